This design comes from an exercise in tuning for small area and a short achievable clock period on the open sky130 flow, not from production work. At most, simulation tests tie the RTL to the original design; equivalence was not proved. Order is by start time. A run may have started before the one above it ended, and the first run may already hold edits. Not every run is shown, and edits may drop behaviour that the tests do not exercise. For run 2, only the layout was checked, not whether the RTL still works. Power and IR drop assume default switching activity.

## flow/run.sh

```bash
#!/bin/bash
# synth_recipe.tcl (not shown) runs the flow's synth.tcl, then flattens the netlist and writes it again
# the make line also repeats each setting of config.mk as NAME=value (left out here)
make -C /OpenROAD-flow-scripts/flow DESIGN_CONFIG=/design/flow/config.mk WORK_HOME=/design/flow/orfs CLKGATE_MAP_FILE= SYNTH_SCRIPT=/design/flow/synth_recipe.tcl finish
```

## flow/config.mk

```make
export PLATFORM = sky130hd
export DESIGN_NAME = core
export DESIGN_NICKNAME = core
export VERILOG_FILES = /design/flow/design.v
export SDC_FILE = /design/flow/constraint.sdc
export NUM_CORES = 4
export LEC_CHECK = 0
export CAP_MARGIN = 20
export CORE_MARGIN = 2
export CORE_UTILIZATION = 35
export PLACE_DENSITY = 0.55
export SLEW_MARGIN = 20
```

## flow/constraint.sdc

```tcl
create_clock -name core_clock -period 13.0 [get_ports {CLK}]
set_input_delay 2.6000 -clock core_clock [delete_from_list [all_inputs] [get_ports {CLK}]]
set_output_delay 2.6000 -clock core_clock [all_outputs]
set_load 0.01 [all_outputs]
```

## flow/design.v

```verilog
`timescale 1ns / 1ps
module miriscv_alu (operator_i, operand_a_i, operand_b_i, result_o, flag_o);
input		[5-1:0]	operator_i;
input		[31:0]				operand_a_i;
input		[31:0]				operand_b_i;
output 		[31:0]				result_o;
output 							flag_o;
assign	result_o	= alu_solve(operator_i, operand_a_i, operand_b_i);
assign	flag_o		= alu_compare(operator_i, operand_a_i, operand_b_i);
function automatic [31:0] alu_solve;
	input [5-1:0] operator_i;
	input [31:0] operand_a_i;
	input [31:0] operand_b_i;
	begin
		case (operator_i)
			5'b00000: alu_solve = operand_a_i  +  operand_b_i;
			5'b01000: alu_solve = operand_a_i  -  operand_b_i;
			5'b00100: alu_solve = operand_a_i  ^  operand_b_i;
			5'b00110 : alu_solve = operand_a_i  |  operand_b_i;
			5'b00111: alu_solve = operand_a_i  &  operand_b_i;
			5'b00101: alu_solve = operand_a_i >>  operand_b_i;
			5'b00001: alu_solve = operand_a_i <<  operand_b_i;
			5'b11110: alu_solve = operand_a_i  <  operand_b_i;
			5'b11111: alu_solve = operand_a_i >=  operand_b_i;
			5'b11000 : alu_solve = operand_a_i ==  operand_b_i;
			5'b11001 : alu_solve = operand_a_i !=  operand_b_i;
			5'b01101: alu_solve = $signed(operand_a_i) >>> $signed(operand_b_i);
			5'b11100: alu_solve = $signed(operand_a_i)  <  $signed(operand_b_i);
			5'b11101: alu_solve = $signed(operand_a_i) >=  $signed(operand_b_i);
			5'b00010: alu_solve = $signed(operand_a_i) < $signed(operand_b_i);
			5'b00011: alu_solve = operand_a_i < operand_b_i;
			default: alu_solve = 32'b0;
		endcase
	end
endfunction
function automatic [31:0] alu_compare;
	input [5-1:0] operator_i;
	input [31:0] operand_a_i;
	input [31:0] operand_b_i;
	begin
		case (operator_i)
			5'b00000: alu_compare = 32'b0;
			5'b01000: alu_compare = 32'b0;
			5'b00100: alu_compare = 32'b0;
			5'b00110 : alu_compare = 32'b0;
			5'b00111: alu_compare = 32'b0;
			5'b01101: alu_compare = 32'b0;
			5'b00101: alu_compare = 32'b0;
			5'b00001: alu_compare = 32'b0;
			5'b11100: alu_compare = result_o;
			5'b11110: alu_compare = result_o;
			5'b11101: alu_compare = result_o;
			5'b11111: alu_compare = result_o;
			5'b11000 : alu_compare = result_o;
			5'b11001 : alu_compare = result_o;
			default: alu_compare = 32'b0;
		endcase
	end
endfunction
endmodule
`timescale 1ns / 1ps
module reg_file (
	input						rst,
	input						clk,
	input			[4:0]		ra1,
	input			[4:0]		ra2,
	input			[4:0]		wa,
	input			[31:0]	wd,
	input						we,
	output 		[31:0]	rd1,
	output 		[31:0]	rd2
);
reg	[31 : 0]	REG	[0:31];
assign rd1 = (ra1 == 5'd0) ? 32'd0 : REG[ra1];
assign rd2 = (ra2 == 5'd0) ? 32'd0 : REG[ra2];
always @(posedge clk) begin
	if (we && wa != 3'b000)
		REG[wa] <= wd;
end
endmodule
`timescale 1ns / 1ps
module miriscv_decode (fetched_instr_i, int_i, int_rst_o, ex_op_a_sel_o,
   ex_op_b_sel_o, alu_op_o, mem_req_o, mem_we_o, mem_size_o, gpr_we_a_o,
   wb_src_sel_o, illegal_instr_o, branch_o, jal_o, jalr_o, csr_sel_o,
   csr_opcode_o);
input        [31:0]               fetched_instr_i;
input                             int_i;
output reg                        int_rst_o;
output reg   [1:0]                ex_op_a_sel_o;
output reg   [2:0]                ex_op_b_sel_o;
output reg   [5-1:0]  alu_op_o;
output reg                        mem_req_o;
output reg                        mem_we_o;
output reg   [2:0]                mem_size_o;
output reg                        gpr_we_a_o;
output reg                        wb_src_sel_o;
output reg                        illegal_instr_o;
output reg                        branch_o;
output reg                        jal_o;
output reg  [1:0]                 jalr_o;
output reg                        csr_sel_o;
output      [2:0]                 csr_opcode_o;
wire     [4:0] op_code  = fetched_instr_i[6:2];
wire     [2:0] funct3   = fetched_instr_i[14:12];
wire     [6:0] funct7   = fetched_instr_i[31:25];
wire           ecall    = fetched_instr_i == 32'h100073;
wire           op_code_2= ecall || int_i;  
reg     [1:0] op_code_10;
assign csr_opcode_o = {op_code_2, op_code_10};
always @(*) begin
   ex_op_a_sel_o     <= 0;
   ex_op_b_sel_o     <= 0;
   alu_op_o          <= 0;
   mem_req_o         <= 0;
   mem_we_o          <= 0;
   mem_size_o        <= 0;
   gpr_we_a_o        <= 0;
   wb_src_sel_o      <= 0;
   illegal_instr_o   <= 0;
   branch_o          <= 0;
   jal_o             <= 0;
   jalr_o            <= 0;
   csr_sel_o         <= 0;
   op_code_10        <= 0;
   int_rst_o         <= 0;
   if (op_code_2) begin
      jalr_o         <= 2'd3;
   end else if (fetched_instr_i[1:0] != 2'b11) begin
      illegal_instr_o <= 1'b1;
   end else begin
   case (op_code)
      5'b01_100:                                                                
         begin                                                                   
            ex_op_a_sel_o  <= 2'd0;
            ex_op_b_sel_o  <= 3'd0;
            mem_req_o      <= 1'd0;
            mem_we_o       <= 0;
            mem_size_o     <= 0;
            gpr_we_a_o     <= 1'd1;
            wb_src_sel_o   <= 1'd0;
            branch_o       <= 1'd0;
            jal_o          <= 1'd0;
            jalr_o         <= 2'd0;
            alu_op_o       <= 0;
            case (funct3)
               3'b000:                                                           
                  begin
                     if (funct7 == 7'b0000000) begin                             
                        alu_op_o          <= 5'b00000;
                     end else if (funct7 == 7'b0100000) begin                    
                        alu_op_o          <= 5'b01000;
                     end else begin                                              
                        illegal_instr_o   <= 1'b1;
                     end
                  end
               3'b001:
                  begin
                     if (funct7 == 7'b0000000) begin                             
                        alu_op_o          <= 5'b00001;
                     end else begin                                              
                        illegal_instr_o   <= 1'b1;
                     end
                  end
               3'b010:
                  begin
                     if (funct7 == 7'b0000000) begin                             
                        alu_op_o          <= 5'b00010;
                     end else begin                                              
                        illegal_instr_o   <= 1'b1;
                     end
                  end
               3'b011:
                   begin
                     if (funct7 == 7'b0000000) begin                             
                        alu_op_o          <= 5'b00011;
                     end else begin                                              
                        illegal_instr_o   <= 1'b1;
                     end
                  end
               3'b100:
                   begin
                     if (funct7 == 7'b0000000) begin                             
                        alu_op_o          <= 5'b00100;
                     end else begin                                              
                        illegal_instr_o   <= 1'b1;
                     end
                  end
               3'b101:
                   begin
                     if (funct7 == 7'b0000000) begin                             
                        alu_op_o          <= 5'b00101;
                     end else if (funct7 == 7'b0000001) begin                    
                        alu_op_o          <= 5'b01101;
                     end else begin                                              
                        illegal_instr_o   <= 1'b1;
                     end
                  end
               3'b110:
                   begin
                     if (funct7 == 7'b0000000) begin                             
                        alu_op_o          <= 5'b00110;
                     end else begin                                              
                        illegal_instr_o   <= 1'b1;
                     end
                  end
               3'b111:
                   begin
                     if (funct7 == 7'b0000000) begin                             
                        alu_op_o          <= 5'b00111;
                     end else begin                                              
                        illegal_instr_o   <= 1'b1;
                     end
                  end
               default:
                     illegal_instr_o      <= 1'b1;
            endcase
         end
      5'b00_100:                                                            
         begin                                                                   
            ex_op_a_sel_o  <= 2'd0;
            ex_op_b_sel_o  <= 3'd1;
            mem_req_o      <= 1'd0;
            mem_we_o       <= 0;
            mem_size_o     <= 0;
            gpr_we_a_o     <= 1'd1;
            wb_src_sel_o   <= 1'd0;
            branch_o       <= 1'd0;
            jal_o          <= 1'd0;
            jalr_o         <= 2'd0;
            alu_op_o       <= 0;
            case (funct3)
               3'b000: alu_op_o             <= 5'b00000;                         
               3'b010: alu_op_o             <= 5'b00010;                        
               3'b011: alu_op_o             <= 5'b00011;                        
               3'b100: alu_op_o             <= 5'b00100;                         
               3'b110: alu_op_o             <= 5'b00110;                          
               3'b111: alu_op_o             <= 5'b00111;                         
               3'b001:
                  begin
                     if (funct7 == 7'b0000000) begin                             
                        alu_op_o          <= 5'b00001;
                     end else begin                                              
                        illegal_instr_o   <= 1'd1;
                     end
                  end
               3'b101:
                  begin
                     if (funct7 == 7'b0000000) begin                             
                        alu_op_o          <= 5'b00101;
                     end else if (funct7 == 7'b0100000) begin                    
                        alu_op_o          <= 5'b01101;
                     end else begin                                              
                        illegal_instr_o   <= 1'd1;
                     end
                  end
               default:
                     illegal_instr_o      <= 1'd1;
            endcase
         end
      5'b01_101:                                                               
         begin
            ex_op_a_sel_o     <= 2'd2;
            ex_op_b_sel_o     <= 3'd2;
            alu_op_o          <= 0;
            mem_req_o         <= 1'd0;
            mem_we_o          <= 0;
            mem_size_o        <= 0;
            gpr_we_a_o        <= 1'd1;
            wb_src_sel_o      <= 1'd0;
            illegal_instr_o   <= 1'd0;
            branch_o          <= 1'd0;
            jal_o             <= 1'd0;
            jalr_o            <= 2'd0;
         end
      5'b00_000:                                                              
         begin
            ex_op_a_sel_o  <= 2'd0;
            ex_op_b_sel_o  <= 3'd1;
            alu_op_o       <= 5'b00000;
            mem_we_o       <= 0;
            gpr_we_a_o     <= 1'd1;
            wb_src_sel_o   <= 1'd1;
            branch_o       <= 1'd0;
            jal_o          <= 1'd0;
            jalr_o         <= 2'd0;
            case (funct3)
               3'b000,                                                           
               3'b001,                                                           
               3'b010,                                                           
               3'b100,                                                           
               3'b101:                                                           
                  begin
                     mem_req_o         <= 1'd1;
                     mem_size_o        <= funct3;
                  end
               default:                                                          
                  begin
                     illegal_instr_o   <= 1'd1;
                     gpr_we_a_o        <= 1'd0;
                  end
            endcase
         end
      5'b01_000:                                                             
         begin
            ex_op_a_sel_o  <= 2'd0;
            ex_op_b_sel_o  <= 3'd3;
            alu_op_o       <= 5'b00000;
            mem_we_o       <= 1'b1;
            gpr_we_a_o     <= 1'd0;
            wb_src_sel_o   <= 1'd1;
            branch_o       <= 1'd0;
            jal_o          <= 1'd0;
            jalr_o         <= 2'd0;
            case (funct3)
               3'b000,                                                           
               3'b001,                                                           
               3'b010:                                                           
                  begin
                     mem_req_o         <= 1'd1;
                     mem_size_o        <= funct3;
                  end
               default:                                                          
                     illegal_instr_o   <= 1'd1;
            endcase
         end
      5'b11_000:                                                            
         begin
            ex_op_a_sel_o     <= 2'd0;
            ex_op_b_sel_o     <= 3'd0;
            mem_req_o         <= 1'd0;
            mem_we_o          <= 0;
            mem_size_o        <= 0;
            gpr_we_a_o        <= 1'd0;
            wb_src_sel_o      <= 0;
            branch_o          <= 1'd1;
            jal_o             <= 1'd0;
            jalr_o            <= 2'd0;
            case (funct3)
               3'b000: alu_op_o   <= 5'b11000;                                    
               3'b001: alu_op_o   <= 5'b11001;                                    
               3'b100: alu_op_o   <= 5'b11100;                                   
               3'b101: alu_op_o   <= 5'b11101;                                   
               3'b110: alu_op_o   <= 5'b11110;                                   
               3'b111: alu_op_o   <= 5'b11111;                                   
               default:
                  illegal_instr_o  <= 1'd1;                                      
            endcase
         end
      5'b11_011:                                                               
         begin
            ex_op_a_sel_o        <= 1'd1;
            ex_op_b_sel_o        <= 3'd4;
            alu_op_o             <= 5'b00000;
            mem_req_o            <= 1'd0;
            mem_we_o             <= 0;
            mem_size_o           <= 0;
            gpr_we_a_o           <= 1'd1;
            wb_src_sel_o         <= 1'd0;
            illegal_instr_o      <= 0;
            branch_o             <= 1'd0;
            jal_o                <= 1'd1;
            jalr_o               <= 2'd0;
         end
      5'b11_001:                                                              
         begin
            if (funct3 == 3'b000) begin
               ex_op_a_sel_o     <= 1'd1;
               ex_op_b_sel_o     <= 3'd4;
               alu_op_o          <= 5'b00000;
               mem_req_o         <= 1'd0;
               mem_we_o          <= 0;
               mem_size_o        <= 0;
               gpr_we_a_o        <= 1'd1;
               wb_src_sel_o      <= 1'd0;
               illegal_instr_o   <= 0;
               branch_o          <= 1'd0;
               jal_o             <= 1'd0;
               jalr_o            <= 2'd1;
            end else begin
               illegal_instr_o   <= 1'b1;
            end
         end
      5'b00_101:                                                             
         begin
            ex_op_a_sel_o        <= 2'd1;
            ex_op_b_sel_o        <= 3'd2;
            alu_op_o             <= 5'b00000;
            mem_req_o            <= 1'd0;
            mem_we_o             <= 0;
            mem_size_o           <= 0;
            gpr_we_a_o           <= 1'd1;
            wb_src_sel_o         <= 1'd0;
            illegal_instr_o      <= 0;
            branch_o             <= 1'd0;
            jal_o                <= 1'd0;
            jalr_o               <= 2'd0;
         end
      5'b00_011:                                                             
         begin
         end
      5'b11_100:                                                            
         begin
            if (fetched_instr_i[31:7] == 25'h2000) begin  
               jalr_o         <= 2'd3;
            end else if (fetched_instr_i[31:7] == 25'h0) begin  
               jalr_o         <= 2'd2;
               int_rst_o      <= 1'd1;
            end else begin
               case (funct3) 
                  3'b001,                                                        
                  3'b010,                                                        
                  3'b011:                                                        
                     begin
                        csr_sel_o   <= 1'd1;
                        op_code_10  <= funct3[1:0];
                        gpr_we_a_o  <= 1'd1;
                     end
               default:
                  illegal_instr_o <= 1'b1;
               endcase
            end
         end
      default:
            illegal_instr_o <= 1'b1;
   endcase
end
end
endmodule
`timescale 1ns / 1ps
module miriscv_lsu (clk, reset, lsu_addr_i, lsu_we_i, lsu_size_i, lsu_data_i,
    lsu_req_i, lsu_busy_o, lsu_data_o, mem_data_mi, mem_req_mo, mem_we_mo,
    mem_mask_mo, mem_addr_mo, mem_data_mo);
input   clk;
input   reset;
input       [31:0]  lsu_addr_i;
input               lsu_we_i;
input       [2:0]   lsu_size_i;
input       [31:0]  lsu_data_i;
input               lsu_req_i;
output              lsu_busy_o;
output reg  [31:0]  lsu_data_o;
input       [31:0]  mem_data_mi;
output              mem_req_mo;
output              mem_we_mo;
output reg  [3:0]   mem_mask_mo;
output      [31:0]  mem_addr_mo;
output reg  [31:0]  mem_data_mo;
wire    [1:0]   offset          = lsu_addr_i[1:0];
wire    [31:0]  x8offset        = offset << 3;
wire    [31:0]  srl_rdata       = mem_data_mi >> x8offset;
assign  lsu_busy_o  = 1'b0;
assign  mem_req_mo  = lsu_req_i;
assign  mem_we_mo   = lsu_we_i;
assign  mem_addr_mo = lsu_addr_i;
always @(*) begin
    lsu_data_o  = srl_rdata;
    mem_mask_mo = 4'b1111;
    mem_data_mo = lsu_data_i;
    case (lsu_size_i)
        3'b000: lsu_data_o    = sign_8extend(srl_rdata);
        3'b001: lsu_data_o    = sign_16extend(srl_rdata);
        3'b010: lsu_data_o    = srl_rdata;
        3'b100: lsu_data_o    = srl_rdata & 'hff;
        3'b101: lsu_data_o    = srl_rdata & 'hffff;
    endcase
    case (lsu_size_i)
        3'b100,
        3'b000: mem_mask_mo   = 4'b1  << offset;
        3'b001,
        3'b101: mem_mask_mo   = 4'b11 << offset;
        3'b010: mem_mask_mo   = 4'b1111;
    endcase
    case (lsu_size_i)
        3'b000: mem_data_mo   = {4{lsu_data_i[7:0]}};
        3'b001: mem_data_mo   = {2{lsu_data_i[15:0]}};
        3'b010: mem_data_mo   = lsu_data_i;
    endcase
end
function automatic [31:0] sign_8extend;
    input [7:0] val;
    begin
        sign_8extend = {{24{val[7]}}, val[7:0]};
    end
endfunction
function automatic [31:0] sign_16extend;
    input [15:0] val;
    begin
        sign_16extend = {{16{val[15]}}, val[15:0]};
    end
endfunction
endmodule
`timescale 1ns / 1ps
module miriscv_csr(clk, reset, csr_opcode_i, csr_mcause_i, csr_pc_i,
    csr_address_i, csr_write_data_i, csr_mie_o, csr_mtvec_o, csr_mepc_o,
    csr_read_data_o);
input           clk;
input           reset;
input   [2:0]   csr_opcode_i;
input   [31:0]  csr_mcause_i;
input   [31:0]  csr_pc_i;
input   [11:0]  csr_address_i;
input   [31:0]  csr_write_data_i;
output  [31:0]  csr_mie_o;
output  [31:0]  csr_mtvec_o;
output  [31:0]  csr_mepc_o;
output  [31:0]  csr_read_data_o;
reg     [31:0]  mie;
reg     [31:0]  mtvec;
reg     [31:0]  mscratch;
reg     [31:0]  mepc;
reg     [31:0]  mcause;
assign  csr_mie_o       = mie;
assign  csr_mtvec_o     = mtvec;
assign  csr_mepc_o      = mepc;
assign  csr_read_data_o = get_reg(csr_address_i);
always @(posedge clk) begin
    if (reset) begin
        mie         <= ~(32'd0);
        mtvec       <= 32'd0;
        mscratch    <= 32'd0;
        mepc        <= 32'd0;
        mcause      <= 32'd0;
    end else if (csr_opcode_i[2]) begin
        mepc        <= csr_pc_i;
        mcause      <= csr_mcause_i;
    end else if (csr_opcode_i != 2'd0) begin
        case (csr_address_i)
            12'h304: mie      <= do_instr(mie);
            12'h305: mtvec    <= do_instr(mtvec);
            12'h340: mscratch <= do_instr(mscratch);
            12'h341: mepc     <= do_instr(mepc);
            12'h342: mcause   <= do_instr(mcause);
        endcase
    end
end
function automatic [31:0] do_instr;
    input   [31:0]  reg_val;
    begin
        case (csr_opcode_i[1:0])
            2'd1: do_instr = csr_write_data_i;
            2'd2: do_instr = csr_write_data_i | reg_val;
            2'd3: do_instr = ~csr_write_data_i & reg_val;
            default: do_instr = reg_val;
        endcase
    end
endfunction
function automatic [31:0] get_reg;
    input   [11:0]  address;
    begin
        case (address)
            12'h304: get_reg = mie;
            12'h305: get_reg = mtvec;
            12'h340: get_reg = mscratch;
            12'h341: get_reg = mepc;
            12'h342: get_reg = mcause;
            default: get_reg = 32'd0;
        endcase
    end
endfunction
endmodule
`timescale 1ns / 1ps
module core(RESET, CLK, raw_instr_mi, core_mem_pc_mo, mem_lsu_data_mi,
    lsu_mem_req_mo, lsu_mem_we_mo, lsu_mem_mask_mo, lsu_mem_addr_mo,
    lsu_mem_data_mo, int_i, dcode_int_rst_o, int_csr_mcause_i, csr_int_mie_o);
input               RESET;
input               CLK;
input       [31:0]  raw_instr_mi;
output      [31:0]  core_mem_pc_mo;
input       [31:0]  mem_lsu_data_mi;
output              lsu_mem_req_mo;
output              lsu_mem_we_mo;
output      [3:0]   lsu_mem_mask_mo;
output      [31:0]  lsu_mem_addr_mo;
output      [31:0]  lsu_mem_data_mo;
input               int_i;
output              dcode_int_rst_o;
input      [31:0]   int_csr_mcause_i;         
output      [31:0]  csr_int_mie_o;
wire            pc_do_branch;
wire    [31:0]  imm_I;
wire    [31:0]  imm_S;
wire    [31:0]  imm_J;
wire    [31:0]  imm_B;
wire    [31:0]  imm_U;
wire    [31:0]  alu_op1_i;
wire    [31:0]  alu_op2_i;
wire    [5 - 1:0]   alu_opcode_i;
wire            alu_flag_o;
wire    [31:0]  alu_sol_o;
wire    [4:0]   rf_ra1_i;
wire    [4:0]   rf_ra2_i;
wire    [4:0]   rf_wa_i;
wire    [31:0]  rf_wd_i;
wire            rf_we_i;
wire    [31:0]  rf_rd1_o;
wire    [31:0]  rf_rd2_o;
wire    [31:0]  dcode_isntr_i;
wire            dcode_int_i;
wire    [1:0]   dcode_alu_op1_sel_o;
wire    [2:0]   dcode_alu_op2_sel_o;
wire    [5-1:0] dcode_alu_opode_o;
wire            dcode_mem_req_o;
wire            dcode_mem_we_o;
wire    [2:0]   dcode_mem_size_o;
wire            dcode_rf_we_o;
wire            dcode_rf_wd_sel_o;
wire            illegal_instr_o;
wire            branch_o;
wire            jal_o;
wire   [1:0]    jalr_o;
wire            dcode_csr_sel_o;
wire     [2:0]  dcode_csr_opcode_o;
wire    [31:0]  lsu_addr_i;
wire            lsu_we_i;
wire    [2:0]   lsu_size_i;
wire    [31:0]  lsu_data_i;
wire            lsu_req_i;
wire    [31:0]  lsu_data_o;
wire    [2:0]  csr_opcode_i;
wire    [31:0] csr_mcause_i;
wire    [11:0]  csr_address_i;
wire    [31:0]  csr_write_data_i;
wire    [31:0]  csr_mie_o;
wire    [31:0]  csr_mtvec_o;
wire    [31:0]  csr_mepc_o;
wire    [31:0]  csr_read_data_o;
reg     [31:0]  reg_pc;
miriscv_alu ALU (
    .operand_a_i    (alu_op1_i   ),         
    .operand_b_i    (alu_op2_i   ),         
    .operator_i     (alu_opcode_i),         
    .flag_o         (alu_flag_o  ),         
    .result_o       (alu_sol_o   )          
);
reg_file REG_FILE (
    .rst            (RESET   ),             
    .clk            (CLK     ),             
    .ra1            (rf_ra1_i),             
    .ra2            (rf_ra2_i),             
    .wa             (rf_wa_i ),             
    .wd             (rf_wd_i ),             
    .we             (rf_we_i ),             
    .rd1            (rf_rd1_o),             
    .rd2            (rf_rd2_o)              
);
miriscv_decode MAIN_DECODER (
    .fetched_instr_i(dcode_isntr_i      ),  
    .int_i          (dcode_int_i        ),  
    .int_rst_o      (dcode_int_rst_o    ),  
    .ex_op_a_sel_o  (dcode_alu_op1_sel_o),  
    .ex_op_b_sel_o  (dcode_alu_op2_sel_o),  
    .alu_op_o       (dcode_alu_opode_o  ),  
    .mem_req_o      (dcode_mem_req_o    ),  
    .mem_we_o       (dcode_mem_we_o     ),  
    .mem_size_o     (dcode_mem_size_o   ),  
    .gpr_we_a_o     (dcode_rf_we_o      ),  
    .wb_src_sel_o   (dcode_rf_wd_sel_o  ),  
    .illegal_instr_o(illegal_instr_o    ),  
    .branch_o       (branch_o           ),  
    .jal_o          (jal_o              ),  
    .jalr_o         (jalr_o             ),  
    .csr_sel_o      (dcode_csr_sel_o    ),  
    .csr_opcode_o   (dcode_csr_opcode_o )   
);
miriscv_lsu LSU (
    .clk            (CLK                ),
    .reset          (RESET              ),
    .lsu_addr_i     (lsu_addr_i         ),
    .lsu_we_i       (lsu_we_i           ),
    .lsu_size_i     (lsu_size_i         ),
    .lsu_data_i     (lsu_data_i         ),
    .lsu_req_i      (lsu_req_i          ),
    .lsu_busy_o     (                   ),
    .lsu_data_o     (lsu_data_o         ),
    .mem_data_mi    (mem_lsu_data_mi    ),
    .mem_req_mo     (lsu_mem_req_mo     ),
    .mem_we_mo      (lsu_mem_we_mo      ),
    .mem_mask_mo    (lsu_mem_mask_mo    ),
    .mem_addr_mo    (lsu_mem_addr_mo    ),
    .mem_data_mo    (lsu_mem_data_mo    )
);
miriscv_csr CSR (
    .clk             (CLK),
    .reset           (RESET),
    .csr_opcode_i    (csr_opcode_i),
    .csr_mcause_i    (csr_mcause_i),
    .csr_pc_i        (reg_pc),
    .csr_address_i   (csr_address_i),
    .csr_write_data_i(csr_write_data_i),
    .csr_mie_o       (csr_mie_o),
    .csr_mtvec_o     (csr_mtvec_o),
    .csr_mepc_o      (csr_mepc_o),
    .csr_read_data_o (csr_read_data_o)
);
assign  alu_op1_i       = decoder_3 (
    dcode_alu_op1_sel_o,                   
    rf_rd1_o,                              
    reg_pc,                                
    32'b0                                  
);
assign  alu_op2_i       = decoder_5 (
    dcode_alu_op2_sel_o,                   
    rf_rd2_o,                              
    imm_I,                                 
    {raw_instr_mi[31:12], 12'b0},          
    imm_S,                                 
    32'd4                                  
);
assign alu_opcode_i     = dcode_alu_opode_o;
assign  rf_ra1_i        = raw_instr_mi[19:15];
assign  rf_ra2_i        = raw_instr_mi[24:20];
assign  rf_wa_i         = raw_instr_mi[11:7];
assign  rf_wd_i         = dcode_csr_sel_o ? csr_read_data_o :
    (dcode_rf_wd_sel_o ? lsu_data_o : alu_sol_o);
assign  rf_we_i         = dcode_rf_we_o;
assign  lsu_addr_i      = alu_sol_o;
assign  lsu_data_i      = rf_rd2_o;
assign  lsu_req_i       = dcode_mem_req_o;
assign  lsu_we_i        = dcode_mem_we_o;
assign  lsu_size_i      = dcode_mem_size_o;
assign  core_mem_pc_mo  = reg_pc;
assign  dcode_isntr_i   = raw_instr_mi;
assign  dcode_int_i     = int_i;
assign  csr_opcode_i    = dcode_csr_opcode_o;
assign  csr_mcause_i    = int_csr_mcause_i;
assign  csr_address_i   = raw_instr_mi[31:20];
assign  csr_write_data_i= rf_rd1_o;
assign  csr_int_mie_o   = csr_mie_o;
assign  pc_do_branch    = jal_o || (alu_flag_o && branch_o);
assign  imm_I           = {
    {21{raw_instr_mi[31]}}, raw_instr_mi[30:20]
};
assign  imm_S           = {
    {21{raw_instr_mi[31]}}, raw_instr_mi[30:25], raw_instr_mi[11:7]
};
assign  imm_B           = {
    {20{raw_instr_mi[31]}}, raw_instr_mi[7], raw_instr_mi[30:25],
    raw_instr_mi[11:8], 1'b0
};
assign  imm_J           = {
    {12{raw_instr_mi[31]}}, raw_instr_mi[19:12], raw_instr_mi[20],
    raw_instr_mi[30:21], 1'b0
};
assign  imm_U           = {
    raw_instr_mi[31:12], 12'b0
};
always @(posedge CLK) begin
    if (RESET) begin
        reg_pc <= 32'b0;
    end
    else begin
        case (jalr_o)
            2'd0:
                begin
                    if (pc_do_branch) begin
                        reg_pc <= reg_pc + (branch_o ? imm_B : imm_J);
                    end else begin
                        reg_pc <= reg_pc + 31'd4;
                    end
                end
            2'd1: reg_pc <= rf_rd1_o + (imm_I << 2);
            2'd2: reg_pc <= csr_mepc_o;
            2'd3: reg_pc <= csr_mtvec_o;
        endcase
    end
end
function automatic [31:0] decoder_3;
    input [1:0]     select;
    input [31:0]    out_0;
    input [31:0]    out_1;
    input [31:0]    out_2;
    begin
        case (select)
            2'd0: decoder_3 = out_0;
            2'd1: decoder_3 = out_1;
            2'd2: decoder_3 = out_2;
            default: decoder_3 = 32'd0;
        endcase
    end
endfunction
function automatic [31:0] decoder_5;
    input [2:0]     select;
    input [31:0]    out_0;
    input [31:0]    out_1;
    input [31:0]    out_2;
    input [31:0]    out_3;
    input [31:0]    out_4;
    begin
        case (select)
            3'd0: decoder_5 = out_0;
            3'd1: decoder_5 = out_1;
            3'd2: decoder_5 = out_2;
            3'd3: decoder_5 = out_3;
            3'd4: decoder_5 = out_4;
            default: decoder_5 = 32'd0;
        endcase
    end
endfunction
function automatic [31:0] reg_file_ws;
    input   ws;
    input   csr;
    begin
        if (csr) begin
            reg_file_ws = csr_read_data_o;
        end else if (ws) begin
            reg_file_ws = lsu_data_o;
        end else begin
            reg_file_ws = alu_sol_o;
        end
    end
endfunction
endmodule
```

==> impl_metrics.csv, run 1 <==
group,metric,value,unit
sta,final.period_utilization,98.00,%
logic_synthesis,synthFlopType,"sky130_fd_sc_hd__edfxtp_1",
global_route,grt_first_pass_wirelength,478200,µm
final_layout,layout.cells.most_common,"sky130_fd_sc_hd__edfxtp_1",
detailed_routing,first_iter_violations,10250,
sta,worst_clock_skew,38.85,ps
die,fp.coreArea,207100,µm²
logic_synthesis,synth_top_family_by_area,"multiplexers",
sta,unrepaired_setup_endpoints_after_global_routing,"no",
detailed_routing,drt_wl_total,350700,µm
global_route,groute.layer.met2.usage,47.02,%
final_layout,design.final.nets,6914,
critical_path,arrival,10140,ps
critical_path,worstSetupStartpointType,"primary input",
detailed_routing,wl_per_cell,36.72,µm
final_layout,layout_common_cells,"sky130_fd_sc_hd__edfxtp_1 (1024), sky130_fd_sc_hd__nand2_1 (493), sky130_fd_sc_hd__buf_4 (474)",
logic_synthesis,post-synth-top-area-cell,"sky130_fd_sc_hd__edfxtp_1",
sta,fin_setup_tns,0,ps
pwr,power_density,142.8,nW/µm²
sta,number_of_endpoints_failing_setup_at_the_final_stage,0,
clock_tree,postCtsSetupRepairBufs,0,
critical_path,timing.critical_path.from,"raw_instr_mi[21]",
place,dp.cells,9302,
die,floorplan.die.width,460.4,µm
detailed_routing,detailedRoute.firstPassIterationCount,7,
clock_tree,ctsResizeCount,0,
logic_synthesis,synth-xor-area-share,1.057,%
place,detailedPlace.worstSlack,360.1,ps
global_route,maximum_number_of_pins_on_one_net_before_global_route_repair,104,
logic_synthesis,synth-edff-count,1024,
critical_path,crit_required,10400,ps
sta,max_freq,0.07849,GHz
die,chipHeight,460.4,µm
detailed_routing,route.antenna.remaining_nets,0,
logic_synthesis,synth_top_cell_area_share,42.17,%
detailed_routing,via_per_inst,6.532,
critical_path,worst-path-max-fanout,38,
sta,final_period_minus_worst_setup_slack,12740,ps
clock_tree,max-clock-path-buffers,3,
sta,worst_slew_pin_tran,1325,ps
final_layout,post_route_cells_drive_above_1_share,19.06,%
die,fp-row-count,167,
logic_synthesis,synth_simple_gate_area_share,10.26,%
sta,fin_hold_ws,476.2,ps
place,place_congestion,1.033,
global_route,global_route.usage.total,32.18,%
sta,final_hold_viol_count,0,
critical_path,cpPeakStageDelay,700,ps
logic_synthesis,async_reset_ff_share,0,%
logic_synthesis,postSynthCellCount,6247,
global_route,grt_pass1_vias,58580,
logic_synthesis,share_of_the_synthesized_area_in_compound_gates_ao_oa_aoi_oai,15.89,%
clock_tree,clock_root_buffer,"sky130_fd_sc_hd__clkbuf_16",
logic_synthesis,synth_mux_area_share,18.73,%
place,hpwlAfterDp,245700,µm
final_layout,fill_cells,19470,
critical_path,rr_endpoint,"REG_FILE.REG[4][25]",
clock_tree,clk_transition_reported_paths,50,ps
detailed_routing,drc,0,
pwr,static-leakage-power,29.86,nW
critical_path,rrSetupSlack,4680,ps
global_route,grt-busiest-layer,"met2",
logic_synthesis,yosys.area_share.adder,2.855,%
logic_synthesis,post_synth_instance_area,72910,µm²
worst_hold_path,hold_class,"reg -> reg",
clock_tree,cts-htree-levels,4,
critical_path,timing.critical_path.max_delay_family,"buffers and inverters",
clock_tree,cts_hold_repair.buffers,0,
global_route,groute.layer.met3.usage,6.794,%
critical_path,cp.buffers_inverters,9,
sta,finalMaxSlewViolations,0,
logic_synthesis,ys_seq_elements,1216,
critical_path,crit_path_capture_type,"output port",
critical_path,critical_path.most_common_cell,"sky130_fd_sc_hd__buf_4",
global_route,overflow,0,
sta,timing.max_slew.rel_slack,10.85,%
final_layout,post-route-util,41.33,%
die,initial_core_utilization,35.21,%
logic_synthesis,synth.area.top_cells,"sky130_fd_sc_hd__edfxtp_1 (42%), sky130_fd_sc_hd__mux4_2 (11%), sky130_fd_sc_hd__mux2i_1 (6.5%), sky130_fd_sc_hd__dfxtp_1 (5.3%), sky130_fd_sc_hd__ha_1 (2.7%)",
sta,worst_slack,259.7,ps
status,outcome,"finished clean",
clock_tree,numCtsBuffers,135,
global_route,antenna_found_initial,20,
global_route,groute.layer.met1.usage,43.31,%
final_layout,finish.cell_count_without_fillers,9552,
critical_path,worstSetupEndpoint,"lsu_mem_mask_mo[0]",
clock_tree,cts_tree,"done",
die,design.portCount,234,
final_layout,areaGrowthSynthToFinish,17.39,%
critical_path,critical_path.slowest_cell,"sky130_fd_sc_hd__buf_4",
critical_path,reg2regPathDepth,24,
logic_synthesis,syn_area_per_cell,11.67,µm²
place,port_buffers,233,
die,floorplan.die_area,212000,µm²
run,maxCapViolCount,0,
pwr,irDropWorstVdd,0.0001587,V
logic_synthesis,synth_warnings,6,
detailed_routing,routed-via-count,62390,
logic_synthesis,yosysUniqueCellTypes,109,
clock_tree,clk-insertion-delay-late,800,ps
clock_tree,cts_sink_count,1216,
logic_synthesis,synth_sequential_area_ratio,47.44,%
critical_path,rr_startpoint,"REG_FILE.REG[11][27]",
critical_path,worstSetupPathType,"in -> out",
critical_path,crit_cells,25,
cells in the mapped netlist, types with 30 or more instances:
cell type	n
sky130_fd_sc_hd__xnor2_1	58
sky130_fd_sc_hd__nor4_1	30
sky130_fd_sc_hd__a31oi_1	54
sky130_fd_sc_hd__nand3_1	133
sky130_fd_sc_hd__nand4_1	31
sky130_fd_sc_hd__a22o_1	44
sky130_fd_sc_hd__a21oi_1	310
sky130_fd_sc_hd__and3_1	37
sky130_fd_sc_hd__o221ai_1	49
sky130_fd_sc_hd__buf_1	43
sky130_fd_sc_hd__nand2_1	494
sky130_fd_sc_hd__a22oi_1	244
sky130_fd_sc_hd__o211ai_1	55
sky130_fd_sc_hd__mux2i_1	470
sky130_fd_sc_hd__buf_4	46
sky130_fd_sc_hd__xor2_1	30
sky130_fd_sc_hd__a211oi_1	101
sky130_fd_sc_hd__a221o_1	30
sky130_fd_sc_hd__a21o_1	43
sky130_fd_sc_hd__buf_2	99
sky130_fd_sc_hd__and2_1	60
sky130_fd_sc_hd__mux4_2	368
sky130_fd_sc_hd__nor2_1	424
sky130_fd_sc_hd__inv_1	120
sky130_fd_sc_hd__edfxtp_1	1024
sky130_fd_sc_hd__a221oi_1	83
sky130_fd_sc_hd__clkbuf_1	284
sky130_fd_sc_hd__o22ai_1	118
sky130_fd_sc_hd__ha_1	160
sky130_fd_sc_hd__mux2_2	48
sky130_fd_sc_hd__nand2b_1	69
sky130_fd_sc_hd__nor3_1	133
sky130_fd_sc_hd__o21bai_1	33
sky130_fd_sc_hd__or3_1	31
sky130_fd_sc_hd__o21ai_0	290
sky130_fd_sc_hd__dfxtp_1	192
routing by layer:
layer / vias up / part of all wire (%) / wire length, µm
met5: - / 0.020 / 70
met4: 12 / 7.5 / 26470
met3: 857 / 12 / 40490
met2: 4471 / 42 / 148600
met1: 31530 / 39 / 135100
li1: 25520 / - / -
state kept, by name, indices dropped and copies added, names as in the netlist:
register	cells
REG_FILE.REG	1024
reg_pc	32
CSR.mie	32
CSR.mepc	32
CSR.mscratch	32
CSR.mcause	32
CSR.mtvec	32
worst min path at each step:
stage	depth (start not counted)	slack, ps	endpoint	from
floorplan	2	450	CSR.mscratch[19]	CSR.mscratch[19]
global placement	2	460	CSR.mscratch[29]	CSR.mscratch[29]
detailed placement	2	470	CSR.mscratch[25]	CSR.mscratch[25]
CTS	2	470	CSR.mscratch[25]	CSR.mscratch[25]
global route	2	500	CSR.mscratch[25]	CSR.mscratch[25]
finish	2	480	CSR.mscratch[23]	CSR.mscratch[23]
area by class of cell:
type | count | area, µm² | share of cell area [%]
flip-flops and latches | 1216 | 34590 | 40.42
repair buffers | 725 | 6259 | 7.312
diodes | 7 | 17.52 | 0.02047
clock buffers | 167 | 3623 | 4.233
inverters | 127 | 476.7 | 0.5570
well taps | 2788 | 3488 | 4.076
multi-input cells | 4446 | 36380 | 42.50
clock inverters | 76 | 757.0 | 0.8844
logic make-up (layout without fill, tap and decap cells):
| group | Yosys count | after routing |
|---|---|---|
| other | 1 | 39 |
| muxes | 892 | 892 |
| and+or+nand+nor | 1582 | 1582 |
| buffers and inverters | 616 | 1095 |
| DFF | 1216 | 1216 |
| adders and majority gates | 164 | 164 |
| AOI/OAI and AO/OA | 1688 | 1688 |
| xor gates and xnor gates | 88 | 88 |
through the flow:
step	area (µm²)	total power [W]
2_1_floorplan	73030	0.006563
3_3_place_gp	81180	0.008286
3_5_place_dp	81190	0.008303
4_1_cts	85570	0.01212
5_1_grt	85570	0.01251
6_report	85590	0.01223
power by group:
group	total (W)	switching, W	internal, W
Combinational	0.00358	0.00244	0.00115
Sequential	0.00478	0.0000601	0.00472
Clock	0.00386	0.00168	0.00218
Total	0.0122	0.00418	0.00805
worst min-delay path, delay by kind of cell (launching register included):
kind	cells	cell delay [ps]
AOI/OAI and AO/OA	2	130
DFF	1	310
==> run 2, diff against run 1 <==
==> flow/design.v (replaced) <==
module miriscv_alu (
	input		[31:0]	a_i,
	input		[31:0]	b_i,
	input				left_i,
	input				arith_i,
	output		[31:0]	shift_o
);
function automatic [31:0] rev;
	input [31:0] x;
	integer k;
	begin
		for (k = 0; k < 32; k = k + 1)
			rev[k] = x[31-k];
	end
endfunction
wire        fill = arith_i & a_i[31];
wire [31:0] x    = left_i ? rev(a_i) : a_i;
wire        big  = |b_i[31:5];
wire [63:0] sh   = {{32{fill}}, x} >> b_i[4:0];
wire [31:0] r    = big ? {32{fill}} : sh[31:0];
assign shift_o = left_i ? rev(r) : r;
endmodule
module reg_file (
	input				clk,
	input		[4:0]	ra1,
	input		[4:0]	ra2,
	input		[4:0]	wa,
	input		[31:0]	wd,
	input				we,
	output reg	[31:0]	rd1,
	output reg	[31:0]	rd2
);
wire [32*32-1:0] flat;
assign flat[31:0] = 32'd0;
genvar g;
generate
	for (g = 1; g < 32; g = g + 1) begin : r
		reg [31:0] q;
		always @(posedge clk)
			if (we && wa == g)
				q <= wd;
		assign flat[g*32 +: 32] = q;
	end
endgenerate
integer i;
always @(*) begin
	rd1 = 32'd0;
	rd2 = 32'd0;
	for (i = 1; i < 32; i = i + 1) begin
		rd1 = rd1 | (flat[i*32 +: 32] & {32{ra1 == i}});
		rd2 = rd2 | (flat[i*32 +: 32] & {32{ra2 == i}});
	end
end
endmodule
module miriscv_lsu (
	input		[2:0]	size_i,		 
	input		[1:0]	off_i,		 
	input		[31:0]	mem_data_i,
	input		[31:0]	st_data_i,
	output		[31:0]	ld_data_o,
	output		[3:0]	mask_o,
	output		[31:0]	st_data_o
);
wire [31:0] srl = mem_data_i >> {off_i, 3'b000};
wire        sx  = ~size_i[2];
assign ld_data_o = size_i[1] ? srl :
                   size_i[0] ? {{16{sx & srl[15]}}, srl[15:0]} :
                               {{24{sx & srl[7]}},  srl[7:0]};
assign mask_o = size_i[1] ? 4'b1111 :
                size_i[0] ? (4'b0011 << off_i) : (4'b0001 << off_i);
assign st_data_o = (size_i[2] | size_i[1]) ? st_data_i :
                   size_i[0] ? {2{st_data_i[15:0]}} : {4{st_data_i[7:0]}};
endmodule
module miriscv_csr (
	input				clk,
	input				reset,
	input				trap_i,		 
	input				csr_i,		 
	input		[1:0]	op_i,		 
	input		[11:0]	addr_i,
	input		[31:0]	wdata_i,
	input		[31:0]	pc_i,
	input		[31:0]	mcause_i,
	output reg	[31:0]	mie,
	output reg	[31:0]	mtvec,
	output reg	[31:0]	mepc,
	output		[31:0]	rdata_o
);
reg [31:0] mscratch;
reg [31:0] mcause;
wire h_mie   = addr_i == 12'h304;
wire h_mtvec = addr_i == 12'h305;
wire h_mscr  = addr_i == 12'h340;
wire h_mepc  = addr_i == 12'h341;
wire h_mcau  = addr_i == 12'h342;
assign rdata_o = ({32{h_mie}}   & mie)
               | ({32{h_mtvec}} & mtvec)
               | ({32{h_mscr}}  & mscratch)
               | ({32{h_mepc}}  & mepc)
               | ({32{h_mcau}}  & mcause);
wire [31:0] nv = op_i[1] ? (op_i[0] ? (~wdata_i & rdata_o) : (wdata_i | rdata_o))
                         : wdata_i;
always @(posedge clk) begin
	if (reset) begin
		mie      <= 32'hffffffff;
		mtvec    <= 32'd0;
		mscratch <= 32'd0;
		mepc     <= 32'd0;
		mcause   <= 32'd0;
	end else if (trap_i) begin
		mepc     <= pc_i;
		mcause   <= mcause_i;
	end else if (csr_i) begin
		if (h_mie)   mie      <= nv;
		if (h_mtvec) mtvec    <= nv;
		if (h_mscr)  mscratch <= nv;
		if (h_mepc)  mepc     <= nv;
		if (h_mcau)  mcause   <= nv;
	end
end
endmodule
`timescale 1ns / 1ps
module core(RESET, CLK, raw_instr_mi, core_mem_pc_mo, mem_lsu_data_mi,
    lsu_mem_req_mo, lsu_mem_we_mo, lsu_mem_mask_mo, lsu_mem_addr_mo,
    lsu_mem_data_mo, int_i, dcode_int_rst_o, int_csr_mcause_i, csr_int_mie_o);
input               RESET;
input               CLK;
input       [31:0]  raw_instr_mi;
output      [31:0]  core_mem_pc_mo;
input       [31:0]  mem_lsu_data_mi;
output              lsu_mem_req_mo;
output              lsu_mem_we_mo;
output      [3:0]   lsu_mem_mask_mo;
output      [31:0]  lsu_mem_addr_mo;
output      [31:0]  lsu_mem_data_mo;
input               int_i;
output              dcode_int_rst_o;
input       [31:0]  int_csr_mcause_i;
output      [31:0]  csr_int_mie_o;
reg     [31:0]  reg_pc;
wire    [31:0]  ir  = raw_instr_mi;
wire    [4:0]   opc = ir[6:2];
wire    [2:0]   f3  = ir[14:12];
wire    [6:0]   f7  = ir[31:25];
wire    trap    = (ir == 32'h00100073) | int_i;
wire    ok      = ~trap & (ir[1:0] == 2'b11);
wire    op_op    = opc == 5'b01_100;
wire    op_imm   = opc == 5'b00_100;
wire    op_lui   = opc == 5'b01_101;
wire    op_auipc = opc == 5'b00_101;
wire    op_load  = opc == 5'b00_000;
wire    op_store = opc == 5'b01_000;
wire    op_br    = opc == 5'b11_000;
wire    op_jal   = opc == 5'b11_011;
wire    op_jalr  = opc == 5'b11_001;
wire    op_sys   = opc == 5'b11_100;
wire    ld_ok    = ok & op_load  & ~(f3[1] & f3[0]) & ~(f3[2] & f3[1]);
wire    st_ok    = ok & op_store & ~f3[2] & ~(f3[1] & f3[0]);
wire    jalr_ok  = ok & op_jalr  & (f3 == 3'b000);
wire    jal_ok   = ok & op_jal;
wire    br_ok    = ok & op_br;
wire    csr_ok   = ok & op_sys & ~f3[2] & (f3[1:0] != 2'b00);
wire    eret     = (ir == 32'h00000073) & ~int_i;
wire    gpr_we   = ok & (op_op | op_imm | op_lui | op_auipc | jal_ok | jalr_ok | csr_ok)
                 | ld_ok;
wire    f7z     = f7 == 7'b0000000;
wire    f7alt   = f7 == 7'b0100000;
wire    f7one   = f7 == 7'b0000001;
wire    alu_sub = op_op & (f3 == 3'b000) & f7alt;
wire    alu_sll = (f3 == 3'b001) & f7z;
wire    alu_srl = (f3 == 3'b101) & f7z;
wire    alu_sra = (f3 == 3'b101) & (op_op ? f7one : f7alt);
wire    f7ok    = op_op ? f7z : 1'b1;
wire    alu_slt = (f3 == 3'b010) & f7ok;
wire    alu_sltu= (f3 == 3'b011) & f7ok;
wire    alu_xor = (f3 == 3'b100) & f7ok;
wire    alu_or  = (f3 == 3'b110) & f7ok;
wire    alu_and = (f3 == 3'b111) & f7ok;
wire    alu_shf = alu_sll | alu_srl | alu_sra;
wire    alu_add = ~(alu_shf | alu_slt | alu_sltu | alu_xor | alu_or | alu_and);
wire    [31:0]  imm_I = {{21{ir[31]}}, ir[30:20]};
wire    [31:0]  imm_S = {{21{ir[31]}}, ir[30:25], ir[11:7]};
wire    [31:0]  imm_B = {{20{ir[31]}}, ir[7], ir[30:25], ir[11:8], 1'b0};
wire    [31:0]  imm_J = {{12{ir[31]}}, ir[19:12], ir[20], ir[30:21], 1'b0};
wire    [31:0]  imm_U = {ir[31:12], 12'b0};
wire    [31:0]  rs1, rs2;
wire    [31:0]  wb;
reg_file REG_FILE (
    .clk    (CLK),
    .ra1    (ir[19:15]),
    .ra2    (ir[24:20]),
    .wa     (ir[11:7]),
    .wd     (wb),
    .we     (gpr_we),
    .rd1    (rs1),
    .rd2    (rs2)
);
wire            a_pc  = op_auipc | op_jal | op_br;
wire    [31:0]  add_a = (a_pc ? reg_pc : rs1) & {32{~op_lui}};
wire    [31:0]  add_b = op_op    ? rs2 :
                        op_store ? imm_S :
                        op_jalr  ? {imm_I[29:0], 2'b00} :
                        op_jal   ? imm_J :
                        op_br    ? imm_B :
                        (op_lui | op_auipc) ? imm_U :
                        imm_I;
wire    [32:0]  sum_x = {add_a, 1'b1} + {add_b ^ {32{alu_sub}}, alu_sub};
wire    [31:0]  sum   = sum_x[32:1];
wire    [31:0]  opb   = opc[3] ? rs2 : imm_I;    
wire            ltu   = rs1 < opb;
wire            lts   = (rs1[31] ^ opb[31]) ? rs1[31] : ltu;
wire            eq    = rs1 == opb;
wire            taken = br_ok & (f3[2] ? ((f3[1] ? ltu : lts) ^ f3[0])
                                       : (~f3[1] & (eq ^ f3[0])));
wire    [31:0]  shf;
miriscv_alu ALU (
    .a_i     (rs1),
    .b_i     (opb),
    .left_i  (alu_sll),
    .arith_i (alu_sra),
    .shift_o (shf)
);
wire    [31:0]  ld_data;
miriscv_lsu LSU (
    .size_i     (f3),
    .off_i      (sum[1:0]),
    .mem_data_i (mem_lsu_data_mi),
    .st_data_i  (rs2),
    .ld_data_o  (ld_data),
    .mask_o     (lsu_mem_mask_mo),
    .st_data_o  (lsu_mem_data_mo)
);
wire    [31:0]  csr_rd, mtvec, mepc;
miriscv_csr CSR (
    .clk      (CLK),
    .reset    (RESET),
    .trap_i   (trap),
    .csr_i    (csr_ok),
    .op_i     (f3[1:0]),
    .addr_i   (ir[31:20]),
    .wdata_i  (rs1),
    .pc_i     (reg_pc),
    .mcause_i (int_csr_mcause_i),
    .mie      (csr_int_mie_o),
    .mtvec    (mtvec),
    .mepc     (mepc),
    .rdata_o  (csr_rd)
);
wire    [31:0]  pc4   = {reg_pc[31:2] + 30'd1, reg_pc[1:0]};
wire            alu_c = op_op | op_imm;
wire            w_lnk = op_jal | op_jalr;
wire            w_oth = ~(alu_c | op_sys | op_load | w_lnk);    
assign wb = ({32{op_sys}} & csr_rd)
          | ({32{op_load}} & ld_data)
          | ({32{w_lnk}} & pc4)
          | ({32{w_oth | (alu_c & alu_add)}} & sum)
          | ({32{alu_c & alu_shf}} & shf)
          | ({32{alu_c & alu_xor}} & (rs1 ^ opb))
          | ({32{alu_c & alu_or}}  & (rs1 | opb))
          | ({32{alu_c & alu_and}} & (rs1 & opb))
          | {31'd0, alu_c & ((alu_slt & lts) | (alu_sltu & ltu))};
always @(posedge CLK) begin
    if (RESET)
        reg_pc <= 32'h00000000;
    else if (trap)
        reg_pc <= mtvec;
    else if (eret)
        reg_pc <= mepc;
    else if (jal_ok | jalr_ok | taken)
        reg_pc <= sum;
    else
        reg_pc <= pc4;
end
assign core_mem_pc_mo  = reg_pc;
assign lsu_mem_req_mo  = ld_ok | st_ok;
assign lsu_mem_we_mo   = opc[3];
assign lsu_mem_addr_mo = sum;
assign dcode_int_rst_o = eret;
endmodule
--- a/flow/config.mk
+++ b/flow/config.mk
@@ -8,5 +8,8 @@
 export CAP_MARGIN = 20
 export CORE_MARGIN = 2
-export CORE_UTILIZATION = 35
-export PLACE_DENSITY = 0.55
+export CORE_UTILIZATION = 55
+export CTS_BUF_LIST = sky130_fd_sc_hd__clkbuf_8
+export PLACE_DENSITY = 0.7
+export SETUP_SLACK_MARGIN = 4
 export SLEW_MARGIN = 20
+export TNS_END_PERCENT = 5
==> impl_metrics.csv, run 2 <==
group,metric,value,unit
logic_synthesis,post-synth-top-area-cell,"sky130_fd_sc_hd__edfxtp_1",
logic_synthesis,yosysUniqueCellTypes,106,
clock_tree,numCtsBuffers,185,
clock_tree,cts-htree-levels,4,
die,design.portCount,234,
status,first-error,"[ERROR GRT-0232] Routing congestion too high. Check the congestion heatmap in the GUI.",
logic_synthesis,postSynthCellCount,6203,
place,dp.cells,7841,
clock_tree,cts_sink_count,1184,
clock_tree,cts_hold_repair.buffers,0,
logic_synthesis,synth_commonest_cells,"sky130_fd_sc_hd__edfxtp_1 (992), sky130_fd_sc_hd__and3_1 (487), sky130_fd_sc_hd__nor2_1 (485)",
die,chipHeight,347.0,µm
logic_synthesis,syn_area_per_cell,10.43,µm²
logic_synthesis,synth.most_common_cell,"sky130_fd_sc_hd__edfxtp_1",
logic_synthesis,ys_seq_elements,1184,
clock_tree,max-clock-path-buffers,3,
place,place_congestion,1.146,
logic_synthesis,post_synth_instance_area,64710,µm²
logic_synthesis,synth-edff-count,992,
clock_tree,clock_root_buffer,"sky130_fd_sc_hd__clkbuf_8",
die,initial_core_utilization,55.54,%
logic_synthesis,synthFlopType,"sky130_fd_sc_hd__edfxtp_1",
place,port_buffers,233,
global_route,overflow,6,
global_route,maximum_number_of_pins_on_one_net_before_global_route_repair,89,
place,placement.cell_area,70830,µm²
logic_synthesis,synth.area.top_cells,"sky130_fd_sc_hd__edfxtp_1 (46%), sky130_fd_sc_hd__dfxtp_1 (5.9%), sky130_fd_sc_hd__a22oi_1 (5.6%), sky130_fd_sc_hd__and3_1 (4.7%), sky130_fd_sc_hd__nand3_1 (3.7%)",
global_route,global_route.usage.total,73.49,%
logic_synthesis,synth_top_cell_area_share,46.03,%
status,lastStage,"global routing (5_1_grt)",
logic_synthesis,synth_sequential_area_ratio,51.97,%
die,fp-row-count,125,
logic_synthesis,synth_warnings,4,
place,hpwlAfterDp,262300,µm
logic_synthesis,async_reset_ff_share,0,%
status,outcome,"stopped before the end",
die,floorplan.die.width,347.0,µm
[run 2: cell types whose count changed after synthesis, sizes merged, moves of 67 or more]
cell	change
a211oi	+82
mux4	-370
nand3	+340
o21ai	-164
nand2	-110
clkbuf	+67
a22oi	+236
o22ai	-100
a2111oi	+107
mux2i	-324
and3	+450
nand4	+133
[run 2: cell families after synthesis]
logic type / synth area share [%]
xor+xnor: 1.270
mux: 3.099
fa+ha+maj: 1.895
compound gates: 18.54
buf+inv: 4.128
flops: 51.97
simple gates: 19.10
[run 2: worst min-delay path by stage]
stage / from / to / slack (ps) / cells after the start
after CTS: CSR.mcause[13] / CSR.mcause[13] / 460 / 2
after detailed placement: CSR.mcause[18] / CSR.mcause[18] / 450 / 2
after global placement: CSR.mcause[17] / CSR.mcause[17] / 440 / 2
after floorplan: CSR.mcause[11] / CSR.mcause[11] / 430 / 2
[run 2: power groups by stage]
stage	logic (W)	clock network, W	registers, W
4_1_cts	0.00314	0.00310	0.00462
3_5_place_dp	0.00273	0	0.00470
3_3_place_gp	0.00272	0	0.00470
2_1_floorplan	0.00125	0	0.00470
[run 2: what timing repair did]
item,4_1_cts
cloned,39
buffers inserted,347
endpoints found under the hold margin,0
setup endpoints to repair,558
resized for setup,748
pin swaps,149
[run 2: routing by layer]
layer / global-route usage (%) / GRT overflow
met5: 38.70 / 0
met4: 71.32 / 2
met3: 57.97 / 0
met2: 87.38 / 3
met1: 75.67 / 1
[run 2: per-stage QoR]
step	setup slack [ps]	hold WS (ps)
floorplan	3830	431.6
global placement	795.0	440.7
detailed placement	744.9	448.8
CTS	3246	460.4
==> run 3, diff against run 2 <==
--- a/flow/design.v
+++ b/flow/design.v
@@ -21,4 +21,63 @@
 assign shift_o = left_i ? rev(r) : r;
 endmodule
+module miriscv_add (
+	input		[127:0]	rs1_part_i,	 
+	input		[31:0]	pc_i,
+	input				a_pc_i,		 
+	input				a_zero_i,	 
+	input		[31:0]	b_i,
+	input				c_i,
+	output		[31:0]	s_o
+);
+wire [31:0] p0, g0;
+add_pg PG (.rs1_part_i(rs1_part_i), .pc_i(pc_i), .a_pc_i(a_pc_i), .a_zero_i(a_zero_i),
+           .b_i(b_i), .c_i(c_i), .p_o(p0), .g_o(g0));
+wire [31:0] p1, g1, p2, g2, p3, g3, p4, g4, g5;
+add_lvl #(.D(1)) L1 (.p_i(p0), .g_i(g0), .p_o(p1), .g_o(g1));
+add_lvl #(.D(2)) L2 (.p_i(p1), .g_i(g1), .p_o(p2), .g_o(g2));
+add_lvl #(.D(4)) L3 (.p_i(p2), .g_i(g2), .p_o(p3), .g_o(g3));
+add_lvl #(.D(8)) L4 (.p_i(p3), .g_i(g3), .p_o(p4), .g_o(g4));
+add_last L5 (.p_i(p4), .g_i(g4), .g_o(g5));
+add_sum SUM (.p_i(p0), .g_i(g5), .c_i(c_i), .s_o(s_o));
+endmodule
+module add_pg (
+	input		[127:0]	rs1_part_i,
+	input		[31:0]	pc_i,
+	input				a_pc_i,
+	input				a_zero_i,
+	input		[31:0]	b_i,
+	input				c_i,
+	output		[31:0]	p_o,
+	output		[31:0]	g_o
+);
+wire [31:0] rs1 = rs1_part_i[31:0] | rs1_part_i[63:32] | rs1_part_i[95:64] | rs1_part_i[127:96];
+wire [31:0] a   = (a_pc_i ? pc_i : rs1) & {32{~a_zero_i}};
+assign p_o = a ^ b_i;
+assign g_o = (a & b_i) | {31'd0, p_o[0] & c_i};
+endmodule
+module add_lvl #(parameter D = 1) (
+	input		[31:0]	p_i,
+	input		[31:0]	g_i,
+	output		[31:0]	p_o,
+	output		[31:0]	g_o
+);
+assign g_o = g_i | (p_i & {g_i[31-D:0], {D{1'b0}}});
+assign p_o = p_i & {p_i[31-D:0], {D{1'b0}}} | {{(32-D){1'b0}}, p_i[D-1:0]};
+endmodule
+module add_last (
+	input		[31:0]	p_i,
+	input		[31:0]	g_i,
+	output		[31:0]	g_o
+);
+assign g_o = g_i | (p_i & {g_i[15:0], 16'd0});
+endmodule
+module add_sum (
+	input		[31:0]	p_i,
+	input		[31:0]	g_i,
+	input				c_i,
+	output		[31:0]	s_o
+);
+assign s_o = p_i ^ {g_i[30:0], c_i};
+endmodule
 module reg_file (
 	input				clk,
@@ -28,6 +87,7 @@
 	input		[31:0]	wd,
 	input				we,
-	output reg	[31:0]	rd1,
-	output reg	[31:0]	rd2
+	output		[31:0]	rd1,
+	output		[31:0]	rd2,
+	output		[127:0]	rd1_part	 
 );
 wire [32*32-1:0] flat;
@@ -43,12 +103,29 @@
 	end
 endgenerate
+wire [31:0] sel1, sel2;
+rf_dec DEC1 (.ra_i(ra1), .sel_o(sel1));
+rf_dec DEC2 (.ra_i(ra2), .sel_o(sel2));
+wire [127:0] part2;
+rf_read RD1 (.flat_i(flat[32*32-1:32]), .sel_i(sel1[31:1]), .part_o(rd1_part));
+rf_read RD2 (.flat_i(flat[32*32-1:32]), .sel_i(sel2[31:1]), .part_o(part2));
+assign rd1 = rd1_part[31:0] | rd1_part[63:32] | rd1_part[95:64] | rd1_part[127:96];
+assign rd2 = part2[31:0] | part2[63:32] | part2[95:64] | part2[127:96];
+endmodule
+module rf_dec (
+	input		[4:0]		ra_i,
+	output		[31:0]		sel_o
+);
+assign sel_o = 32'd1 << ra_i;
+endmodule
+module rf_read (
+	input		[31*32-1:0]	flat_i,
+	input		[30:0]		sel_i,
+	output reg	[127:0]		part_o
+);
 integer i;
 always @(*) begin
-	rd1 = 32'd0;
-	rd2 = 32'd0;
-	for (i = 1; i < 32; i = i + 1) begin
-		rd1 = rd1 | (flat[i*32 +: 32] & {32{ra1 == i}});
-		rd2 = rd2 | (flat[i*32 +: 32] & {32{ra2 == i}});
-	end
+	part_o = 128'd0;
+	for (i = 0; i < 31; i = i + 1)
+		part_o[((i+1)/8)*32 +: 32] = part_o[((i+1)/8)*32 +: 32] | (flat_i[i*32 +: 32] & {32{sel_i[i]}});
 end
 endmodule
@@ -185,4 +262,5 @@
 wire    [31:0]  imm_U = {ir[31:12], 12'b0};
 wire    [31:0]  rs1, rs2;
+wire    [127:0] rs1_part;
 wire    [31:0]  wb;
 reg_file REG_FILE (
@@ -194,8 +272,8 @@
     .we     (gpr_we),
     .rd1    (rs1),
-    .rd2    (rs2)
+    .rd2    (rs2),
+    .rd1_part (rs1_part)
 );
 wire            a_pc  = op_auipc | op_jal | op_br;
-wire    [31:0]  add_a = (a_pc ? reg_pc : rs1) & {32{~op_lui}};
 wire    [31:0]  add_b = op_op    ? rs2 :
                         op_store ? imm_S :
@@ -205,6 +283,7 @@
                         (op_lui | op_auipc) ? imm_U :
                         imm_I;
-wire    [32:0]  sum_x = {add_a, 1'b1} + {add_b ^ {32{alu_sub}}, alu_sub};
-wire    [31:0]  sum   = sum_x[32:1];
+wire    [31:0]  sum;
+miriscv_add ADD (.rs1_part_i(rs1_part), .pc_i(reg_pc), .a_pc_i(a_pc), .a_zero_i(op_lui),
+                 .b_i(add_b ^ {32{alu_sub}}), .c_i(alu_sub), .s_o(sum));
 wire    [31:0]  opb   = opc[3] ? rs2 : imm_I;    
 wire            ltu   = rs1 < opb;
--- a/flow/config.mk
+++ b/flow/config.mk
@@ -8,8 +8,9 @@
 export CAP_MARGIN = 20
 export CORE_MARGIN = 2
-export CORE_UTILIZATION = 55
+export CORE_UTILIZATION = 40
 export CTS_BUF_LIST = sky130_fd_sc_hd__clkbuf_8
-export PLACE_DENSITY = 0.7
+export PLACE_DENSITY = 0.6
 export SETUP_SLACK_MARGIN = 4
 export SLEW_MARGIN = 20
+export SYNTH_HIERARCHICAL = 1
 export TNS_END_PERCENT = 5
==> impl_metrics.csv, run 3 <==
group,metric,value,unit
status,outcome,"finished clean",
global_route,grt_first_pass_wirelength,432800,µm
global_route,grt-busiest-layer,"met2",
die,floorplan.die.width,399.7,µm
sta,fin_setup_tns,0,ps
sta,timing.max_slew.rel_slack,11.94,%
place,port_buffers,233,
sta,finalMaxSlewViolations,0,
critical_path,worstSetupStartpointType,"primary input",
sta,final_hold_viol_count,0,
critical_path,critical_path.slowest_cell,"sky130_fd_sc_hd__or4_4",
global_route,grt_pass1_vias,52590,
global_route,overflow,0,
critical_path,worst-path-max-fanout,14,
place,place_congestion,1.109,
die,initial_core_utilization,40.19,%
critical_path,arrival,7280,ps
final_layout,design.final.nets,6067,
final_layout,layout.cells.most_common,"sky130_fd_sc_hd__edfxtp_1",
run,maxCapViolCount,0,
logic_synthesis,syn_area_per_cell,11.84,µm²
global_route,maximum_number_of_pins_on_one_net_before_global_route_repair,60,
sta,number_of_endpoints_failing_setup_at_the_final_stage,0,
final_layout,fill_cells,13760,
clock_tree,max-clock-path-buffers,3,
clock_tree,cts_tree,"done",
clock_tree,clock_root_buffer,"sky130_fd_sc_hd__clkbuf_8",
sta,worst_slew_pin_tran,1321,ps
global_route,groute.layer.met2.usage,55.26,%
critical_path,timing.critical_path.max_delay_family,"simple AND/OR/NAND/NOR gates",
global_route,antenna_found_initial,31,
critical_path,crit_path_capture_type,"output port",
critical_path,worstSetupPathType,"in -> out",
place,hpwlAfterDp,221300,µm
sta,final.period_utilization,76.04,%
critical_path,critical_path.most_common_cell,"sky130_fd_sc_hd__a21o_1",
critical_path,cells_traversed_along_the_worst_timing_path,"clkbuf_16 -> nand3b_1 -> buf_6 -> nor2_2 -> buf_8 -> a22oi_2 -> nand4_1 -> or4_4 -> o21ai_4 -> xnor2_2 -> ha_1 -> and2_4 -> and2_4 -> a21o_1 -> a21o_1 -> a21o_1 -> xor2_2 -> buf_4 -> buf_6",
detailed_routing,route.antenna.remaining_nets,0,
detailed_routing,first_iter_violations,9575,
logic_synthesis,post_synth_instance_area,62630,µm²
detailed_routing,drt_wl_total,321300,µm
final_layout,areaGrowthSynthToFinish,23.25,%
clock_tree,cts_hold_repair.buffers,0,
clock_tree,numCtsBuffers,193,
global_route,global_route.usage.total,39.00,%
detailed_routing,drc,0,
critical_path,cpPeakStageDelay,880,ps
final_layout,layout_common_cells,"sky130_fd_sc_hd__edfxtp_1 (992), sky130_fd_sc_hd__a22oi_1 (972), sky130_fd_sc_hd__buf_4 (449)",
clock_tree,cts-htree-levels,4,
die,floorplan.die_area,159800,µm²
logic_synthesis,postSynthCellCount,5289,
global_route,groute.layer.met1.usage,49.30,%
clock_tree,clk_transition_reported_paths,60,ps
die,design.portCount,234,
sta,worst_clock_skew,114.6,ps
pwr,static-leakage-power,26.75,nW
pwr,irDropWorstVdd,0.0001076,V
final_layout,largest_register_ff_count,992,
die,chipHeight,399.7,µm
sta,unrepaired_setup_endpoints_after_global_routing,"yes",
pwr,power_density,147.7,nW/µm²
detailed_routing,routed-via-count,56740,
sta,max_freq,0.1012,GHz
final_layout,post_route_cells_drive_above_1_share,22.96,%
die,fp.coreArea,155800,µm²
worst_hold_path,hold_class,"reg -> reg",
detailed_routing,via_per_inst,7.032,
clock_tree,clk-insertion-delay-late,1040,ps
detailed_routing,wl_per_cell,39.83,µm
final_layout,largest_register,"REG_FILE.r.q",
pwr,p_total,0.01140,W
detailed_routing,detailedRoute.firstPassIterationCount,10,
logic_synthesis,synth_warnings,11,
sta,final_period_minus_worst_setup_slack,9885,ps
clock_tree,cts_sink_count,1184,
critical_path,crit_required,10400,ps
global_route,groute.layer.met3.usage,13.07,%
critical_path,cp.buffers_inverters,5,
die,fp-row-count,145,
-- run 3: power breakdown --
part           switching [W]  total [W]  internal (W)  leakage [nW]
Sequential         0.0000162    0.00459       0.00458          10.5
Combinational        0.00228    0.00331       0.00103          14.0
Clock                0.00167    0.00350       0.00183          2.23
Total                0.00396     0.0114       0.00744          26.8
-- run 3: area by class of cell --
| type | count | area (µm²) | share of cell area [%] |
|---|---|---|---|
| Tap cell | 2058 | 2575 | 3.336 |
| Inverter | 92 | 345.3 | 0.4474 |
| Multi-Input combinational cell | 3583 | 28900 | 37.44 |
| Clock buffer | 205 | 2821 | 3.655 |
| Antenna cell | 9 | 22.52 | 0.02918 |
| Clock inverter | 152 | 1286 | 1.666 |
| Timing Repair Buffer | 785 | 7607 | 9.855 |
| Sequential cell | 1184 | 33630 | 43.57 |
-- run 3: final timing paths --
path	startpoint	to	slack [ps]	cells past startpoint
setup / recovery	raw_instr_mi[20]	lsu_mem_addr_mo[25]	3120	19
hold / removal	CSR.mscratch[10]	CSR.mscratch[10]	450	2
setup reg to reg	REG_FILE.r[8].q[13]	REG_FILE.r[14].q[30]	5790	17
hold reg to reg	CSR.mscratch[10]	CSR.mscratch[10]	450	2
-- run 3: worst min-delay path, stage by stage (launching register included) --
cell and delay (ps):
sky130_fd_sc_hd__dfxtp_1 310, sky130_fd_sc_hd__nand2_1 50, sky130_fd_sc_hd__o21ai_1 50
-- run 3: stage by stage --
stage	cell area [µm²]	cells	hold slack [ps]	setup slack, ps	utilization [%]
3_5_place_dp	67990	7407	441.6	975.3	43.63
6_report	77190	8068	448.8	3115	49.53
5_1_grt	77170	8061	461.0	3294	49.52
2_1_floorplan	62650	5289	424.4	4036	-
3_3_place_gp	67880	7403	433.2	991.8	43.56
4_1_cts	76540	8021	451.7	3437	49.11
-- run 3: timing repair --
item                                    in CTS  in global routing
buffers inserted                           240                 32
endpoints found under the setup margin    1060                620
gates cloned                                17                  4
pin swaps                                  239                 61
resized for setup                          619                 49
-- run 3: metal layers --
metal  up-vias  routed length (µm)
met1     28180              114900
met5         -                 333
li1      22740                   -
met4        24               30000
met3      1021               44130
met2      4766              132000
==> run 4, diff against run 3 <==
==> flow/flow/run.sh (new file) <==
#!/bin/bash
# Layout flow: the standard ORFS layout (standard.sh, unchanged synthesis)
# with two placement/CTS options changed through ORFS's own variables:
#  - ports are buffered with sky130_fd_sc_hd__buf_2 instead of the default
#    delay-buffer cell that buffer_ports picks on this platform;
#  - clock tree synthesis runs without dummy loads.
# make's full output goes to flow_make.log in the work folder; ORFS writes each
# step's own log under orfs/logs/.
set -euo pipefail
export BUFFER_PORTS_ARGS="-buffer_cell sky130_fd_sc_hd__buf_2"
export CTS_ARGS="-sink_clustering_enable -repair_clock_nets -dont_use_dummy_load -buf_list sky130_fd_sc_hd__clkbuf_8"
bash standard.sh > flow_make.log 2>&1
==> flow/standard.sh (new file) <==
#!/bin/bash
# synth_recipe.tcl (not shown) runs the flow's synth.tcl, then flattens the netlist and writes it again
# the make line also repeats each setting of config.mk as NAME=value (left out here)
make -C /OpenROAD-flow-scripts/flow DESIGN_CONFIG=/design/flow/config.mk WORK_HOME=/design/flow/orfs CLKGATE_MAP_FILE= SYNTH_SCRIPT=/design/flow/synth_recipe.tcl "${@:-finish}"
removed: flow/run.sh
==> impl_metrics.csv, run 4 <==
group,metric,value,unit
sta,timing.max_slew.rel_slack,14.18,%
global_route,maximum_number_of_pins_on_one_net_before_global_route_repair,60,
global_route,global_route.usage.total,37.83,%
die,fp.coreArea,155800,µm²
critical_path,worst-path-max-fanout,5,
place,dp.cells,7353,
critical_path,rr_startpoint,"REG_FILE.r[10].q[23]",
critical_path,crit_path_capture_type,"output port",
final_layout,post_route_cells_drive_above_1_share,22.96,%
final_layout,largest_register,"REG_FILE.r.q",
sta,worst_slack,3300,ps
detailed_routing,drt_wl_total,310800,µm
die,design.portCount,234,
final_layout,design.final.nets,5923,
detailed_routing,first_iter_violations,9716,
critical_path,worstSetupStartpointType,"primary input",
sta,worst_slew_pin_tran,1287,ps
final_layout,post-route-util,46.99,%
pwr,static-leakage-power,25.05,nW
sta,final.period_utilization,74.61,%
place,hpwlAfterDp,207100,µm
die,initial_core_utilization,40.19,%
place,place_congestion,1.067,
sta,final_hold_viol_count,0,
clock_tree,clk-insertion-delay-late,1040,ps
critical_path,timing.critical_path.from,"raw_instr_mi[20]",
detailed_routing,wl_per_cell,39.97,µm
clock_tree,clock_root_buffer,"sky130_fd_sc_hd__clkbuf_8",
final_layout,largest_register_ff_count,992,
worst_hold_path,hold_class,"reg -> reg",
logic_synthesis,postSynthCellCount,5289,
critical_path,arrival,7100,ps
global_route,grt_pass1_vias,51720,
detailed_routing,via_per_inst,7.175,
logic_synthesis,syn_area_per_cell,11.84,µm²
final_layout,areaGrowthSynthToFinish,16.94,%
logic_synthesis,synth_warnings,11,
worst_hold_path,hold_path_startpoint,"CSR.mscratch[21]",
sta,fin_setup_tns,0,ps
clock_tree,max-clock-path-buffers,3,
die,floorplan.die_area,159800,µm²
pwr,power_density,141.5,nW/µm²
logic_synthesis,post_synth_instance_area,62630,µm²
global_route,overflow,0,
global_route,grt_first_pass_wirelength,421300,µm
sta,number_of_endpoints_failing_setup_at_the_final_stage,0,
sta,finalMaxSlewViolations,0,
die,chipHeight,399.7,µm
clock_tree,numCtsBuffers,195,
place,port_buffers,233,
clock_tree,clk_transition_reported_paths,60,ps
run,maxCapViolCount,0,
final_layout,layout.cells.most_common,"sky130_fd_sc_hd__edfxtp_1",
die,floorplan.die.width,399.7,µm
sta,fin_hold_ws,447.7,ps
global_route,antenna_found_initial,39,
status,outcome,"finished clean",
die,fp-row-count,145,
clock_tree,cts_sink_count,1184,
clock_tree,cts_tree,"done",
detailed_routing,drc,0,
sta,final_period_minus_worst_setup_slack,9700,ps
pwr,irDropWorstVdd,0.0001470,V
detailed_routing,routed-via-count,55800,
final_layout,finish.cell_count_without_fillers,7776,
final_layout,layout_common_cells,"sky130_fd_sc_hd__edfxtp_1 (992), sky130_fd_sc_hd__a22oi_1 (985), sky130_fd_sc_hd__buf_4 (335)",
sta,worst_clock_skew,159.3,ps
critical_path,worstSetupPathType,"in -> out",
detailed_routing,detailedRoute.firstPassIterationCount,12,
critical_path,crit_required,10400,ps
detailed_routing,route.antenna.remaining_nets,0,
sta,unrepaired_setup_endpoints_after_global_routing,"yes",
clock_tree,cts-htree-levels,4,
place,detailedPlace.worstSlack,1890,ps
sta,max_freq,0.1031,GHz
==> run 4: layout make-up <==
cell class	instances	area (µm²)
Antenna cell	25	62.56
Sequential cell	1184	33630
Multi-Input combinational cell	3580	28640
Fill cell	13910	82610
Inverter	92	345.3
Clock buffer	195	2684
Tap cell	2058	2575
Timing Repair Buffer	642	5299
==> run 4: worst paths after layout <==
check	endpoint	slack [ps]	depth (start not counted)
worst max-delay path	lsu_mem_addr_mo[25]	3300	20
worst min-delay path	CSR.mscratch[21]	450	2
worst max register to register	REG_FILE.r[17].q[30]	5860	15
worst min register to register	CSR.mscratch[21]	450	2
==> run 4: timing repair <==
action / in CTS / in global routing
cloned: 19 / 1
gates resized for setup: 380 / 37
pin swaps: 176 / 22
setup buffers: 168 / 14
hold buffers: 0 / 0
endpoints found under the setup margin: 712 / 162
==> run 4: worst max-delay path: stages <==
cell	delay (ps)
sky130_fd_sc_hd__buf_16	130
sky130_fd_sc_hd__nand3b_1	150
sky130_fd_sc_hd__buf_4	140
sky130_fd_sc_hd__buf_6	90
sky130_fd_sc_hd__nor2_4	60
sky130_fd_sc_hd__clkbuf_16	160
sky130_fd_sc_hd__a22oi_2	140
sky130_fd_sc_hd__nand4_1	790
sky130_fd_sc_hd__or4_4	780
sky130_fd_sc_hd__nand2_2	80
sky130_fd_sc_hd__o21ai_2	70
sky130_fd_sc_hd__xor2_2	300
sky130_fd_sc_hd__ha_4	280
sky130_fd_sc_hd__and2_4	170
sky130_fd_sc_hd__a21o_1	200
sky130_fd_sc_hd__a21o_1	160
sky130_fd_sc_hd__a21o_1	150
sky130_fd_sc_hd__a21o_1	200
sky130_fd_sc_hd__xor2_2	270
sky130_fd_sc_hd__buf_2	180
==> run 4: metrics by stage <==
stage | power [W] | area (µm²)
floorplan | 0.005904 | 62650
global placement | 0.007226 | 66320
detailed placement | 0.007242 | 66380
CTS | 0.01019 | 72890
global route | 0.01053 | 73190
finish | 0.01036 | 73240
==> run 4: where the power goes <==
group	leakage (nW)	internal (W)	switching, W
combinational	13.1	0.000870	0.00219
sequential	10.5	0.00458	0.0000162
clock	1.40	0.00131	0.00140
total	25.1	0.00676	0.00361
==> run 4: layer usage <==
layer  routed length [µm]  GRT usage, %  vias up
li1                     -             -    22300
met1               111100         47.24    27740
met2               126400         53.57     4629
met3                44160         13.77     1105
met4                28920         27.77       24
met5                  183        0.2119        -
==> run 5, diff against run 4 <==
--- a/flow/design.v
+++ b/flow/design.v
@@ -22,5 +22,5 @@
 endmodule
 module miriscv_add (
-	input		[127:0]	rs1_part_i,	 
+	input		[63:0]	rs1_nor_i,	 
 	input		[31:0]	pc_i,
 	input				a_pc_i,		 
@@ -31,5 +31,5 @@
 );
 wire [31:0] p0, g0;
-add_pg PG (.rs1_part_i(rs1_part_i), .pc_i(pc_i), .a_pc_i(a_pc_i), .a_zero_i(a_zero_i),
+add_pg PG (.rs1_nor_i(rs1_nor_i), .pc_i(pc_i), .a_pc_i(a_pc_i), .a_zero_i(a_zero_i),
            .b_i(b_i), .c_i(c_i), .p_o(p0), .g_o(g0));
 wire [31:0] p1, g1, p2, g2, p3, g3, p4, g4, g5;
@@ -42,5 +42,5 @@
 endmodule
 module add_pg (
-	input		[127:0]	rs1_part_i,
+	input		[63:0]	rs1_nor_i,
 	input		[31:0]	pc_i,
 	input				a_pc_i,
@@ -51,5 +51,5 @@
 	output		[31:0]	g_o
 );
-wire [31:0] rs1 = rs1_part_i[31:0] | rs1_part_i[63:32] | rs1_part_i[95:64] | rs1_part_i[127:96];
+wire [31:0] rs1 = ~(rs1_nor_i[31:0] & rs1_nor_i[63:32]);
 wire [31:0] a   = (a_pc_i ? pc_i : rs1) & {32{~a_zero_i}};
 assign p_o = a ^ b_i;
@@ -89,5 +89,5 @@
 	output		[31:0]	rd1,
 	output		[31:0]	rd2,
-	output		[127:0]	rd1_part	 
+	output		[63:0]	rd1_nor	 
 );
 wire [32*32-1:0] flat;
@@ -106,9 +106,9 @@
 rf_dec DEC1 (.ra_i(ra1), .sel_o(sel1));
 rf_dec DEC2 (.ra_i(ra2), .sel_o(sel2));
-wire [127:0] part2;
-rf_read RD1 (.flat_i(flat[32*32-1:32]), .sel_i(sel1[31:1]), .part_o(rd1_part));
-rf_read RD2 (.flat_i(flat[32*32-1:32]), .sel_i(sel2[31:1]), .part_o(part2));
-assign rd1 = rd1_part[31:0] | rd1_part[63:32] | rd1_part[95:64] | rd1_part[127:96];
-assign rd2 = part2[31:0] | part2[63:32] | part2[95:64] | part2[127:96];
+wire [63:0] nor2_;
+rf_read RD1 (.flat_i(flat[32*32-1:32]), .sel_i(sel1[31:1]), .nor_o(rd1_nor));
+rf_read RD2 (.flat_i(flat[32*32-1:32]), .sel_i(sel2[31:1]), .nor_o(nor2_));
+assign rd1 = ~(rd1_nor[31:0] & rd1_nor[63:32]);
+assign rd2 = ~(nor2_[31:0] & nor2_[63:32]);
 endmodule
 module rf_dec (
@@ -121,12 +121,14 @@
 	input		[31*32-1:0]	flat_i,
 	input		[30:0]		sel_i,
-	output reg	[127:0]		part_o
+	output		[63:0]		nor_o
 );
+reg [63:0] part;
 integer i;
 always @(*) begin
-	part_o = 128'd0;
+	part = 64'd0;
 	for (i = 0; i < 31; i = i + 1)
-		part_o[((i+1)/8)*32 +: 32] = part_o[((i+1)/8)*32 +: 32] | (flat_i[i*32 +: 32] & {32{sel_i[i]}});
+		part[((i+1)/16)*32 +: 32] = part[((i+1)/16)*32 +: 32] | (flat_i[i*32 +: 32] & {32{sel_i[i]}});
 end
+assign nor_o = ~part;
 endmodule
 module miriscv_lsu (
@@ -262,5 +264,5 @@
 wire    [31:0]  imm_U = {ir[31:12], 12'b0};
 wire    [31:0]  rs1, rs2;
-wire    [127:0] rs1_part;
+wire    [63:0]  rs1_nor;
 wire    [31:0]  wb;
 reg_file REG_FILE (
@@ -273,5 +275,5 @@
     .rd1    (rs1),
     .rd2    (rs2),
-    .rd1_part (rs1_part)
+    .rd1_nor (rs1_nor)
 );
 wire            a_pc  = op_auipc | op_jal | op_br;
@@ -284,5 +286,5 @@
                         imm_I;
 wire    [31:0]  sum;
-miriscv_add ADD (.rs1_part_i(rs1_part), .pc_i(reg_pc), .a_pc_i(a_pc), .a_zero_i(op_lui),
+miriscv_add ADD (.rs1_nor_i(rs1_nor), .pc_i(reg_pc), .a_pc_i(a_pc), .a_zero_i(op_lui),
                  .b_i(add_b ^ {32{alu_sub}}), .c_i(alu_sub), .s_o(sum));
 wire    [31:0]  opb   = opc[3] ? rs2 : imm_I;    
==> flow/flow/run.sh (replaced) <==
#!/bin/bash
# Layout flow: the standard ORFS layout (standard.sh, unchanged synthesis)
# with two placement/CTS options changed through ORFS's own variables:
#  - ports are buffered with sky130_fd_sc_hd__buf_2 instead of the default
#    delay-buffer cell that buffer_ports picks on this platform;
#  - clock tree synthesis runs without dummy loads, with clkbuf_16 buffers
#    driving clusters of up to 18 flip-flops.
# make's full output goes to flow_make.log in the work folder; ORFS writes each
# step's own log under orfs/logs/.
set -euo pipefail
export BUFFER_PORTS_ARGS="-buffer_cell sky130_fd_sc_hd__buf_2"
export CTS_ARGS="-sink_clustering_enable -repair_clock_nets -dont_use_dummy_load -buf_list sky130_fd_sc_hd__clkbuf_16 -sink_clustering_size 18 -sink_clustering_max_diameter 80"
bash standard.sh > flow_make.log 2>&1
==> impl_metrics.csv, run 5 <==
group,metric,value,unit
final_layout,largest_register_ff_count,992,
final_layout,design.final.nets,5858,
critical_path,timing.critical_path.from,"raw_instr_mi[22]",
clock_tree,clock_root_buffer,"sky130_fd_sc_hd__clkbuf_16",
global_route,maximum_number_of_pins_on_one_net_before_global_route_repair,64,
critical_path,crit_path_capture_type,"flop",
place,hpwlAfterDp,201300,µm
clock_tree,clk-insertion-delay-late,770,ps
die,fp.coreArea,156400,µm²
final_layout,finish.cell_count_without_fillers,7698,
clock_tree,numCtsBuffers,84,
worst_hold_path,hold_path_startpoint,"CSR.mscratch[14]",
critical_path,worstSetupPathType,"in -> reg",
clock_tree,cts_tree,"done",
final_layout,layout.cells.most_common,"sky130_fd_sc_hd__edfxtp_1",
pwr,power_density,136.7,nW/µm²
pwr,power.share.sequential,45.4,%
run,maxCapViolCount,0,
pwr,power.combinational.fraction,30.2,%
place,place_congestion,1.104,
pwr,static-leakage-power,25.08,nW
die,chipHeight,400.9,µm
critical_path,worstSetupStartpointType,"primary input",
critical_path,rr_startpoint,"REG_FILE.r[5].q[26]",
pwr,sw_frac_of_total,35.15,%
clock_tree,max-clock-path-buffers,3,
pwr,p_total,0.01007,W
critical_path,rr_endpoint,"REG_FILE.r[1].q[8]",
global_route,grt_first_pass_wirelength,421600,µm
final_layout,areaGrowthSynthToFinish,16.87,%
critical_path,worst-path-max-fanout,17,
sta,finalMaxSlewViolations,0,
place,detailedPlace.worstSlack,2150,ps
clock_tree,cts-htree-levels,3,
detailed_routing,drc,0,
sta,final_hold_viol_count,0,
detailed_routing,first_iter_violations,10590,
detailed_routing,route.antenna.remaining_nets,0,
sta,worst_slack,3298,ps
detailed_routing,wl_per_cell,40.68,µm
sta,max_freq,0.1031,GHz
global_route,global_route.usage.total,37.47,%
critical_path,crit_required,13450,ps
pwr,irDropWorstVdd,0.0001136,V
detailed_routing,via_per_inst,7.282,
sta,unrepaired_setup_endpoints_after_global_routing,"yes",
logic_synthesis,postSynthCellCount,5312,
clock_tree,clk_transition_reported_paths,70,ps
status,outcome,"finished clean",
sta,final.period_utilization,74.63,%
critical_path,rrSetupSlack,5600,ps
final_layout,layout_common_cells,"sky130_fd_sc_hd__edfxtp_1 (992), sky130_fd_sc_hd__a22oi_1 (499), sky130_fd_sc_hd__buf_4 (350)",
die,fp-row-count,145,
sta,final_period_minus_worst_setup_slack,9702,ps
global_route,grt_pass1_vias,51010,
place,port_buffers,233,
detailed_routing,detailedRoute.firstPassIterationCount,12,
logic_synthesis,syn_area_per_cell,11.86,µm²
sta,worst_slew_pin_tran,1206,ps
sta,worst_clock_skew,103.7,ps
final_layout,fill_cells,14000,
die,initial_core_utilization,40.30,%
pwr,clockPowerShare,24.4,%
pwr,p_int,0.006531,W
worst_hold_path,hold_class,"reg -> reg",
sta,number_of_endpoints_failing_setup_at_the_final_stage,0,
final_layout,largest_register,"REG_FILE.r.q",
die,design.portCount,234,
pwr,netSwitchingPower,0.003541,W
critical_path,worstSetupEndpoint,"REG_FILE.r[1].q[8]",
final_layout,post_route_cells_drive_above_1_share,22.92,%
final_layout,post-route-util,47.10,%
place,dp.cells,7349,
logic_synthesis,post_synth_instance_area,63020,µm²
sta,fin_setup_tns,0,ps
global_route,overflow,0,
detailed_routing,drt_wl_total,313100,µm
critical_path,reg2regPathDepth,16,
clock_tree,cts_sink_count,1184,
logic_synthesis,synth_warnings,11,
critical_path,arrival,10150,ps
detailed_routing,routed-via-count,56050,
die,floorplan.die_area,160700,µm²
die,floorplan.die.width,400.9,µm
sta,timing.max_slew.rel_slack,19.62,%
global_route,antenna_found_initial,26,
run 5: power by group through the flow:
stage	clock [W]	combinational, W	sequential (W)
finish	0.00246	0.00304	0.00458
global route	0.00258	0.00303	0.00458
CTS	0.00245	0.00280	0.00457
detailed placement	0	0.00250	0.00466
global placement	0	0.00248	0.00466
floorplan	0	0.00121	0.00467
run 5: through the flow:
step | hold WS [ps] | area [µm²]
after floorplan | 424.4 | 63040
after global placement | 432.9 | 66620
after detailed placement | 441.2 | 66680
after CTS | 452.1 | 73080
after global routing | 471.7 | 73640
final | 448.7 | 73660
run 5: what timing repair did:
action	CTS	global route
endpoints found under the hold margin	0	0
gates cloned	26	1
setup endpoints to repair	849	114
pin swaps	176	63
hold buffers	0	0
buffers inserted	193	33
resized for setup	480	54
run 5: how the worst min path moves through the flow:
| stage | to | slack, ps | depth (start not counted) |
|---|---|---|---|
| finish | CSR.mscratch[14] | 450 | 2 |
| floorplan | CSR.mscratch[0] | 420 | 2 |
| global route | CSR.mscratch[18] | 470 | 2 |
| global placement | CSR.mscratch[18] | 430 | 2 |
| detailed placement | CSR.mscratch[14] | 440 | 2 |
| CTS | CSR.mscratch[14] | 450 | 2 |
run 5: layer usage:
layer | share of wire [%] | wire length (µm) | global-route usage, % | vias to the layer above
li1 | - | - | - | 22230
met1 | 35 | 108500 | 46.32 | 27780
met2 | 40 | 126500 | 52.33 | 4945
met3 | 16 | 48920 | 15.66 | 1081
met4 | 9.3 | 29060 | 27.09 | 16
met5 | 0.032 | 99 | 0 | -
run 5: cell type report:
cell class	instances	area [µm²]	area share (%)
flip-flops and latches	1184	33630	45.66
well taps	2058	2575	3.496
clock buffers	84	2102	2.854
multi-input cells	3603	29450	39.98
diodes	12	30.03	0.04077
repair buffers	662	5512	7.483
inverters	95	359.1	0.4875
run 5: critical path, stage by stage:
cell and delay, ps:
sky130_fd_sc_hd__buf_12 90, sky130_fd_sc_hd__buf_12 120, sky130_fd_sc_hd__or2_4 220, sky130_fd_sc_hd__nor2_4 90
sky130_fd_sc_hd__bufbuf_16 320, sky130_fd_sc_hd__a22oi_1 180, sky130_fd_sc_hd__nand4_1 500, sky130_fd_sc_hd__nor2_4 620
sky130_fd_sc_hd__nand2_4 130, sky130_fd_sc_hd__buf_4 150, sky130_fd_sc_hd__a21oi_1 530, sky130_fd_sc_hd__inv_1 150
sky130_fd_sc_hd__nor4_1 460, sky130_fd_sc_hd__nand4_1 560, sky130_fd_sc_hd__o21ai_1 620, sky130_fd_sc_hd__o31ai_1 160
sky130_fd_sc_hd__a211oi_1 570, sky130_fd_sc_hd__mux2i_1 380, sky130_fd_sc_hd__a221oi_1 480, sky130_fd_sc_hd__nand2_1 690
sky130_fd_sc_hd__buf_4 470
==> run 6, diff against run 5 <==
--- a/flow/config.mk
+++ b/flow/config.mk
@@ -8,7 +8,6 @@
 export CAP_MARGIN = 20
 export CORE_MARGIN = 2
-export CORE_UTILIZATION = 40
-export CTS_BUF_LIST = sky130_fd_sc_hd__clkbuf_8
-export PLACE_DENSITY = 0.6
+export CORE_UTILIZATION = 45
+export PLACE_DENSITY = 0.65
 export SETUP_SLACK_MARGIN = 4
 export SLEW_MARGIN = 20
==> impl_metrics.csv, run 6 <==
group,metric,value,unit
detailed_routing,via_per_inst,7.332,
sta,finalMaxSlewViolations,0,
sta,final_hold_viol_count,0,
sta,timing.max_slew.rel_slack,20.85,%
global_route,grt_pass1_vias,50550,
detailed_routing,routed-via-count,54860,
critical_path,reg2regPathDepth,14,
die,floorplan.die.width,378.2,µm
pwr,irDropWorstVdd,0.00009309,V
sta,number_of_endpoints_failing_setup_at_the_final_stage,0,
logic_synthesis,syn_area_per_cell,11.86,µm²
clock_tree,cts_sink_count,1184,
global_route,antenna_found_initial,17,
detailed_routing,route.antenna.remaining_nets,0,
die,initial_core_utilization,45.28,%
critical_path,rrSetupSlack,6230,ps
sta,max_freq,0.1039,GHz
clock_tree,max-clock-path-buffers,3,
detailed_routing,detailedRoute.firstPassIterationCount,10,
final_layout,layout_common_cells,"sky130_fd_sc_hd__edfxtp_1 (992), sky130_fd_sc_hd__a22oi_1 (513), sky130_fd_sc_hd__buf_4 (326)",
final_layout,areaGrowthSynthToFinish,15.50,%
sta,fin_hold_ws,450.7,ps
final_layout,largest_register,"REG_FILE.r.q",
critical_path,worstSetupPathType,"in -> out",
final_layout,post_route_cells_drive_above_1_share,22.59,%
sta,fin_setup_tns,0,ps
detailed_routing,drc,0,
place,dp.cells,7173,
critical_path,worstSetupStartpointType,"primary input",
sta,unrepaired_setup_endpoints_after_global_routing,"yes",
clock_tree,numCtsBuffers,82,
critical_path,crit_required,10400,ps
global_route,overflow,0,
die,fp-row-count,137,
pwr,power_density,137.0,nW/µm²
worst_hold_path,hold-path-cell-count,2,
worst_hold_path,hold_path_startpoint,"CSR.mscratch[28]",
die,floorplan.die_area,143100,µm²
die,design.portCount,234,
final_layout,postLayoutCellArea,72790,µm²
place,hpwlAfterDp,200700,µm
critical_path,rr_startpoint,"REG_FILE.r[1].q[16]",
detailed_routing,first_iter_violations,10160,
clock_tree,clk_transition_reported_paths,80,ps
global_route,grt_first_pass_wirelength,410600,µm
sta,final.period_utilization,74.02,%
global_route,global_route.usage.total,41.39,%
worst_hold_path,hold_class,"reg -> reg",
die,chipHeight,378.2,µm
logic_synthesis,synth_warnings,11,
pwr,static-leakage-power,24.86,nW
clock_tree,cts_tree,"done",
critical_path,rr_endpoint,"REG_FILE.r[2].q[1]",
final_layout,finish.cell_count_without_fillers,7482,
place,port_buffers,233,
status,outcome,"finished clean",
critical_path,arrival,7020,ps
detailed_routing,wl_per_cell,40.55,µm
place,place_congestion,1.064,
clock_tree,cts-htree-levels,3,
sta,worst_clock_skew,128.4,ps
logic_synthesis,postSynthCellCount,5312,
die,fp.coreArea,139200,µm²
critical_path,crit_path_capture_type,"output port",
place,placement.cell_area,66510,µm²
detailed_routing,drt_wl_total,303400,µm
global_route,maximum_number_of_pins_on_one_net_before_global_route_repair,64,
final_layout,design.final.nets,5825,
final_layout,layout.cells.most_common,"sky130_fd_sc_hd__edfxtp_1",
worst_hold_path,hold_crit_endpoint,"CSR.mscratch[28]",
sta,worst_slew_pin_tran,1175,ps
final_layout,largest_register_ff_count,992,
critical_path,worst-path-max-fanout,32,
run,maxCapViolCount,0,
clock_tree,clock_root_buffer,"sky130_fd_sc_hd__clkbuf_16",
logic_synthesis,post_synth_instance_area,63020,µm²
sta,final_period_minus_worst_setup_slack,9623,ps
clock_tree,clk-insertion-delay-late,770,ps
==> run 6: layer usage <==
layer	wire [µm]	global-route usage, %	vias up
met4	27080	29.20	8
met2	124000	58.66	4574
met5	45	0.1029	-
met3	44890	14.40	872
li1	-	-	22140
met1	107400	52.62	27260
==> run 6: how the worst max path moves through the flow <==
stage | startpoint | endpoint
2_1_floorplan | raw_instr_mi[23] | lsu_mem_mask_mo[2]
3_3_place_gp | raw_instr_mi[22] | lsu_mem_addr_mo[31]
3_5_place_dp | raw_instr_mi[22] | lsu_mem_addr_mo[8]
4_1_cts | raw_instr_mi[20] | lsu_mem_addr_mo[30]
5_1_grt | raw_instr_mi[24] | lsu_mem_addr_mo[31]
6_report | raw_instr_mi[24] | lsu_mem_addr_mo[31]
==> run 6: critical path: stages <==
cell and delay (ps):
sky130_fd_sc_hd__buf_8 160, sky130_fd_sc_hd__nand2b_4 230, sky130_fd_sc_hd__buf_4 140, sky130_fd_sc_hd__nor2_2 40, sky130_fd_sc_hd__buf_8 190, sky130_fd_sc_hd__a22oi_1 210, sky130_fd_sc_hd__nand4_1 490, sky130_fd_sc_hd__nor2_4 620
sky130_fd_sc_hd__nand2_2 150, sky130_fd_sc_hd__nand2_1 80, sky130_fd_sc_hd__o21ai_1 100, sky130_fd_sc_hd__xnor2_1 200, sky130_fd_sc_hd__ha_2 340, sky130_fd_sc_hd__and2_1 160, sky130_fd_sc_hd__and2_1 170, sky130_fd_sc_hd__and2_1 180
sky130_fd_sc_hd__and2_1 160, sky130_fd_sc_hd__a21o_1 230, sky130_fd_sc_hd__xor2_4 330, sky130_fd_sc_hd__buf_6 160
==> run 6: area by class of cell <==
class	count	area, µm²
antenna	11	27.53
fill	12060	66400
tap	1876	2347
inverter	95	356.6
clock buffer	82	2052
sequential	1184	33630
timing repair buffer	636	5012
multi-input combinational	3598	29360
==> run 6: metrics by stage <==
step / power (W) / worst slack (ps) / util, %
final: 0.009971 / 3377 / 52.30
after global routing: 0.01010 / 3492 / 52.28
after CTS: 0.009775 / 3697 / 52.09
after detailed placement: 0.007178 / 1789 / 47.78
after global placement: 0.007163 / 1827 / 47.75
after floorplan: 0.005880 / 4000 / -
==> run 6: power by group <==
| group | internal, W | total [W] | leakage [nW] | switching (W) |
|---|---|---|---|---|
| logic | 0.000810 | 0.00301 | 13.3 | 0.00221 |
| registers | 0.00457 | 0.00458 | 10.5 | 0.00000662 |
| clock network | 0.00111 | 0.00238 | 1.01 | 0.00127 |
| total | 0.00649 | 0.00997 | 24.9 | 0.00348 |
==> run 6: what timing repair did <==
item / CTS / global route
buffers inserted: 180 / 20
gates cloned: 15 / 0
endpoints found under the setup margin: 1035 / 32
hold buffers: 0 / 0
resized for setup: 506 / 19
pin swaps: 166 / 22
==> run 7, diff against run 6 <==
==> flow/config.mk (replaced) <==
export PLATFORM = sky130hd
export DESIGN_NAME = core
export DESIGN_NICKNAME = core
export VERILOG_FILES = /design/flow/design.v
export SDC_FILE = /design/flow/constraint.sdc
export NUM_CORES = 4
export LEC_CHECK = 0
export CAP_MARGIN = 10
export CORE_MARGIN = 2
export CORE_UTILIZATION = 40
export PLACE_DENSITY = 0.6
export SETUP_SLACK_MARGIN = 4
export SLEW_MARGIN = 10
export SYNTH_HIERARCHICAL = 1
export TNS_END_PERCENT = 5
==> impl_metrics.csv, run 7 <==
group,metric,value,unit
logic_synthesis,synth_warnings,11,
die,design.portCount,234,
critical_path,cells_traversed_along_the_worst_timing_path,"buf_12 -> or3b_4 -> nor2_4 -> buf_12 -> buf_4 -> buf_8 -> a22oi_1 -> nand4_1 -> nor2_4 -> nand2_4 -> nor2_1 -> a21oi_2 -> xnor2_1 -> ha_1 -> a21o_1 -> a21o_1 -> a21o_1 -> a21o_1 -> a21o_1 -> xor2_4 -> buf_6",
global_route,maximum_number_of_pins_on_one_net_before_global_route_repair,64,
place,place_congestion,1.104,
die,initial_core_utilization,40.30,%
detailed_routing,drt_wl_total,310400,µm
sta,final.period_utilization,74.36,%
final_layout,design.final.nets,5851,
logic_synthesis,syn_area_per_cell,11.86,µm²
pwr,irDropWorstVdd,0.0001779,V
sta,max_freq,0.1034,GHz
logic_synthesis,postSynthCellCount,5312,
detailed_routing,first_iter_violations,10360,
sta,final_period_minus_worst_setup_slack,9667,ps
clock_tree,clk-insertion-delay-late,780,ps
die,floorplan.die.width,400.9,µm
detailed_routing,routed-via-count,55650,
sta,fin_hold_ws,447.9,ps
final_layout,largest_register_ff_count,992,
status,outcome,"finished clean",
detailed_routing,wl_per_cell,40.35,µm
clock_tree,cts_hold_repair.buffers,0,
critical_path,rr_startpoint,"REG_FILE.r[5].q[17]",
clock_tree,clock_root_buffer,"sky130_fd_sc_hd__clkbuf_16",
critical_path,worstSetupPathType,"in -> out",
die,fp-row-count,145,
critical_path,crit_required,10400,ps
clock_tree,cts-htree-levels,3,
critical_path,worst-path-max-fanout,7,
detailed_routing,drc,0,
pwr,power_density,136.9,nW/µm²
clock_tree,numCtsBuffers,82,
final_layout,largest_register,"REG_FILE.r.q",
die,fp.coreArea,156400,µm²
sta,finalMaxSlewViolations,0,
clock_tree,cts_sink_count,1184,
sta,unrepaired_setup_endpoints_after_global_routing,"yes",
final_layout,layout_common_cells,"sky130_fd_sc_hd__edfxtp_1 (992), sky130_fd_sc_hd__a22oi_1 (513), sky130_fd_sc_hd__buf_4 (349)",
clock_tree,cts_tree,"done",
final_layout,layout.cells.most_common,"sky130_fd_sc_hd__edfxtp_1",
pwr,static-leakage-power,24.98,nW
pwr,p_total,0.01004,W
final_layout,areaGrowthSynthToFinish,16.41,%
critical_path,worstSetupStartpointType,"primary input",
place,hpwlAfterDp,201100,µm
pwr,sw_frac_of_total,35.03,%
place,port_buffers,233,
pwr,netSwitchingPower,0.003518,W
critical_path,crit_path_capture_type,"output port",
sta,worst_clock_skew,83.09,ps
final_layout,post_route_cells_drive_above_1_share,22.77,%
critical_path,critical_path.slowest_cell,"sky130_fd_sc_hd__nand4_1",
detailed_routing,detailedRoute.firstPassIterationCount,9,
pwr,power.share.sequential,45.6,%
global_route,global_route.usage.total,37.20,%
pwr,clockPowerShare,24.0,%
global_route,grt_first_pass_wirelength,418900,µm
critical_path,reg2regPathDepth,20,
clock_tree,max-clock-path-buffers,3,
sta,number_of_endpoints_failing_setup_at_the_final_stage,0,
worst_hold_path,hold-path-cell-count,2,
die,floorplan.die_area,160700,µm²
critical_path,rr_endpoint,"REG_FILE.r[17].q[9]",
worst_hold_path,hold_path_startpoint,"CSR.mscratch[14]",
sta,worst_slew_pin_tran,1216,ps
sta,final_hold_viol_count,0,
global_route,antenna_found_initial,29,
critical_path,rrSetupSlack,5830,ps
pwr,power.combinational.fraction,30.5,%
global_route,overflow,0,
worst_hold_path,hold_class,"reg -> reg",
sta,timing.max_slew.rel_slack,18.77,%
worst_hold_path,hold_crit_endpoint,"CSR.mscratch[14]",
detailed_routing,route.antenna.remaining_nets,0,
logic_synthesis,post_synth_instance_area,63020,µm²
clock_tree,clk_transition_reported_paths,80,ps
critical_path,critical_path.most_common_cell,"sky130_fd_sc_hd__a21o_1",
die,chipHeight,400.9,µm
pwr,p_int,0.006524,W
global_route,grt_pass1_vias,50860,
detailed_routing,via_per_inst,7.236,
run,maxCapViolCount,0,
critical_path,arrival,7070,ps
sta,fin_setup_tns,0,ps
critical_path,cpPeakStageDelay,510,ps
==> run 7: cell count changes in the layout (fill, tap and decap cells not counted), moves of 5 or more <==
cell	before	now
sky130_fd_sc_hd__buf_4	326	349
sky130_fd_sc_hd__buf_12	36	44
sky130_fd_sc_hd__nand3_2	15	7
sky130_fd_sc_hd__nand3_1	77	84
sky130_fd_sc_hd__and4_4	13	19
sky130_fd_sc_hd__nor2_4	119	125
sky130_fd_sc_hd__buf_2	216	211
sky130_fd_sc_hd__xor2_2	11	6
sky130_fd_sc_hd__xor2_4	19	24
==> run 7: what timing repair did <==
action,4_1_cts,5_1_grt
pin swaps,197,29
gates resized for setup,520,24
buffers inserted,215,11
gates cloned,24,0
setup endpoints to repair,694,447
==> run 7: worst max-delay path by stage <==
stage,startpoint,end,slack [ps],cells past startpoint
2_1_floorplan,raw_instr_mi[23],lsu_mem_mask_mo[2],4000,23
3_3_place_gp,raw_instr_mi[20],lsu_mem_addr_mo[29],2190,18
3_5_place_dp,raw_instr_mi[22],lsu_mem_addr_mo[31],2160,19
4_1_cts,raw_instr_mi[20],lsu_mem_addr_mo[25],3720,19
5_1_grt,raw_instr_mi[20],lsu_mem_addr_mo[18],3390,21
6_report,raw_instr_mi[20],lsu_mem_addr_mo[27],3330,21
==> run 7: power by group through the flow <==
stage,Clock [W],Combinational (W),Sequential (W)
floorplan,0,0.00121,0.00467
CTS,0.00240,0.00285,0.00457
global placement,0,0.00248,0.00466
detailed placement,0,0.00250,0.00466
global route,0.00254,0.00306,0.00457
finish,0.00241,0.00306,0.00457
==> run 7: stage by stage <==
stage	area, µm²	worst slack [ps]	instances	utilization, %
2_1_floorplan	63040	4000	5312	-
3_3_place_gp	66620	2186	7347	42.60
3_5_place_dp	66620	2162	7347	42.60
4_1_cts	73130	3716	7668	46.76
5_1_grt	73340	3387	7682	46.90
6_report	73360	3333	7691	46.91
==> run 7: per-layer routing <==
metal | share of wire [%] | wire, µm | track usage, %
met3 | 15 | 47140 | 14.55
met2 | 40 | 125100 | 52.36
met4 | 9.5 | 29340 | 27.02
met1 | 35 | 108600 | 46.25
met5 | 0.036 | 111 | 0
==> run 7: final cells by class <==
class | instances | area (µm²)
Fill cell | 14060 | 83020
Sequential cell | 1184 | 33630
Multi-Input combinational cell | 3603 | 29450
Timing Repair Buffer | 657 | 5271
Tap cell | 2058 | 2575
Clock buffer | 82 | 2052
Inverter | 95 | 356.6
Antenna cell | 12 | 30.03
==> run 7: critical path, delay by kind of cell <==
family                   cells  cell delay [ps]
AND/OR/NAND/NOR              6             1450
XOR/XNOR                     2              460
buffers and inverters        5              700
adder cells (fa/ha/maj)      1              350
AO/OA/AOI/OAI                7             1470
==> run 8, diff against run 7 <==
==> flow/design.v: back to that of run 3 <==
==> flow/config.mk (replaced) <==
export PLATFORM = sky130hd
export DESIGN_NAME = core
export DESIGN_NICKNAME = core
export VERILOG_FILES = /design/flow/design.v
export SDC_FILE = /design/flow/constraint.sdc
export NUM_CORES = 4
export LEC_CHECK = 0
export CAP_MARGIN = 20
export CORE_MARGIN = 2
export CORE_UTILIZATION = 45
export PLACE_DENSITY = 0.65
export SETUP_SLACK_MARGIN = 4
export SLEW_MARGIN = 20
export SYNTH_HIERARCHICAL = 1
export TNS_END_PERCENT = 5
==> impl_metrics.csv, run 8 <==
group,metric,value,unit
status,outcome,"finished clean",
critical_path,rr_startpoint,"REG_FILE.r[12].q[26]",
sta,worst_clock_skew,104.8,ps
global_route,grt_pass1_vias,50970,
pwr,power_density,138.2,nW/µm²
die,fp-row-count,136,
die,design.portCount,234,
clock_tree,numCtsBuffers,81,
final_layout,largest_register_ff_count,992,
clock_tree,cts_hold_repair.buffers,0,
critical_path,cp.buffers_inverters,4,
detailed_routing,via_per_inst,7.479,
detailed_routing,first_iter_violations,10500,
sta,unrepaired_setup_endpoints_after_global_routing,"yes",
global_route,grt_first_pass_wirelength,416800,µm
final_layout,multi_input_comb_area,29000,µm²
critical_path,rrSetupSlack,5790,ps
die,floorplan.die.width,377.1,µm
place,placement.cell_area,66050,µm²
pwr,netSwitchingPower,0.003532,W
global_route,overflow,0,
detailed_routing,routed-via-count,55740,
die,floorplan.die_area,142200,µm²
sta,timing.max_slew.rel_slack,14.66,%
sta,number_of_endpoints_failing_setup_at_the_final_stage,0,
sta,finalMaxSlewViolations,0,
critical_path,reg2regPathDepth,17,
final_layout,layout.cells.most_common,"sky130_fd_sc_hd__edfxtp_1",
die,fp.coreArea,137800,µm²
pwr,sw_frac_of_total,34.89,%
critical_path,cells_traversed_along_the_worst_timing_path,"buf_16 -> nand3b_1 -> buf_6 -> nor2_2 -> buf_12 -> a22oi_1 -> nand4_1 -> or4_4 -> nand2_4 -> o21ai_4 -> xor2_2 -> ha_4 -> a21o_1 -> a21o_1 -> a21o_1 -> a21o_1 -> a21o_1 -> xor2_2 -> buf_2",
die,initial_core_utilization,45.44,%
critical_path,arrival,7250,ps
sta,max_freq,0.1016,GHz
final_layout,largest_register,"REG_FILE.r.q",
final_layout,sequential_cell_area,33630,µm²
critical_path,critical_path.most_common_cell,"sky130_fd_sc_hd__a21o_1",
sta,worst_slew_pin_tran,1274,ps
detailed_routing,detailedRoute.firstPassIterationCount,14,
final_layout,design.final.nets,5864,
place,dp.cells,7091,
pwr,clockPowerShare,23.5,%
detailed_routing,wl_per_cell,41.36,µm
global_route,antenna_found_initial,55,
worst_hold_path,hold-path-cell-count,2,
critical_path,rr_endpoint,"REG_FILE.r[7].q[19]",
critical_path,worst-path-max-fanout,32,
critical_path,worstSetupPathType,"in -> out",
pwr,static-leakage-power,25.06,nW
logic_synthesis,postSynthCellCount,5289,
global_route,global_route.usage.total,42.13,%
die,chipHeight,377.1,µm
clock_tree,max-clock-path-buffers,3,
run,maxCapViolCount,0,
sta,final_period_minus_worst_setup_slack,9846,ps
clock_tree,cts_sink_count,1184,
pwr,p_total,0.01012,W
critical_path,timing.critical_path.max_delay_family,"simple AND/OR/NAND/NOR gates",
pwr,power.combinational.fraction,31.2,%
pwr,p_int,0.006592,W
sta,final.period_utilization,75.74,%
worst_hold_path,hold_class,"reg -> reg",
final_layout,areaGrowthSynthToFinish,16.97,%
critical_path,cpPeakStageDelay,880,ps
place,port_buffers,233,
critical_path,critical_path.slowest_cell,"sky130_fd_sc_hd__or4_4",
global_route,maximum_number_of_pins_on_one_net_before_global_route_repair,64,
pwr,power.share.sequential,45.3,%
worst_hold_path,hold_crit_endpoint,"CSR.mscratch[11]",
clock_tree,clk_transition_reported_paths,70,ps
clock_tree,clk-insertion-delay-late,750,ps
final_layout,finish.cell_count_without_fillers,7453,
detailed_routing,route.antenna.remaining_nets,0,
pwr,irDropWorstVdd,0.0001345,V
final_layout,fill_cells,11640,
sta,fin_setup_tns,0,ps
critical_path,worstSetupStartpointType,"primary input",
place,hpwlAfterDp,205500,µm
sta,final_hold_viol_count,0,
clock_tree,cts_tree,"done",
place,place_congestion,1.100,
detailed_routing,drt_wl_total,308300,µm
final_layout,post_route_cells_drive_above_1_share,22.79,%
logic_synthesis,syn_area_per_cell,11.84,µm²
final_layout,layout_common_cells,"sky130_fd_sc_hd__edfxtp_1 (992), sky130_fd_sc_hd__a22oi_1 (972), sky130_fd_sc_hd__buf_4 (375)",
final_layout,postLayoutCellArea,73260,µm²
detailed_routing,drc,0,
logic_synthesis,synth_warnings,11,
worst_hold_path,hold_path_startpoint,"CSR.mscratch[11]",
clock_tree,clock_root_buffer,"sky130_fd_sc_hd__clkbuf_16",
sta,fin_hold_ws,451.8,ps
critical_path,crit_required,10400,ps
critical_path,crit_path_capture_type,"output port",
logic_synthesis,post_synth_instance_area,62630,µm²
clock_tree,cts-htree-levels,3,
## run 8: worst max path at each step
| stage | from | endpoint | slack [ps] | cells after the start |
|---|---|---|---|---|
| 2_1_floorplan | raw_instr_mi[24] | lsu_mem_mask_mo[2] | 4040 | 21 |
| 3_3_place_gp | raw_instr_mi[22] | lsu_mem_addr_mo[29] | 1630 | 18 |
| 3_5_place_dp | raw_instr_mi[22] | lsu_mem_addr_mo[23] | 1820 | 18 |
| 4_1_cts | raw_instr_mi[23] | lsu_mem_addr_mo[29] | 3570 | 18 |
| 5_1_grt | raw_instr_mi[23] | lsu_mem_addr_mo[29] | 3320 | 19 |
| 6_report | raw_instr_mi[20] | lsu_mem_addr_mo[29] | 3150 | 19 |
## run 8: worst min-delay path: cells and delay by family (launching register included)
kind	cells	cell delay, ps
DFF	1	310
and+or+nand+nor	1	50
AOI/OAI and AO/OA	1	50
## run 8: power by group through the flow
| stage | logic [W] | clock network (W) | registers (W) |
|---|---|---|---|
| detailed placement | 0.00255 | 0 | 0.00467 |
| CTS | 0.00291 | 0.00236 | 0.00459 |
| global placement | 0.00252 | 0 | 0.00467 |
| floorplan | 0.00123 | 0 | 0.00467 |
| finish | 0.00316 | 0.00238 | 0.00459 |
| global route | 0.00315 | 0.00248 | 0.00459 |
## run 8: timing repair
action                     in CTS  in global routing
setup endpoints to repair     709                670
cloned                         25                  2
pin swaps                     195                 60
setup buffers                 194                 32
resized for setup             424                 62
## run 8: cell type report
type | instances | area share, %
Antenna cell | 25 | 0.08540
Clock buffer | 81 | 2.767
Inverter | 92 | 0.4748
Multi-Input combinational cell | 3581 | 39.59
Sequential cell | 1184 | 45.91
Tap cell | 1794 | 3.064
Timing Repair Buffer | 696 | 8.109
## run 8: metal layers
layer	vias to the layer above	routed length (µm)	global-route usage [%]
li1	22230	-	-
met1	27430	108600	52.67
met2	4897	123900	58.77
met3	1134	46880	16.95
met4	40	28570	30.12
met5	-	390	0.7547
## run 8: per-stage QoR
step	utilization (%)	setup slack, ps
6_report	53.15	3154
4_1_cts	52.67	3566
5_1_grt	53.12	3323
3_5_place_dp	47.92	1818
3_3_place_gp	47.86	1631
2_1_floorplan	-	4036
==> run 9, diff against run 8 <==
--- a/flow/config.mk
+++ b/flow/config.mk
@@ -8,6 +8,6 @@
 export CAP_MARGIN = 20
 export CORE_MARGIN = 2
-export CORE_UTILIZATION = 45
-export PLACE_DENSITY = 0.65
+export CORE_UTILIZATION = 50
+export PLACE_DENSITY = 0.7
 export SETUP_SLACK_MARGIN = 4
 export SLEW_MARGIN = 20
==> impl_metrics.csv, run 9 <==
group,metric,value,unit
clock_tree,cts_sink_count,1184,
place,placement.cell_area,65740,µm²
place,port_buffers,233,
critical_path,arrival,7170,ps
final_layout,layout_common_cells,"sky130_fd_sc_hd__edfxtp_1 (992), sky130_fd_sc_hd__a22oi_1 (978), sky130_fd_sc_hd__buf_4 (337)",
sta,final_hold_viol_count,0,
critical_path,crit_required,10400,ps
run,maxCapViolCount,0,
global_route,overflow,0,
sta,max_freq,0.1024,GHz
global_route,maximum_number_of_pins_on_one_net_before_global_route_repair,60,
die,fp.coreArea,124000,µm²
clock_tree,cts_tree,"done",
final_layout,postLayoutCellArea,72530,µm²
detailed_routing,drc,0,
critical_path,crit_path_capture_type,"output port",
detailed_routing,route.antenna.remaining_nets,0,
place,hpwlAfterDp,201400,µm
global_route,grt_pass1_vias,50840,
die,floorplan.die.width,357.9,µm
logic_synthesis,synth_warnings,11,
logic_synthesis,post_synth_instance_area,62630,µm²
detailed_routing,detailedRoute.firstPassIterationCount,12,
clock_tree,clock_root_buffer,"sky130_fd_sc_hd__clkbuf_16",
logic_synthesis,postSynthCellCount,5289,
pwr,irDropWorstVdd,0.0001289,V
final_layout,largest_register,"REG_FILE.r.q",
clock_tree,numCtsBuffers,78,
place,place_congestion,1.142,
sta,worst_slack,3234,ps
sta,unrepaired_setup_endpoints_after_global_routing,"yes",
final_layout,fill_cells,10070,
critical_path,worstSetupPathType,"in -> out",
die,initial_core_utilization,50.52,%
critical_path,worst-path-max-fanout,6,
sta,final.period_utilization,75.13,%
final_layout,layout.cells.most_common,"sky130_fd_sc_hd__edfxtp_1",
global_route,grt_first_pass_wirelength,407500,µm
sta,fin_hold_ws,451.5,ps
sta,timing.max_slew.rel_slack,17.03,%
sta,fin_setup_tns,0,ps
die,chipHeight,357.9,µm
place,detailedPlace.worstSlack,1992,ps
detailed_routing,drt_wl_total,303100,µm
die,floorplan.die_area,128100,µm²
final_layout,design.final.nets,5820,
sta,worst_clock_skew,115.3,ps
sta,finalMaxSlewViolations,0,
detailed_routing,via_per_inst,7.751,
critical_path,worstSetupStartpointType,"primary input",
worst_hold_path,hold_class,"reg -> reg",
pwr,p_total,0.01001,W
sta,final_period_minus_worst_setup_slack,9766,ps
clock_tree,clk-insertion-delay-late,750,ps
clock_tree,clk_transition_reported_paths,80,ps
global_route,antenna_found_initial,48,
clock_tree,cts-htree-levels,3,
pwr,power_density,138.0,nW/µm²
final_layout,largest_register_ff_count,992,
die,fp-row-count,129,
detailed_routing,first_iter_violations,11420,
sta,worst_slew_pin_tran,1240,ps
die,design.portCount,234,
status,outcome,"finished clean",
logic_synthesis,syn_area_per_cell,11.84,µm²
pwr,static-leakage-power,24.81,nW
global_route,global_route.usage.total,45.79,%
clock_tree,max-clock-path-buffers,3,
detailed_routing,routed-via-count,56210,
final_layout,post_route_cells_drive_above_1_share,22.09,%
detailed_routing,wl_per_cell,41.79,µm
final_layout,areaGrowthSynthToFinish,15.81,%
sta,number_of_endpoints_failing_setup_at_the_final_stage,0,
==> run 9: area by class of cell <==
| type | count | area, µm² | share of cell area, % |
|---|---|---|---|
| tap | 1637 | 2048 | 2.824 |
| multi-input combinational | 3581 | 28830 | 39.75 |
| antenna | 25 | 62.56 | 0.08625 |
| timing repair buffer | 655 | 5663 | 7.807 |
| inverter | 92 | 345.3 | 0.4761 |
| sequential | 1184 | 33630 | 46.37 |
| clock buffer | 78 | 1952 | 2.691 |
==> run 9: power by group <==
group          internal (W)  switching (W)
clock               0.00106        0.00125
sequential          0.00457      0.0000162
combinational      0.000907        0.00220
total               0.00654        0.00347
==> run 9: worst max-delay path: stages <==
cell and delay, ps:
sky130_fd_sc_hd__buf_16 130, sky130_fd_sc_hd__nand3b_1 200, sky130_fd_sc_hd__buf_4 170, sky130_fd_sc_hd__nor2_4 40
sky130_fd_sc_hd__buf_12 160, sky130_fd_sc_hd__buf_8 150, sky130_fd_sc_hd__a22oi_2 180, sky130_fd_sc_hd__nand4_1 650
sky130_fd_sc_hd__or4_4 800, sky130_fd_sc_hd__nand2_1 80, sky130_fd_sc_hd__o21ai_0 100, sky130_fd_sc_hd__xor2_1 170
sky130_fd_sc_hd__ha_1 360, sky130_fd_sc_hd__a21o_1 200, sky130_fd_sc_hd__a21o_1 170, sky130_fd_sc_hd__a21o_1 190
sky130_fd_sc_hd__a21o_1 160, sky130_fd_sc_hd__a21o_1 210, sky130_fd_sc_hd__xor2_4 280, sky130_fd_sc_hd__buf_6 140
==> run 9: worst paths after layout <==
path,startpoint,endpoint,slack [ps],cells after the start
max,raw_instr_mi[20],lsu_mem_addr_mo[29],3230,20
min,CSR.mscratch[16],CSR.mscratch[16],450,2
max reg2reg,REG_FILE.r[10].q[27],REG_FILE.r[11].q[28],5640,14
min reg2reg,CSR.mscratch[16],CSR.mscratch[16],450,2
==> run 9: timing repair <==
action,4_1_cts,5_1_grt
cloned,20,8
hold buffers,0,0
endpoints found under the setup margin,705,636
pin swaps,146,96
setup buffers,153,51
gates resized for setup,364,99
==> run 9: metal layers <==
metal | global-route usage [%] | part of all wire, % | up-vias | wire length (µm)
li1 | - | - | 22130 | -
met1 | 55.33 | 33 | 27270 | 99600
met2 | 63.38 | 40 | 5470 | 119900
met3 | 21.28 | 17 | 1304 | 52140
met4 | 34.50 | 10 | 30 | 31100
met5 | 0.6296 | 0.088 | - | 266
==> run 9: through the flow <==
step	util [%]	instances
floorplan	-	5289
global placement	52.94	6910
detailed placement	53.03	6915
CTS	57.55	7166
global route	58.47	7232
finish	58.51	7252

-- afterwards: timing with drivers on the ports --
Ports are ideal in the flow. The routed layouts listed here were re-timed in OpenROAD.
Step 1, drivers: a clkbuf_16 drives CLK and a buf_2 each remaining input, both assumed.
Step 2 also shifts input and output timing later by t, the mid clock arrival at the registers, as if the neighbouring blocks saw the same clock.
Slacks: ideal ports / drivers / drivers and shift; pairs: ideal ports / drivers.
| run | shift t [ns] | slack for setup (ns) | worst setup path at the end | latest minus earliest clock arrival (ns) | pins driven straight from the clock port |
|---|---|---|---|---|---|
| run 1 | 0.873 | 0.260 / 0.122 / 0.122 | input to output | 0.039 / 0.039 | 1 |
| run 3 | 1.062 | 3.115 / 2.748 / 2.515 | input to register | 0.115 / 0.115 | 1 |
| run 4 | 1.042 | 3.300 / 2.928 / 2.543 | input to register | 0.159 / 0.159 | 1 |
| run 5 | 0.801 | 3.298 / 3.122 / 2.320 | input to register | 0.103 / 0.103 | 1 |
| run 6 | 0.778 | 3.377 / 3.213 / 3.129 | input to register | 0.129 / 0.129 | 1 |
| run 7 | 0.821 | 3.333 / 3.072 / 2.612 | input to register | 0.083 / 0.083 | 1 |
| run 8 | 0.775 | 3.154 / 2.862 / 2.529 | input to register | 0.105 / 0.105 | 1 |
| run 9 | 0.773 | 3.234 / 2.963 / 2.430 | input to register | 0.116 / 0.116 | 1 |
After both steps setup and hold are still met in every run listed. The setup slack of run 5, which loses most, moves by -0.176 ns with the drivers and by -0.978 ns with both steps.
